Background: an optimization exercise with open tools, aiming at small area. Do not read the settings as production practice.
Where RTL was checked, it was by simulation tests only, not by an equivalence proof against the original.
Runs are listed by start time; runs that overlapped did not see each other's results, and the first one shown may already differ from the original design.
Not every run is shown, and edits may drop behaviour that the tests do not exercise.
Function not checked in runs 2, 8, 9 and 13: the RTL went through the layout flow alone.
The clock port is modelled as an ideal driver, which makes a skipped or thinned clock tree look cheaper than it is; a real chip needs a root buffer or a tree.
Power and IR drop assume default switching activity.

`config.mk`:
```
export PLATFORM = sky130hd
export DESIGN_NAME = RS_232_top
export DESIGN_NICKNAME = RS_232_top
export VERILOG_FILES = /design/flow/design.v
export SDC_FILE = /design/flow/constraint.sdc
export NUM_CORES = 4
export LEC_CHECK = 0
export CAP_MARGIN = 20
export CORE_MARGIN = 2
export CORE_UTILIZATION = 40
export PLACE_DENSITY = 0.6
export SLEW_MARGIN = 20
```
`constraint.sdc`:
```
create_clock -name core_clock -period 10.0 [get_ports {clk_i}]
set_input_delay 2.0000 -clock core_clock [delete_from_list [all_inputs] [get_ports {clk_i}]]
set_output_delay 2.0000 -clock core_clock [all_outputs]
set_load 0.01 [all_outputs]
```
`design.v`:
```
`timescale 1ns / 1ps
module Receiver(
    input clk_i,
    input rst_i,
    input RXD_i,
    output [7:0] data,
    output state
    );
    reg [7:0] data_buff;
    reg state_buff;
    reg transmission;
    parameter baud = 9600;
    localparam integer cycle_time = 100000000/baud;
    integer counter;
    always @(posedge clk_i or posedge rst_i)
        begin
            if(rst_i) 
                begin
                    counter = 0;
                    data_buff <= 8'b00000000;
                    transmission = 0;
                    state_buff <= 0;
                end
            else 
                begin
                    if(RXD_i == 0 && transmission == 0)
                        transmission = 1;  
                    else if(transmission == 1)
                        begin
                            if(counter == cycle_time*3/2)
                                data_buff[0] <= RXD_i;
                            else if (counter == cycle_time*5/2)
                                data_buff[1] <= RXD_i;
                            else if (counter == cycle_time*7/2)
                                data_buff[2] <= RXD_i;
                            else if (counter == cycle_time*9/2)
                                data_buff[3] <= RXD_i;
                            else if (counter == cycle_time*11/2)
                                data_buff[4] <= RXD_i;
                            else if (counter == cycle_time*13/2)
                                data_buff[5] <= RXD_i;
                            else if (counter == cycle_time*15/2)
                                data_buff[6] <= RXD_i;
                            else if (counter == cycle_time*17/2)
                                data_buff[7] <= RXD_i;            
                            else if (counter > cycle_time*17/2 && RXD_i == 1)
                                begin
                                    state_buff <= !state_buff;
                                    counter = 0;
                                    transmission = 0;
                                end
                            counter = counter + 1;
                        end
                end
        end
    assign data = data_buff;
    assign state = state_buff;
endmodule
`timescale 1ns / 1ps
module Transceiver(
    input clk_i,
    input rst_i, 
    output reg TXD_o, 
    input state, 
    input [7:0] data
    );
    reg transmission;
    reg [7:0] data_buff;
    reg new_state;
    parameter baud = 9600;
    integer counter;
    localparam integer cycle_time = 100000000/baud;
    always @(posedge clk_i or posedge rst_i)
        begin
            if(rst_i)
               begin
                   transmission = 0;
                   TXD_o <= 1;
                   counter = 0;
                   new_state = 0;
               end
            else
                begin
                    if(state!=new_state)
                        begin
                            new_state=state;
                            transmission = 1;
                        end
                    else if (transmission == 1)
                        begin
                            if(counter < cycle_time)
                                begin
                                    TXD_o <= 0;
                                  data_buff = data + 32;
                                end
                            else if (counter == cycle_time)
                                TXD_o <= data_buff[0];
                            else if (counter == cycle_time * 2)
                                TXD_o <= data_buff[1];
                            else if (counter == cycle_time * 3)
                                TXD_o <= data_buff[2];
                            else if (counter == cycle_time * 4)
                                TXD_o <= data_buff[3];
                            else if (counter == cycle_time * 5)
                                TXD_o <= data_buff[4];
                            else if (counter == cycle_time * 6)
                                TXD_o <= data_buff[5];
                            else if (counter == cycle_time * 7)
                                TXD_o <= data_buff[6];
                            else if (counter == cycle_time * 8)
                                TXD_o <= data_buff[7];
                            else if (counter > cycle_time * 9)
                                begin
                                    TXD_o <= 1;
                                    transmission = 0;
                                    counter = 0;
                                end	
                            counter = counter +1;			
                        end
                end
        end
endmodule
`timescale 1ns / 1ps
module RS_232_top(
    input clk_i, 
    input rst_i, 
    input RXD_i, 
    output TXD_o
    );
    wire state;
    wire [7:0] data;
    Receiver odbiornik(.clk_i(clk_i), .rst_i(rst_i), .RXD_i(RXD_i), .data(data), .state(state));
    Transceiver nadajnik(.clk_i(clk_i), .rst_i(rst_i), .TXD_o(TXD_o), .data(data), .state(state));
endmodule
```
`run.sh`:
```
#!/bin/bash
# synth_recipe.tcl (not shown) runs the flow's synth.tcl, then flattens the netlist and writes it again
# the make line also repeats each setting of config.mk as NAME=value (left out here)
make -C /OpenROAD-flow-scripts/flow DESIGN_CONFIG=/design/flow/config.mk WORK_HOME=/design/flow/orfs CLKGATE_MAP_FILE= SYNTH_SCRIPT=/design/flow/synth_recipe.tcl finish
```
==> results of run 1 <==
## sequential cells by signal (all words and copies together), names as in the netlist
register                flops
nadajnik.TXD_o              1
nadajnik.counter           32
nadajnik.data_buff          8
nadajnik.new_state          1
nadajnik.transmission       1
odbiornik.counter          32
odbiornik.data_buff         8
odbiornik.state_buff        1
odbiornik.transmission      1
## worst register-to-register path, delay by kind of cell (launching register included)
kind | cells | cell delay [ns]
and+or+nand+nor | 9 | 3.13
adders and majority gates | 1 | 0.22
AOI/OAI and AO/OA | 4 | 1.05
DFF | 1 | 0.42
## cell families (layout without fill, tap and decap cells)
| family | count (synthesis) | count (layout) | synth area share (%) |
|---|---|---|---|
| simple gates | 276 | 276 | 29.7 |
| compound gates | 136 | 136 | 16.8 |
| flops | 85 | 85 | 42.2 |
| buf+inv | 61 | 43 | 5.21 |
| mux | 19 | 19 | 3.95 |
| xor+xnor | 8 | 8 | 1.36 |
| fa+ha+maj | 3 | 3 | 0.731 |
## final timing paths
check / slack, ns / cells after the start / endpoint / start
worst min-delay path: 0.44 / 0 / nadajnik.new_state$_DFFE_PP0P_ / odbiornik.state_buff$_DFFE_PP0P_
max in group asynchronous: 7.28 / 3 / odbiornik.counter[25]$_DFFE_PP0P_ / rst_i
min in group asynchronous: 2.03 / 2 / nadajnik.TXD_o$_DFFE_PP1P_ / rst_i
worst max register to register: 5.07 / 14 / nadajnik.counter[24]$_DFFE_PP0P_ / nadajnik.counter[0]$_DFFE_PP0P_
worst max-delay path: 5.07 / 14 / nadajnik.counter[24]$_DFFE_PP0P_ / nadajnik.counter[0]$_DFFE_PP0P_
worst min register to register: 0.44 / 0 / nadajnik.new_state$_DFFE_PP0P_ / odbiornik.state_buff$_DFFE_PP0P_
## layer usage
| metal | vias up | part of all wire [%] |
|---|---|---|
| li1 | 2112 | - |
| met1 | 2108 | 46 |
| met2 | 111 | 48 |
| met3 | 27 | 4.1 |
| met4 | 0 | 2.4 |
| met5 | - | 0 |
## where the power goes
| part | switching (uW) | leakage (uW) | internal, uW |
|---|---|---|---|
| logic | 240 | 0.00101 | 123 |
| registers | 90.6 | 0.00109 | 405 |
| clock network | 140 | 0.000175 | 268 |
## layout make-up
type / count / area (um^2) / share of cell area, %
Timing Repair Buffer: 7 / 63.8 / 1.14
Clock inverter: 7 / 136 / 2.44
Sequential cell: 85 / 2170 / 38.8
Multi-Input combinational cell: 442 / 2710 / 48.4
Clock buffer: 9 / 225 / 4.03
Tap cell: 172 / 215 / 3.85
Inverter: 20 / 76.3 / 1.37
## synthesized netlist by cell type, types with 9 or more instances
| master | n |
|---|---|
| nor2_1 | 37 |
| clkbuf_1 | 28 |
| a21oi_1 | 32 |
| mux2i_1 | 9 |
| inv_1 | 18 |
| a21o_1 | 10 |
| and3_1 | 21 |
| nand3_1 | 30 |
| a22o_1 | 9 |
| nor2b_1 | 11 |
| nand2_1 | 64 |
| nand4_1 | 15 |
| mux2_2 | 10 |
| dfrtp_1 | 76 |
| nor4_1 | 16 |
| buf_2 | 10 |
| o21ai_0 | 44 |
| nor3_1 | 19 |
| and2_1 | 14 |
## metrics by stage
step | instance area [um^2] | instances | total power [uW]
finish | 5590 | 742 | 1270
global route | 5590 | 742 | 1350
CTS | 5580 | 742 | 1270
detailed placement | 5220 | 726 | 861
global placement | 5220 | 726 | 851
floorplan | 5140 | 588 | 768
## cell usage in the layout, fill, tap and decap left out, types with 5 or more instances in the layout
cell        n
dfrtp_1    76
nand2_1    64
o21ai_0    44
nor2_1     37
a21oi_1    32
nand3_1    30
and3_1     21
nor3_1     18
inv_1      17
nor4_1     16
nand4_1    15
and2_1     14
nor2b_1    11
a21o_1     10
mux2_2     10
mux2i_1     9
a22o_1      9
clkbuf_16   9
nor3b_1     8
edfxtp_1    8
and4_1      7
nor4b_1     7
nand3b_1    6
o31ai_1     5
==> summary.md, run 1 <==
| Metric | Value |
|---|---|
| Avg WL per Cell | 16.2 um |
| M2 GR Usage | 29.3% |
| Top post-synthesis cells by area | dfrtp_1, edfxtp_1, nand2_1 |
| Final GP Congestion | 0.885 |
| Grt met1 use | between 20% and 30% |
| 1st-iter DRT viols | 350 |
| Final #Nets | 571 |
| Largest net degree at the start of global routing | 77 |
| Final Hold Vio Count | 0 |
| Fmax | 203 MHz |
| Worst hold margin | 0.444 ns |
| GRT Max-Usage Layer | met2 |
| Vias per inst | 5.87 |
| Async SR Flop Fraction | approximately nine tenths |
| Initial DRT Pass Iterations | 5 |
| Area Overhead vs Synth | 8.84% |
| Hold Crit Class | reg -> reg |
| Clock skew | 0.00818 ns |
| Setup WS pre-CTS | between 4 and 5 ns |
| Yosys cell types | 59 |
| Io pins | 4 |
| TritonCTS clock tree | done |
| Synthesized net count | 594 |
| Mapped Cells | 588 |
| Max_slew headroom | 43.6% |
| Minimum clock period | 4.93 ns |
| Syn. warnings | 2 |
| Core area | approximately 0.013 mm^2 |
| GRT overflow | 0 |
| Share of cells above drive strength 1 | 6.84% |
| Startpoint types | register |
| Reg clk slew, reported paths | about 0.070 ns |
| Arrival time worst endpoint | around 5.2 ns |
| Cell area after synthesis | 0.00514 mm^2 |
| Most used DFF post-synth | dfrtp_1 |
| Clk sinks | 85 |
| Row count | 41 |
| Static leakage | approximately 0.0023 uW |
| CP bufs+invs | 0 |
| Slowest-stage cell, CP | nor4_1 |
| RSZ-0062 raised after global routing | no |
| Residual DRC | 0 |
| Vias in the first global route | 4,139 |
| Initial antenna violation count | 0 |
| Die W | between 100 and 150 um |
| Final setup margin | between 5 and 6 ns |
| PwrDens | 227 mW/mm^2 |
| Final Cycle Share | 49.3% |
| WS Path Type | reg -> reg |
| Vias | 4,358 |
| Setup TNS | 0 ns |
| Max_cap viols | 0 |
| Bufs on Longest Clock Path | 2 |
| Port-buffer cells | 3 |
| Slowest cell delay on critical path | 0.61 ns |
| Hold-fix buffers at CTS | 0 |
| Num CTS Buffers | 9 |
| Antenna-violating nets left | 0 |
| Tot GR Track Use | 18.1% |
| Syn Area/Cell | 8.73 um^2 |
| Die footprint | 0.0138 mm^2 |
| Postcts setup bufs | 0 |
| Pins over their slew limit | 0 |
| Clock latency (worst-skew pair) | 0.35 ns |
| Sequential share of the synthesized area | 42.2% |
| First-pass GRT wire length | 20,600 um |
| H-tree depth | 3 |
| Chip Height | 117 um |
| Worst Path Max Fanout | 18 |
| Area share of the largest cell type after synthesis | a little under two fifths |
| Worst EP required | 10.24 ns |
| Starting Density | 40.9% |
| Fillers | between 1,000 and 1,500 |
| DP HPWL | 7980 um |
| Diode count | 0 |
| CP cell instances | nor4_1, nand2_1, o41ai_1, o21ai_1, nand2_1, and2_1, ha_1, nand3_1, or4_4, nor3b_4, and2_1, nand4_1, a21o_1, a22o_1 |
| #FFs+latches synth | 85 |
| Drt total wl | 12,100 um |
| Top Family by Delay on Critical Path | simple AND/OR/NAND/NOR gates |
| Setup violators final | 0 |
| Number of flops mapped to enable cells by yosys | 8 |
| CTS Root Cell | clkbuf_16 |
| Status | complete, no violations |
| Met3 GRT Util | 3.55% |
| Least-Margin Pin Slew | 0.838 ns |
| VDD IR max | 119 uV |
| CP Capture Type | register |
| Biggest area consumer among synthesized cells | dfrtp_1 |
| Core Util, Final | 44.5% |
| Post-CTS sizing | 0 |
==> run 2: changes to the inputs <==
==> design.v (replaced) <==
`timescale 1ns / 1ps
module Receiver(
    input clk_i,
    input rst_i,
    input RXD_i,
    output [7:0] data,
    output state
    );
    reg [7:0] data_buff;
    reg busy;
    reg [12:0] t;
    reg [4:0] h;
    wire wrap = (t & 13'd5207) == 13'd5207;
    wire h16 = h[4] & ~h[1] & ~h[0];
    wire run = busy & ~h16;
    always @(posedge clk_i or posedge rst_i)
        if (rst_i) begin
            busy <= 1'b0;
            t <= 13'd5207;
            h <= 5'd30;
        end else begin
            if (run) begin
                t <= (t + 13'd1) & ~(wrap ? 13'd5208 : 13'd0);
                h <= h + {4'd0, wrap};
            end
            if (!busy) begin
                busy <= ~RXD_i;
                if (h16)
                    h <= 5'd31;
            end else if (h16 && RXD_i)
                busy <= 1'b0;
        end
    always @(posedge clk_i)
        if (wrap && h[0] && !h[4])
            data_buff[h[3:1]] <= RXD_i;
    assign data = data_buff;
    assign state = ~busy & h16;
endmodule
`timescale 1ns / 1ps
module Transceiver(
    input clk_i,
    input rst_i,
    output reg TXD_o,
    input state,
    input [7:0] data
    );
    reg busy;
    reg [12:0] t;
    reg [4:0] h;
    reg c;
    wire wrap = (t & 13'd5207) == 13'd5207;
    wire run = busy & ~state;
    wire [2:0] j = h[3:1];
    wire ev = wrap & ~h[0] & ~h[4];
    wire fin = h[4] & ~h[1] & h[0];
    wire j5 = j == 3'd5;
    wire x = j5 | (c & j[2] & j[1]);
    wire d = data[j];
    always @(posedge clk_i or posedge rst_i)
        if (rst_i) begin
            busy <= 1'b0;
            TXD_o <= 1'b1;
            t <= 13'd5207;
            h <= 5'd30;
        end else begin
            if (state)
                busy <= 1'b1;
            else if (busy) begin
                if (fin) begin
                    busy <= 1'b0;
                    TXD_o <= 1'b1;
                    h <= 5'd31;
                end else begin
                    t <= (t + 13'd1) & ~(wrap ? 13'd5208 : 13'd0);
                    h <= h + {4'd0, wrap};
                    if (h[4] & h[1])
                        TXD_o <= 1'b0;
                    else if (ev)
                        TXD_o <= d ^ x;
                end
            end
        end
    always @(posedge clk_i)
        if (run && ev)
            c <= d & (c | j5);
endmodule
`timescale 1ns / 1ps
module RS_232_top(
    input clk_i, 
    input rst_i, 
    input RXD_i, 
    output TXD_o
    );
    wire state;
    wire [7:0] data;
    Receiver odbiornik(.clk_i(clk_i), .rst_i(rst_i), .RXD_i(RXD_i), .data(data), .state(state));
    Transceiver nadajnik(.clk_i(clk_i), .rst_i(rst_i), .TXD_o(TXD_o), .data(data), .state(state));
endmodule
==> summary.md, run 2 <==
| Metric | Value |
|---|---|
| Setup TNS | 0 ns |
| DP Cell Count | 321 |
| Cell area after synthesis | 0.00256 mm^2 |
| CP bufs+invs | 1 |
| Io pins | 4 |
| CP Capture Type | output pin |
| Vias | 1,772 |
| Number of flops mapped to enable cells by yosys | 9 |
| Async SR Flop Fraction | 81.3% |
| Placed instance area | 0.00266 mm^2 |
| Port-buffer cells | 3 |
| Final setup margin | 6.63 ns |
| Final GP Congestion | 0.726 |
| Levels on crit path | 1 |
| R2r setup slk | approximately 7.8 ns |
| DP HPWL | 3140 um |
| Reg clk slew, reported paths | 0.09 ns |
| Least-Margin Pin Slew | 0.753 ns |
| Filler-free cell count of the finished design | 329 |
| RSZ-0062 raised after global routing | no |
| Most frequent cells after synthesis | nand2_1, dfstp_2, o21ai_0 |
| Top post-synthesis cells by area | dfstp_2, dfrtp_1, edfxtp_1 |
| Hold Crit Class | reg -> reg |
| Core area | 0.00628 mm^2 |
| Biggest area consumer among synthesized cells | dfstp_2 |
| Share of cells above drive strength 1 | 17.1% |
| Arrival time worst endpoint | 1.37 ns |
| Syn. warnings | 2 |
| Pins over their slew limit | 0 |
| CTS Root Cell | clkbuf_8 |
| Clock latency (worst-skew pair) | around 0.30 ns |
| Synthesized net count | 263 |
| Drt total wl | 4420 um |
| Die footprint | 0.00706 mm^2 |
| Diode count | 0 |
| TritonCTS clock tree | done |
| Grt met1 use | 19.3% |
| Status | complete, no violations |
| Avg WL per Cell | about 13 um |
| Vias per inst | 5.39 |
| Critical Path Start | nadajnik.TXD_o$_DFFE_PP1P_ |
| H-tree depth | 2 |
| Final Cell Area | between 0.002 and 0.003 mm^2 |
| Setup violators final | 0 |
| Fmax | 297 MHz |
| Antenna-violating nets left | 0 |
| Syn Area/Cell | 10.3 um^2 |
| #FFs+latches synth | 48 |
| Max_slew headroom | 49.7% |
| Clk sinks | 48 |
| Row count | 29 |
| Commonest non-fill, non-tap cell in the layout | nand2_1 |
| Vias in the first global route | between 1,500 and 2,000 |
| Clock skew | 0.0108 ns |
| Worst Path Max Fanout | 3 |
| Yosys cell types | 39 |
| Mapped Cells | around 250 |
| Worst setup endpoint | TXD_o |
| Final Cycle Share | 33.7% |
| Final #Nets | 265 |
| GRT Max-Usage Layer | met2 |
| Startpoint types | register |
| Slowest-stage cell, CP | dfstp_2 |
| M2 GR Usage | 21.1% |
| Post-CTS sizing | 0 |
| Die W | 84 um |
| Sequential share of the synthesized area | 49.8% |
| Final Hold Vio Count | 0 |
| Slowest cell delay on critical path | 0.55 ns |
| Worst EP required | 8.00 ns |
| GRT overflow | 0 |
| R2R cell count | 5 |
| Area Overhead vs Synth | 7.48% |
| Top-count cell post-synth | nand2_1 |
| 1st-iter DRT viols | 85 |
| Critical R2R Capture | odbiornik.data_buff[4]$_DFFE_PP_ |
| Max_cap viols | 0 |
| Area share of the largest cell type after synthesis | 23.6% |
| Top Family by Delay on Critical Path | flip-flops |
| Reg-to-Reg Start | odbiornik.h[1]$_DFF_PP1_ |
| Setup WS pre-CTS | 6.90 ns |
| Highest-count cells in the layout ignoring fill and taps | nand2_1, dfstp_2, o21ai_0 |
| Postcts setup bufs | 0 |
| Initial DRT Pass Iterations | 4 |
| Initial antenna violation count | 0 |
| Hold-fix buffers at CTS | 0 |
| Bufs on Longest Clock Path | 2 |
| First-pass GRT wire length | 7910 um |
| Starting Density | 40.8% |
| CP cell instances | clkdlybuf4s50_1 |
| Met3 GRT Util | under 10% |
| Most used DFF post-synth | dfstp_2 |
| Largest net degree at the start of global routing | 40 |
| Residual DRC | 0 |
| Tot GR Track Use | about 14% |
| Minimum clock period | 3.37 ns |
| WS Path Type | reg -> out |
| Chip Height | 84 um |
| Num CTS Buffers | 5 |
## run 2: changes by cell type after synthesis, sizes merged, moves of 11 or more
cell | before | now
nor4 | 17 | 2
dfrtp | 76 | 16
and3 | 21 | 1
nor3 | 19 | 8
nand2 | 64 | 25
nor2 | 37 | 15
buf | 13 | 2
clkbuf | 28 | 7
nand3 | 31 | 14
and2 | 15 | 1
a21oi | 32 | 12
o21ai | 48 | 17
dfstp | 1 | 23
## run 2: logic make-up (layout without fill, tap and decap cells)
family,count (synthesis),after routing,synth area share (%)
xor+xnor,21,21,7.18
mux,12,12,6.06
compound gates,39,39,8.85
buf+inv,22,25,3.37
flops,48,48,49.8
simple gates,96,96,19.4
fa+ha+maj,11,11,5.38
## run 2: layout make-up
class | instances | area [um^2]
Clock inverter | 2 | 12.5
Tap cell | 77 | 96.3
Sequential cell | 48 | 1270
Timing Repair Buffer | 4 | 37.5
Clock buffer | 6 | 82.6
Fill cell | 605 | 3530
Multi-Input combinational cell | 179 | 1200
Inverter | 13 | 48.8
## run 2: worst min-delay path by stage
stage / startpoint / endpoint / depth (start not counted) / slack, ns
floorplan: nadajnik.t[7]$_DFFE_PP0P_ / nadajnik.t[7]$_DFFE_PP0P_ / 1 / 0.43
global route: odbiornik.t[12]$_DFFE_PP1N_ / odbiornik.t[12]$_DFFE_PP1N_ / 2 / 0.49
detailed placement: nadajnik.t[7]$_DFFE_PP0P_ / nadajnik.t[7]$_DFFE_PP0P_ / 1 / 0.46
CTS: nadajnik.t[7]$_DFFE_PP0P_ / nadajnik.t[7]$_DFFE_PP0P_ / 1 / 0.48
finish: odbiornik.t[12]$_DFFE_PP1N_ / odbiornik.t[12]$_DFFE_PP1N_ / 2 / 0.47
global placement: odbiornik.t[12]$_DFFE_PP1N_ / odbiornik.t[12]$_DFFE_PP1N_ / 2 / 0.45
## run 2: metal layers
layer,wire (um),share of wire (%)
met5,0,0
met4,31,0.70
met3,97,2.2
met2,2130,48
met1,2170,49
## run 2: stage by stage
| step | util [%] | hold WS, ns |
|---|---|---|
| floorplan | - | 0.435 |
| CTS | 43.8 | 0.476 |
| global route | 43.8 | 0.486 |
| detailed placement | 42.3 | 0.457 |
| global placement | 42.3 | 0.455 |
| finish | 43.8 | 0.470 |
Power of run 2 is not shown: the default activity estimate is doubtful for this run.
==> run 3: changes to the inputs <==
==> design.v (replaced) <==
`timescale 1ns / 1ps
module Receiver(
    input clk_i,
    input rst_i,
    input RXD_i,
    output [7:0] data,
    output state
    );
    reg [7:0] data_buff;
    reg busy;
    reg first;
    reg [12:0] t;
    reg [4:0] h;
    wire w = t[1] & t[2] & t[3] & ~t[4] & t[5] & ~t[7] & ~t[8] & ~t[9] & t[10] & t[11] & t[12];
    wire h16 = h[4] & ~h[0];
    wire run = busy & ~first & ~h16;
    wire g = run & ~w;
    always @(posedge clk_i or posedge rst_i)
        if (rst_i) begin
            busy <= 1'b0;
            first <= 1'b1;
        end else begin
            if (!busy)
                busy <= ~RXD_i;
            else if (h16 && RXD_i)
                busy <= 1'b0;
            if (busy)
                first <= 1'b0;
        end
    always @(posedge clk_i) begin
        t <= g ? {~t[11:0], t[3] ^ t[12]} : 13'h1fff;
        h <= busy ? h + {4'd0, run & w} : 5'd31;
        if (run && w && h[0] && !h[4])
            data_buff[h[3:1]] <= RXD_i;
    end
    assign data = data_buff;
    assign state = ~busy & h16;
endmodule
`timescale 1ns / 1ps
module Transceiver(
    input clk_i,
    input rst_i,
    output reg TXD_o,
    input state,
    input [7:0] data
    );
    reg busy;
    reg first;
    reg [12:0] t;
    reg [4:0] h;
    reg c;
    wire w = t[1] & t[2] & t[3] & ~t[4] & t[5] & ~t[7] & ~t[8] & ~t[9] & t[10] & t[11] & t[12];
    wire h17 = h[4] & ~h[1] & h[0];
    wire fin = busy & h17 & ~c & ~state;
    wire run = busy & ~first & ~fin;
    wire g = run & ~w;
    wire [2:0] j = h[3:1];
    wire ev = run & w & ~h[0] & ~h[4];
    wire j5 = j == 3'd5;
    wire x = j5 | (c & j[2] & j[1]);
    wire d = data[j];
    always @(posedge clk_i or posedge rst_i)
        if (rst_i) begin
            busy <= 1'b0;
            first <= 1'b1;
            TXD_o <= 1'b1;
        end else begin
            if (state)
                busy <= 1'b1;
            else if (fin)
                busy <= 1'b0;
            if (busy)
                first <= 1'b0;
            if (fin)
                TXD_o <= 1'b1;
            else if (busy & h[4] & h[1])
                TXD_o <= 1'b0;
            else if (ev)
                TXD_o <= d ^ x;
        end
    always @(posedge clk_i) begin
        t <= g ? {~t[11:0], t[3] ^ t[12]} : 13'h1fff;
        h <= busy ? h + {4'd0, run & w} : 5'd31;
        if (ev)
            c <= d & (j5 | (c & j == 3'd6));
        else if (busy & state & ~h17)
            c <= 1'b1;
        else if (busy & h17 & ~state)
            c <= 1'b0;
    end
endmodule
`timescale 1ns / 1ps
module RS_232_top(
    input clk_i, 
    input rst_i, 
    input RXD_i, 
    output TXD_o
    );
    wire state;
    wire [7:0] data;
    Receiver odbiornik(.clk_i(clk_i), .rst_i(rst_i), .RXD_i(RXD_i), .data(data), .state(state));
    Transceiver nadajnik(.clk_i(clk_i), .rst_i(rst_i), .TXD_o(TXD_o), .data(data), .state(state));
endmodule
==> summary.md, run 3 <==
| Metric | Value |
|---|---|
| Diode count | 0 |
| 1st-iter DRT viols | between 40 and 50 |
| Status | complete, no violations |
| WS Path Type | reg -> out |
| Number of flops mapped to enable cells by yosys | 9 |
| Async SR Flop Fraction | 10.0% |
| Vias | approximately 1,300 |
| Worst hold margin | between 0.3 and 0.4 ns |
| Comb pwr share | 18.1% |
| Highest-count cells in the layout ignoring fill and taps | nand2_1, dfxtp_1, nand3_1, o21ai_0, edfxtp_1 |
| Syn Area/Cell | 10.5 um^2 |
| Mapped Cells | 197 |
| Num CTS Buffers | 5 |
| Final setup margin | 6.64 ns |
| CP bufs+invs | 1 |
| Tot GR Track Use | around an eighth |
| Most used DFF post-synth | dfxtp_1 |
| Setup violators final | 0 |
| Arrival time worst endpoint | roughly 1.4 ns |
| Final Hold Vio Count | 0 |
| Pins over their slew limit | 0 |
| Postcts setup bufs | 0 |
| Clock skew | 0.00728 ns |
| Static leakage | 0.000922 uW |
| Setup WS pre-CTS | 6.91 ns |
| Antenna-violating nets left | 0 |
| Fmax | 298 MHz |
| Worst Path Max Fanout | 2 |
| Top-count cell post-synth | nand2_1 |
| CP Capture Type | output pin |
| Compound-Gate Fraction of Synth Area | 6.33% |
| DP HPWL | between 2000 and 2500 um |
| Post-synthesis xor/xnor area fraction | 4.22% |
| Power Total | 550 uW |
| Clk sinks | 50 |
| Max_cap viols | 0 |
| Residual DRC | 0 |
| GRT overflow | 0 |
| P_sw | 162 uW |
| Row count | 26 |
| Port-buffer cells | 3 |
| Hold Crit Class | reg -> reg |
| Initial antenna violation count | 0 |
| Core area | 0.00504 mm^2 |
| Least-Margin Pin Slew | roughly 0.68 ns |
| Synth Area in Adders | under 10% |
| Area Overhead vs Synth | 8.02% |
| Internal power | just under 400 uW |
| Synthesized net count | 208 |
| Die W | 76.0 um |
| H-tree depth | 2 |
| Register area | 0.00112 mm^2 |
| Vias per inst | 4.83 |
| Clock latency (worst-skew pair) | 0.30 ns |
| TritonCTS clock tree | done |
| Avg WL per Cell | 11.8 um |
| Yosys cell types | between 40 and 50 |
| Startpoint types | register |
| Slowest-stage cell, CP | dfstp_2 |
| Fillers | about 480 |
| Area share of the largest cell type after synthesis | a little over a third |
| Die footprint | 0.00578 mm^2 |
| Largest net degree at the start of global routing | 16 |
| Post-CTS sizing | 0 |
| Syn. warnings | 2 |
| Commonest non-fill, non-tap cell in the layout | nand2_1 |
| Multiplexer share of the synthesized area | 4.70% |
| CTS Root Cell | clkbuf_8 |
| Largest family of logic cells by synthesized area | simple AND/OR/NAND/NOR gates |
| Top post-synthesis cells by area | dfxtp_1, edfxtp_1, nand2_1 |
| Sequential share of the synthesized area | around 54% |
| Drt total wl | 3200 um |
| Final GP Congestion | 0.697 |
| Switching Share | 29.4% |
| Minimum clock period | 3.36 ns |
| Clock share of power | 24.8% |
| Starting Density | 41.1% |
| Sequential Power Share | 57.0% |
| Bufs on Longest Clock Path | 2 |
| CP cell instances | clkdlybuf4s50_1 |
| Setup TNS | 0 ns |
| RSZ-0062 raised after global routing | no |
| First-pass GRT wire length | around 5400 um |
| Max_slew headroom | between 50% and 60% |
| Slowest cell delay on critical path | 0.54 ns |
| Worst EP required | 8.00 ns |
| Cell area after synthesis | roughly 0.0021 mm^2 |
| Placed instance area | roughly 0.0021 mm^2 |
| Chip Height | between 70 and 80 um |
| Final #Nets | 210 |
| PwrDens | 245 mW/mm^2 |
| Post-Synth Simple-Gate Area | between 20% and 30% |
| Share of cells above drive strength 1 | a little over a tenth |
| Final Cell Area | 0.00224 mm^2 |
| Top Family by Delay on Critical Path | flip-flops |
| Final Cycle Share | around a third |
| VDD IR max | 98.2 uV |
| #FFs+latches synth | 50 |
| Multi-input logic area | ~870 um^2 |
| Initial DRT Pass Iterations | 4 |
| Most frequent cells after synthesis | nand2_1, dfxtp_1, edfxtp_1, nand3_1, o21ai_0 |
| Biggest area consumer among synthesized cells | dfxtp_1 |
| Reg clk slew, reported paths | 0.09 ns |
| Io pins | 4 |
| Vias in the first global route | 1,231 |
| Hold-fix buffers at CTS | 0 |
-- run 3: changes by cell type in the layout (fill, tap and decap cells not counted), moves of 11 or more --
cell	change
dfxtp_1	+36
nand2_1	+22
dfstp_2	-20
dfrtp_1	-14
a21oi_1	-11
-- run 3: logic make-up (layout without fill, tap and decap cells) --
family | Yosys count | count (layout)
AO/OA/AOI/OAI | 18 | 18
XOR/XNOR | 10 | 10
adder cells (fa/ha/maj) | 8 | 8
buffers and inverters | 13 | 16
flip-flops | 50 | 50
multiplexers | 9 | 9
AND/OR/NAND/NOR | 89 | 89
-- run 3: metrics by stage --
step | instances | util, %
floorplan | 197 | -
global placement | 262 | 42.2
detailed placement | 262 | 42.2
CTS | 270 | 44.4
global route | 270 | 44.4
finish | 270 | 44.4
-- run 3: layer usage --
metal / GRT usage (%) / vias to the layer above / part of all wire, %
met4: 7.09 / 0 / 2.0
met3: 3.20 / 5 / 1.9
met1: 15.8 / 623 / 51
li1: - / 671 / -
met2: 17.8 / 5 / 45
met5: 0 / - / 0
-- run 3: worst paths after layout --
| kind | start | cells after the start | end | slack, ns |
|---|---|---|---|---|
| worst min-delay path | nadajnik.t[6]$_SDFF_PN1_ | 1 | nadajnik.t[7]$_SDFF_PN1_ | 0.37 |
| max in group asynchronous | rst_i | 2 | nadajnik.TXD_o$_DFFE_PP1P_ | 7.84 |
| worst max-delay path | nadajnik.TXD_o$_DFFE_PP1P_ | 1 | TXD_o | 6.64 |
| worst min register to register | nadajnik.t[6]$_SDFF_PN1_ | 1 | nadajnik.t[7]$_SDFF_PN1_ | 0.37 |
| min in group asynchronous | rst_i | 2 | nadajnik.busy$_DFFE_PP0P_ | 1.92 |
| worst max register to register | odbiornik.t[4]$_SDFF_PN1_ | 5 | odbiornik.data_buff[4]$_DFFE_PP_ | 7.73 |
-- run 3: layout make-up --
type | count | area share (%)
tap | 70 | 3.91
sequential | 50 | 50.0
inverter | 5 | 0.838
timing repair buffer | 3 | 1.34
multi-input combinational | 134 | 39.0
clock buffer | 8 | 4.97
-- run 3: power by group through the flow --
| stage | Combinational [uW] | Clock [uW] | Sequential [uW] |
|---|---|---|---|
| after floorplan | 99.6 | 0 | 300 |
| after global placement | 98.8 | 0 | 317 |
| after detailed placement | 102 | 0 | 318 |
| after CTS | 103 | 140 | 314 |
| after global routing | 115 | 147 | 322 |
| final | 99.7 | 136 | 313 |
==> run 4: changes to the inputs <==
--- a/config.mk
+++ b/config.mk
@@ -7,2 +7,3 @@
 export LEC_CHECK = 0
+export ABC_AREA = 1
 export CAP_MARGIN = 20
==> summary.md, run 4 <==
| Metric | Value |
|---|---|
| Syn Area/Cell | 9.20 um^2 |
| GRT overflow | 0 |
| Clk sinks | 50 |
| Synthesized net count | 240 |
| Worst EP required | around 8 ns |
| Syn. warnings | 2 |
| Yosys cell types | 31 |
| Largest net degree at the start of global routing | 15 |
| Fmax | a little under 300 MHz |
| Initial DRT Pass Iterations | 4 |
| Clock skew | 0.00744 ns |
| RSZ-0062 raised after global routing | no |
| Core area | approximately 0.0051 mm^2 |
| Reg clk slew, reported paths | 0.08 ns |
| Share of cells above drive strength 1 | 9.91% |
| Vias in the first global route | 1,439 |
| Sequential Power Share | 57.8% |
| CP bufs+invs | 1 |
| Critical Path Start | nadajnik.TXD_o$_DFFE_PP1P_ |
| CP cell instances | clkdlybuf4s50_1 |
| Cell area after synthesis | 0.00211 mm^2 |
| Antenna-violating nets left | 0 |
| Tot GR Track Use | 13.1% |
| Diode count | 0 |
| Chip Height | about 77 um |
| Least-Margin Pin Slew | about 0.74 ns |
| DP HPWL | ~2500 um |
| Setup TNS | 0 ns |
| Slowest-stage cell, CP | dfstp_2 |
| Worst Path Max Fanout | 2 |
| Max_slew headroom | 50.7% |
| Final Cycle Share | between 30% and 40% |
| H-tree depth | 2 |
| Startpoint types | register |
| Port-buffer cells | 3 |
| CP Capture Type | output pin |
| Area share of the largest cell type after synthesis | 34.2% |
| #FFs+latches synth | 50 |
| PwrDens | roughly 240 mW/mm^2 |
| Initial antenna violation count | 0 |
| Residual DRC | 0 |
| HP Start | odbiornik.t[0]$_SDFF_PN1_ |
| Highest-count cells in the layout ignoring fill and taps | dfxtp_1, nand3_1, nand2_1 |
| Clock latency (worst-skew pair) | 0.30 ns |
| First-pass GRT wire length | between 6000 and 7000 um |
| Switching Share | 30.2% |
| Avg WL per Cell | 11.6 um |
| Arrival time worst endpoint | 1.35 ns |
| Hold-fix buffers at CTS | 0 |
| Reg-to-Reg Start | odbiornik.t[7]$_SDFF_PN1_ |
| Post-CTS sizing | 0 |
| Vias per inst | 4.98 |
| Final Cell Area | 0.00226 mm^2 |
| 1st-iter DRT viols | 129 |
| Postcts setup bufs | 0 |
| Vias | 1,503 |
| CTS Root Cell | clkbuf_8 |
| Minimum clock period | 3.35 ns |
| Status | complete, no violations |
| Num CTS Buffers | 5 |
| Pins over their slew limit | 0 |
| Drt total wl | roughly 3500 um |
| Bufs on Longest Clock Path | 2 |
| Hold Crit Class | reg -> reg |
| P_sw | roughly 160 uW |
| Worst hold margin | 0.393 ns |
| Area Overhead vs Synth | 7.43% |
| Static leakage | 0.000990 uW |
| Mapped Cells | 229 |
| Max_cap viols | 0 |
| Placed instance area | 0.00217 mm^2 |
| Final Hold Vio Count | 0 |
| Die W | 76.6 um |
| Most used DFF post-synth | dfxtp_1 |
| Die footprint | between 0.005 and 0.006 mm^2 |
| Sequential share of the synthesized area | between 50% and 60% |
| Final #Nets | around 240 |
| VDD IR max | around 140 uV |
| WS Path Type | reg -> out |
| Setup violators final | 0 |
| Top Family by Delay on Critical Path | flip-flops |
| Internal power | between 300 and 400 uW |
| Commonest non-fill, non-tap cell in the layout | dfxtp_1 |
| Biggest area consumer among synthesized cells | dfxtp_1 |
| Top-count cell post-synth | dfxtp_1 |
| Starting Density | 41.2% |
| Row count | 26 |
| Most frequent cells after synthesis | dfxtp_1, nand3_1, nand2_1 |
| Core Util, Final | 44.3% |
| Clock share of power | between 20 and 25% |
| Final GP Congestion | 0.710 |
| Top post-synthesis cells by area | dfxtp_1, edfxtp_1, nand3_1 |
| Io pins | 4 |
| TritonCTS clock tree | done |
| Slowest cell delay on critical path | 0.53 ns |
| Async SR Flop Fraction | about 10% |
| Comb pwr share | 20.3% |
| Number of flops mapped to enable cells by yosys | 9 |
## run 4: cell types whose count changed in the layout (fill, tap and decap cells not counted), moves of 4 or more
cell,before,now
nand3_1,9,30
nand2_1,47,27
xor2_1,4,0
inv_1,5,26
a21oi_1,1,5
mux2_2,6,0
o21ai_1,0,5
o21ai_0,9,15
nor2_2,0,4
nand4_1,3,17
## run 4: metrics by stage
step                instances  setup WS, ns  total power [uW]
finish                    302          6.65               537
global route              302          6.61               575
CTS                       302          6.64               543
detailed placement        294          6.73               423
global placement          294          6.78               422
floorplan                 229          7.44               399
## run 4: cell type report
type	instances	area, um^2
fillers	511	2850
inverters	30	120
repair buffers	3	30.0
clock buffers	7	86.3
well taps	70	87.6
multi-input cells	141	813
flip-flops and latches	50	1120
clock inverters	1	5.00
## run 4: layer usage
| metal | track usage, % | vias up | part of all wire [%] |
|---|---|---|---|
| li1 | - | 787 | - |
| met1 | 16.9 | 689 | 48 |
| met2 | 21.4 | 20 | 47 |
| met3 | 2.49 | 7 | 2.6 |
| met4 | 6.00 | 0 | 2.0 |
| met5 | 0 | - | 0 |
## run 4: cells by family after synthesis
logic type / share of synthesized area [%]
simple gates: 24.9
xor+xnor: 2.02
flops: 53.2
fa+ha+maj: 4.75
compound gates: 6.95
buf+inv: 8.20
## run 4: power by group through the flow
stage          Sequential (uW)  Combinational [uW]  Clock (uW)
4_1_cts                    310                 111         122
2_1_floorplan              300                99.6           0
3_5_place_dp               313                 111           0
6_report                   310                 109         117
5_1_grt                    319                 128         129
3_3_place_gp               314                 108           0
## run 4: worst paths after layout
check                                              endpoint  slack [ns]  cells past startpoint
hold reg to reg                   odbiornik.t[1]$_SDFF_PN1_        0.39                      1
max in group asynchronous        nadajnik.first$_DFFE_PP1P_        7.86                      2
hold / removal                    odbiornik.t[1]$_SDFF_PN1_        0.39                      1
setup / recovery                                      TXD_o        6.65                      1
min in group asynchronous         nadajnik.busy$_DFFE_PP0P_        1.89                      2
setup reg to reg           odbiornik.data_buff[3]$_DFFE_PP_        7.55                      6
==> run 5: changes to the inputs <==
--- a/config.mk
+++ b/config.mk
@@ -7,3 +7,3 @@
 export LEC_CHECK = 0
-export ABC_AREA = 1
+export ABC_CLOCK_PERIOD_IN_PS = 10000
 export CAP_MARGIN = 20
==> summary.md, run 5 <==
| Metric | Value |
|---|---|
| Status | complete, no violations |
| Num CTS Buffers | 5 |
| GRT overflow | 0 |
| Top Family by Delay on Critical Path | flip-flops |
| Biggest area consumer among synthesized cells | dfxtp_1 |
| DP HPWL | 2310 um |
| TritonCTS clock tree | done |
| Highest-count cells in the layout ignoring fill and taps | nand2_1, dfxtp_1, nand3_1, o21ai_0, edfxtp_1 |
| Switching Share | 29.4% |
| R2r setup slk | 7.73 ns |
| Pins over their slew limit | 0 |
| Clock latency (worst-skew pair) | 0.30 ns |
| Final Cycle Share | 33.6% |
| Synthesized net count | 208 |
| Comb pwr share | a little under a fifth |
| Setup TNS | 0 ns |
| Most frequent cells after synthesis | nand2_1, dfxtp_1, edfxtp_1, nand3_1, o21ai_0 |
| RSZ-0062 raised after global routing | no |
| Sequential share of the synthesized area | 54.0% |
| Least-Margin Pin Slew | 0.678 ns |
| Max_cap viols | 0 |
| Residual DRC | 0 |
| Worst EP required | 8.00 ns |
| Filler-free cell count of the finished design | 270 |
| Syn Area/Cell | 10.5 um^2 |
| Core area | 0.00504 mm^2 |
| HP Start | nadajnik.t[6]$_SDFF_PN1_ |
| CP bufs+invs | 1 |
| Most used DFF post-synth | dfxtp_1 |
| Internal power | 388 uW |
| #FFs+latches synth | 50 |
| Vias per inst | 4.83 |
| Top post-synthesis cells by area | dfxtp_1, edfxtp_1, nand2_1 |
| P_sw | 162 uW |
| CTS Root Cell | clkbuf_8 |
| Port-buffer cells | 3 |
| Final GP Congestion | roughly 0.7 |
| Cell area after synthesis | between 0.002 and 0.0025 mm^2 |
| Vias in the first global route | 1,231 |
| Chip Height | between 70 and 80 um |
| Hold Crit Class | reg -> reg |
| Bufs on Longest Clock Path | 2 |
| Hold path cells | 1 |
| VDD IR max | 98.2 uV |
| Sequential Power Share | 57.0% |
| Arrival time worst endpoint | 1.36 ns |
| Reg-to-Reg Start | odbiornik.t[4]$_SDFF_PN1_ |
| R2R cell count | 5 |
| Area Overhead vs Synth | 8.02% |
| DP Cell Count | 262 |
| Area share of the largest cell type after synthesis | between 30% and 40% |
| Syn. warnings | 2 |
| Yosys cell types | 41 |
| Postcts setup bufs | 0 |
| WS Path Type | reg -> out |
| Mapped Cells | 197 |
| Io pins | 4 |
| Avg WL per Cell | 11.8 um |
| CP cell instances | clkdlybuf4s50_1 |
| Minimum clock period | 3.36 ns |
| Share of cells above drive strength 1 | 11.0% |
| Final Hold Vio Count | 0 |
| Hold-fix buffers at CTS | 0 |
| Clock share of power | 24.8% |
| Antenna-violating nets left | 0 |
| Clk sinks | 50 |
| Startpoint types | register |
| H-tree depth | 2 |
| Clock skew | 0.00728 ns |
| Diode count | 0 |
| Post-CTS sizing | 0 |
| Worst Path Max Fanout | 2 |
| Die W | around 76 um |
| Commonest non-fill, non-tap cell in the layout | nand2_1 |
| Initial antenna violation count | 0 |
| Tot GR Track Use | 12.0% |
| Static leakage | 0.000922 uW |
| 1st-iter DRT viols | around 50 |
| Drt total wl | 3200 um |
| Top-count cell post-synth | nand2_1 |
| PwrDens | 245 mW/mm^2 |
| Vias | 1,304 |
| Largest net degree at the start of global routing | 16 |
| Async SR Flop Fraction | about a tenth |
| Die footprint | 0.00578 mm^2 |
| Initial DRT Pass Iterations | 4 |
| Fmax | 298 MHz |
| Starting Density | 41.1% |
| Row count | 26 |
| Slowest cell delay on critical path | 0.54 ns |
| Slowest-stage cell, CP | dfstp_2 |
| Number of flops mapped to enable cells by yosys | 9 |
| Reg clk slew, reported paths | ~0.090 ns |
| Critical R2R Capture | odbiornik.data_buff[4]$_DFFE_PP_ |
| Max_slew headroom | 54.7% |
| CP Capture Type | output pin |
| Setup violators final | 0 |
| First-pass GRT wire length | 5430 um |
| Final #Nets | 210 |
| Hold Path End | nadajnik.t[7]$_SDFF_PN1_ |
-- run 5: worst max-delay path by stage --
stage                                     startpoint                               end  cells past startpoint
after floorplan           nadajnik.TXD_o$_DFFE_PP1P_                             TXD_o                      0
after global placement                         RXD_i  odbiornik.data_buff[2]$_DFFE_PP_                      2
after detailed placement                       RXD_i  odbiornik.data_buff[2]$_DFFE_PP_                      2
after CTS                 nadajnik.TXD_o$_DFFE_PP1P_                             TXD_o                      1
after global routing      nadajnik.TXD_o$_DFFE_PP1P_                             TXD_o                      1
final                     nadajnik.TXD_o$_DFFE_PP1P_                             TXD_o                      1
-- run 5: cell families after synthesis --
group | synth area share, %
simple gates | 22.0
buf+inv | 3.92
mux | 4.70
fa+ha+maj | 4.83
xor+xnor | 4.22
compound gates | 6.33
flops | 54.0
-- run 5: routing by layer --
| layer | vias up | share of wire [%] | track usage (%) |
|---|---|---|---|
| li1 | 671 | - | - |
| met1 | 623 | 51 | 15.8 |
| met2 | 5 | 45 | 17.8 |
| met3 | 5 | 1.9 | 3.20 |
| met4 | 0 | 2.0 | 7.09 |
| met5 | - | 0 | 0 |
-- run 5: cell type report --
class	instances	area (um^2)
fillers	482	2800
flip-flops and latches	50	1120
multi-input cells	134	873
clock buffers	8	111
well taps	70	87.6
repair buffers	3	30.0
inverters	5	18.8
-- run 5: power by group through the flow --
stage / Sequential [uW] / Combinational [uW] / Clock (uW)
finish: 313 / 99.7 / 136
CTS: 314 / 103 / 140
global route: 322 / 115 / 147
floorplan: 300 / 99.6 / 0
global placement: 317 / 98.8 / 0
detailed placement: 318 / 102 / 0
-- run 5: through the flow --
| stage | utilization (%) | power [uW] | instance area [um^2] | worst slack (ns) | hold slack (ns) |
|---|---|---|---|---|---|
| finish | 44.4 | 550 | 2240 | 6.64 | 0.369 |
| global route | 44.4 | 584 | 2240 | 6.62 | 0.383 |
| CTS | 44.4 | 557 | 2240 | 6.63 | 0.373 |
| detailed placement | 42.2 | 420 | 2130 | 6.91 | 0.351 |
| global placement | 42.2 | 416 | 2130 | 6.91 | 0.344 |
| floorplan | - | 399 | 2070 | 7.47 | 0.343 |
==> run 6: changes to the inputs <==
--- a/design.v
+++ b/design.v
@@ -11,8 +11,9 @@
     reg first;
-    reg [12:0] t;
     reg [4:0] h;
-    wire w = t[1] & t[2] & t[3] & ~t[4] & t[5] & ~t[7] & ~t[8] & ~t[9] & t[10] & t[11] & t[12];
+    wire w;
     wire h16 = h[4] & ~h[0];
     wire run = busy & ~first & ~h16;
-    wire g = run & ~w;
+    wire e = run & w;
+    wire we = e & h[0] & ~h[4];
+    HalfBit timer(.clk_i(clk_i), .run(run), .w(w));
     always @(posedge clk_i or posedge rst_i)
@@ -29,7 +30,8 @@
         end
+    integer i;
     always @(posedge clk_i) begin
-        t <= g ? {~t[11:0], t[3] ^ t[12]} : 13'h1fff;
-        h <= busy ? h + {4'd0, run & w} : 5'd31;
-        if (run && w && h[0] && !h[4])
-            data_buff[h[3:1]] <= RXD_i;
+        h <= busy ? h + {4'd0, e} : 5'd31;
+        for (i = 0; i < 8; i = i + 1)
+            if (we && h[3:1] == i)
+                data_buff[i] <= RXD_i;
     end
@@ -37,2 +39,13 @@
     assign state = ~busy & h16;
+endmodule
+module HalfBit(
+    input clk_i,
+    input run,
+    output w
+    );
+    reg [12:0] t;
+    assign w = t[1] & t[2] & t[3] & ~t[4] & t[5] & ~t[7] & ~t[8] & ~t[9] & t[10] & t[11] & t[12];
+    wire g = run & ~w;
+    always @(posedge clk_i)
+        t <= g ? {~t[11:0], t[3] ^ t[12]} : 13'h1fff;
 endmodule
@@ -48,6 +61,5 @@
     reg first;
-    reg [12:0] t;
     reg [4:0] h;
     reg c;
-    wire w = t[1] & t[2] & t[3] & ~t[4] & t[5] & ~t[7] & ~t[8] & ~t[9] & t[10] & t[11] & t[12];
+    wire w;
     wire h17 = h[4] & ~h[1] & h[0];
@@ -55,3 +67,2 @@
     wire run = busy & ~first & ~fin;
-    wire g = run & ~w;
     wire [2:0] j = h[3:1];
@@ -61,2 +72,3 @@
     wire d = data[j];
+    HalfBit timer(.clk_i(clk_i), .run(run), .w(w));
     always @(posedge clk_i or posedge rst_i)
@@ -81,3 +93,2 @@
     always @(posedge clk_i) begin
-        t <= g ? {~t[11:0], t[3] ^ t[12]} : 13'h1fff;
         h <= busy ? h + {4'd0, run & w} : 5'd31;
--- a/config.mk
+++ b/config.mk
@@ -7,3 +7,2 @@
 export LEC_CHECK = 0
-export ABC_CLOCK_PERIOD_IN_PS = 10000
 export CAP_MARGIN = 20
==> summary.md, run 6 <==
| Metric | Value |
|---|---|
| Status | complete, no violations |
| Vias | approximately 1,100 |
| Worst EP required | 8.00 ns |
| H-tree depth | 2 |
| Core area | 0.00441 mm^2 |
| Multi-input logic area | 691 um^2 |
| DP Cell Count | between 200 and 250 |
| Cell area after synthesis | around 0.0019 mm^2 |
| Initial DRT Pass Iterations | 4 |
| Clock latency (worst-skew pair) | 0.30 ns |
| Row count | 24 |
| First-pass GRT wire length | a little under 5000 um |
| Area Overhead vs Synth | 10.5% |
| Chip Height | 72.2 um |
| GRT overflow | 0 |
| Reg clk slew, reported paths | 0.09 ns |
| Hold-fix buffers at CTS | 0 |
| Mapped Cells | 165 |
| Antenna-violating nets left | 0 |
| Max_slew headroom | 37.2% |
| Async SR Flop Fraction | 10.0% |
| Clk sinks | 50 |
| Register area | between 0.001 and 0.0015 mm^2 |
| VDD IR max | 114 uV |
| Biggest area consumer among synthesized cells | dfxtp_1 |
| Initial antenna violation count | 0 |
| 1st-iter DRT viols | 61 |
| Setup TNS | 0 ns |
| Starting Density | 42.2% |
| Bufs on Longest Clock Path | 2 |
| Syn. warnings | 3 |
| Worst Path Max Fanout | 2 |
| Highest-count cells in the layout ignoring fill and taps | nand2_1, dfxtp_1, edfxtp_1 |
| Max_cap viols | 0 |
| Pins over their slew limit | 0 |
| RSZ-0062 raised after global routing | no |
| Yosys cell types | 38 |
| Least-Margin Pin Slew | 0.940 ns |
| Num CTS Buffers | 5 |
| Worst hold margin | 0.370 ns |
| CP Capture Type | output pin |
| Top-count cell post-synth | nand2_1 |
| Die W | 72.2 um |
| Top Family by Delay on Critical Path | flip-flops |
| Drt total wl | 2690 um |
| Avg WL per Cell | 12.1 um |
| Post-CTS sizing | 0 |
| Share of cells above drive strength 1 | 10.0% |
| TritonCTS clock tree | done |
| CP bufs+invs | 1 |
| CP cell instances | clkdlybuf4s50_1 |
| CTS Root Cell | clkbuf_8 |
| Vias in the first global route | 1,100 |
| Area share of the largest cell type after synthesis | roughly two fifths |
| Hold Crit Class | reg -> reg |
| DP HPWL | 1970 um |
| WS Path Type | reg -> out |
| Arrival time worst endpoint | 1.37 ns |
| Commonest non-fill, non-tap cell in the layout | nand2_1 |
| Slowest-stage cell, CP | dfstp_2 |
| Final #Nets | 177 |
| Residual DRC | 0 |
| Final Hold Vio Count | 0 |
| Tot GR Track Use | 12.3% |
| Die footprint | 0.00522 mm^2 |
| Minimum clock period | ~3.4 ns |
| Most used DFF post-synth | dfxtp_1 |
| Fmax | 297 MHz |
| Final GP Congestion | 0.742 |
| Largest net degree at the start of global routing | 17 |
| Clock skew | between 0.01 and 0.015 ns |
| Io pins | 4 |
| Most frequent cells after synthesis | nand2_1, dfxtp_1, edfxtp_1 |
| Static leakage | 0.000825 uW |
| Startpoint types | register |
| Filler-free cell count of the finished design | 222 |
| Diode count | 0 |
| Slowest cell delay on critical path | 0.54 ns |
| Fillers | roughly 400 |
| Syn Area/Cell | 11.3 um^2 |
| Number of flops mapped to enable cells by yosys | 9 |
| Vias per inst | 5.00 |
| Final Cycle Share | 33.7% |
| PwrDens | around 260 mW/mm^2 |
| Top post-synthesis cells by area | dfxtp_1, edfxtp_1, nand2_1 |
| #FFs+latches synth | 50 |
| Synthesized net count | 173 |
| Postcts setup bufs | 0 |
| Sequential share of the synthesized area | 60.1% |
| Setup violators final | 0 |
| Port-buffer cells | 3 |
-- run 6: path summary, 6_finish.rpt --
check                                          startpoint  cells after the start                          endpoint  slack [ns]
hold / removal             nadajnik.timer.t[0]$_SDFF_PN1_                      1    nadajnik.timer.t[1]$_SDFF_PN1_        0.37
setup reg to reg                 odbiornik.busy$_DFF_PP0_                      6  odbiornik.data_buff[0]$_DFFE_PP_        7.59
hold reg to reg            nadajnik.timer.t[0]$_SDFF_PN1_                      1    nadajnik.timer.t[1]$_SDFF_PN1_        0.37
setup / recovery               nadajnik.TXD_o$_DFFE_PP1P_                      1                             TXD_o        6.63
min in group asynchronous                           rst_i                      2          odbiornik.busy$_DFF_PP0_        1.90
max in group asynchronous                           rst_i                      2        nadajnik.TXD_o$_DFFE_PP1P_        7.87
-- run 6: layout make-up --
| class | instances | area share, % |
|---|---|---|
| Multi-Input combinational cell | 104 | 33.6 |
| Clock inverter | 2 | 1.89 |
| Sequential cell | 50 | 54.4 |
| Clock buffer | 6 | 4.56 |
| Tap cell | 52 | 3.16 |
| Inverter | 5 | 0.912 |
| Timing Repair Buffer | 3 | 1.46 |
-- run 6: per-stage QoR --
step	setup WS (ns)	total power, uW	instance area, um^2	utilization (%)
finish	6.63	535	2060	46.6
floorplan	7.47	365	1860	-
detailed placement	6.96	386	1920	43.6
global placement	6.97	381	1920	43.6
CTS	6.61	544	2060	46.6
global route	6.57	573	2060	46.6
-- run 6: per-layer routing --
metal | wire length [um] | up-vias | global-route usage [%]
met5 | 0 | - | 0
met1 | 1260 | 521 | 15.2
met4 | 56 | 0 | 5.66
li1 | - | 571 | -
met2 | 1270 | 12 | 19.0
met3 | 103 | 5 | 4.72
-- run 6: cell families (layout without fill, tap and decap cells) --
logic type / Yosys count / in the layout / synth area share, %
muxes: 4 / 4 / 4.64
DFF: 50 / 50 / 60.1
adders and majority gates: 5 / 5 / 3.36
AOI/OAI and AO/OA: 9 / 9 / 4.03
buffers and inverters: 11 / 16 / 2.76
and+or+nand+nor: 76 / 76 / 20.4
xor gates and xnor gates: 10 / 10 / 4.70
-- run 6: where the power goes --
part / internal [uW] / switching (uW) / leakage [uW] / total (uW)
registers: 269 / 40.5 / 0.000433 / 309
logic: 33.4 / 37.6 / 0.000326 / 71.0
clock network: 90.1 / 65.0 / 0.0000665 / 155
total: 392 / 143 / 0.000825 / 535
==> run 7: changes to the inputs <==
==> flow/run.sh (new file) <==
#!/bin/bash
# Own layout flow: the standard flow (standard.sh, all ORFS steps) with
#  - an area-oriented ABC script for the combinational logic (the registers
#    come out of synthesis exactly as in the standard synthesis),
#  - buf_1 cells as the port buffers,
#  - a clock tree without dummy loads, built from small clock buffers.
# make's output goes to flow.log; each ORFS step keeps its own log under
# orfs/logs/.
set -euo pipefail
here=$(pwd)
rm -rf "$here/scripts"
cp -r "$FLOW_HOME/scripts" "$here/scripts"
cp "$here/flow/abc_area.script" "$here/scripts/abc_area.script"
bash "$here/standard.sh" SCRIPTS_DIR="$here/scripts" ABC_AREA=1 \
  BUFFER_PORTS_ARGS="-buffer_cell sky130_fd_sc_hd__buf_1" \
  CTS_ARGS="-sink_clustering_enable -repair_clock_nets -dont_use_dummy_load -buf_list sky130_fd_sc_hd__clkbuf_8" \
  finish > "$here/flow.log" 2>&1
==> flow/abc_area.script (new file) <==
&get -n
&st
&dch -f
&nf -R 1000
&put
topo
==> standard.sh (new file) <==
#!/bin/bash
# synth_recipe.tcl (not shown) runs the flow's synth.tcl, then flattens the netlist and writes it again
# the make line also repeats each setting of config.mk as NAME=value (left out here)
make -C /OpenROAD-flow-scripts/flow DESIGN_CONFIG=/design/flow/config.mk WORK_HOME=/design/flow/orfs CLKGATE_MAP_FILE= SYNTH_SCRIPT=/design/flow/synth_recipe.tcl "${@:-finish}"
removed: run.sh
==> summary.md, run 7 <==
| Metric | Value |
|---|---|
| Status | complete, no violations |
| TritonCTS clock tree | done |
| Startpoint types | register |
| P_sw | 140 uW |
| R2r setup slk | 7.44 ns |
| Sequential share of the synthesized area | 63.3% |
| Diode count | 0 |
| Multi-input logic area | about 640 um^2 |
| Critical R2R Capture | odbiornik.data_buff[3]$_DFFE_PP_ |
| Final #Nets | 180 |
| 1st-iter DRT viols | just under 70 |
| Setup violators final | 0 |
| Io pins | 4 |
| Fillers | 423 |
| Die footprint | ~0.0050 mm^2 |
| Chip Height | approximately 71 um |
| R2R cell count | 7 |
| Comb pwr share | 15.9% |
| RSZ-0062 raised after global routing | no |
| Compound-Gate Fraction of Synth Area | 2.83% |
| Slowest cell delay on critical path | 0.55 ns |
| Top-count cell post-synth | nand2_1 |
| Cell area after synthesis | 0.00177 mm^2 |
| Worst Path Max Fanout | 2 |
| Postcts setup bufs | 0 |
| Worst hold margin | ~0.35 ns |
| Highest-count cells in the layout ignoring fill and taps | nand2_1, dfxtp_1, nor2_1, edfxtp_1 |
| Post-synthesis xor/xnor area fraction | ~3.5% |
| Fmax | ~330 MHz |
| Reg-to-Reg Start | odbiornik.timer.t[4]$_SDFF_PN1_ |
| Hold-fix buffers at CTS | 0 |
| Async SR Flop Fraction | 10.0% |
| Largest family of logic cells by synthesized area | simple AND/OR/NAND/NOR gates |
| Yosys cell types | 28 |
| Sequential Power Share | 63.4% |
| Mapped Cells | roughly 160 |
| GRT overflow | 0 |
| Switching Share | 28.6% |
| Max_slew headroom | 55.0% |
| Final Hold Vio Count | 0 |
| Top post-synthesis cells by area | dfxtp_1, edfxtp_1, nand2_1 |
| Syn. warnings | 3 |
| Area share of the largest cell type after synthesis | 40.7% |
| Initial antenna violation count | 0 |
| DP HPWL | ~2000 um |
| Final setup margin | 7.01 ns |
| CP cell instances | buf_1 |
| Most frequent cells after synthesis | nand2_1, dfxtp_1, edfxtp_1, nor2_1 |
| Max_cap viols | 0 |
| Clock share of power | 20.7% |
| Share of cells above drive strength 1 | 6.47% |
| Vias in the first global route | 1,100 |
| Core area | 0.00429 mm^2 |
| Final GP Congestion | 0.754 |
| Hold Crit Class | reg -> reg |
| Antenna-violating nets left | 0 |
| Internal power | 348 uW |
| Reg clk slew, reported paths | 0.10 ns |
| Pins over their slew limit | 0 |
| Static leakage | approximately 0.00076 uW |
| Initial DRT Pass Iterations | 4 |
| Area Overhead vs Synth | 8.62% |
| Vias | 1,096 |
| Post-CTS sizing | 0 |
| Top Family by Delay on Critical Path | flip-flops |
| H-tree depth | 2 |
| First-pass GRT wire length | between 4000 and 5000 um |
| Syn Area/Cell | 11.0 um^2 |
| WS Path Type | reg -> out |
| Largest net degree at the start of global routing | 17 |
| Levels on crit path | 1 |
| Residual DRC | 0 |
| Synth Area in Adders | under 10% |
| Avg WL per Cell | roughly 12 um |
| Num CTS Buffers | 5 |
| Number of flops mapped to enable cells by yosys | 9 |
| Worst setup endpoint | TXD_o |
| Most used DFF post-synth | dfxtp_1 |
| Drt total wl | 2680 um |
| Setup WS pre-CTS | 7.34 ns |
| Setup TNS | 0 ns |
| Worst EP required | 8.00 ns |
| Minimum clock period | 2.99 ns |
| Synthesized net count | 169 |
| Final Cycle Share | 29.9% |
| Least-Margin Pin Slew | between 0.6 and 0.7 ns |
| Core Util, Final | 44.8% |
| VDD IR max | 132 uV |
| Multiplexer share of the synthesized area | 3.11% |
| PwrDens | 254 mW/mm^2 |
| Clock latency (worst-skew pair) | 0.30 ns |
| Row count | 24 |
| Commonest non-fill, non-tap cell in the layout | nand2_1 |
| Port-buffer cells | 3 |
| Clk sinks | 50 |
| CP bufs+invs | 1 |
| Post-Synth Simple-Gate Area | a little under a quarter |
| CTS Root Cell | clkbuf_8 |
| #FFs+latches synth | 50 |
| Vias per inst | 4.94 |
| Die W | 70.5 um |
| Biggest area consumer among synthesized cells | dfxtp_1 |
| Clock skew | 0.0229 ns |
| Starting Density | 41.2% |
| Register area | 0.00112 mm^2 |
| Bufs on Longest Clock Path | 2 |
| Tot GR Track Use | 12.5% |
| Slowest-stage cell, CP | dfstp_2 |
| Arrival time worst endpoint | a little under 1 ns |
| CP Capture Type | output pin |
| Critical Path Start | nadajnik.TXD_o$_DFFE_PP1P_ |
-- run 7: cell count changes after synthesis, sizes merged, moves of 2 or more --
| cell | previous run | this run |
|---|---|---|
| xor2 | 4 | 2 |
| a21oi | 0 | 2 |
| or4b | 0 | 2 |
| a31oi | 0 | 2 |
| buf | 3 | 0 |
| nor2 | 6 | 9 |
| clkbuf | 3 | 0 |
| nand2b | 5 | 8 |
| inv | 5 | 0 |
| nand3 | 6 | 8 |
| clkinv | 0 | 3 |
-- run 7: power groups by stage --
stage / Combinational, uW / Sequential [uW] / Clock, uW
6_report: 77.7 / 309 / 101
5_1_grt: 93.6 / 319 / 116
4_1_cts: 80.5 / 310 / 104
3_5_place_dp: 79.8 / 314 / 0
3_3_place_gp: 75.0 / 311 / 0
2_1_floorplan: 62.1 / 301 / 0
-- run 7: worst register-to-register path: cells and delay by family (launching register included) --
family	cells	cell delay, ns
and+or+nand+nor	6	1.71
DFF	1	0.31
adders and majority gates	1	0.26
-- run 7: per-stage QoR --
stage          instance area (um^2)  total power [uW]  instances
2_1_floorplan                  1770               363        161
3_3_place_gp                   1850               386        217
3_5_place_dp                   1850               394        217
4_1_cts                        1920               495        222
5_1_grt                        1920               529        222
6_report                       1920               488        222
-- run 7: worst min path at each step --
| stage | to | from | cells after the start |
|---|---|---|---|
| floorplan | nadajnik.timer.t[1]$_SDFF_PN1_ | nadajnik.timer.t[0]$_SDFF_PN1_ | 1 |
| global placement | nadajnik.timer.t[1]$_SDFF_PN1_ | nadajnik.timer.t[0]$_SDFF_PN1_ | 1 |
| detailed placement | nadajnik.timer.t[7]$_SDFF_PN1_ | nadajnik.timer.t[6]$_SDFF_PN1_ | 1 |
| CTS | nadajnik.timer.t[7]$_SDFF_PN1_ | nadajnik.timer.t[6]$_SDFF_PN1_ | 1 |
| global route | odbiornik.timer.t[7]$_SDFF_PN1_ | odbiornik.timer.t[6]$_SDFF_PN1_ | 1 |
| finish | nadajnik.timer.t[7]$_SDFF_PN1_ | nadajnik.timer.t[6]$_SDFF_PN1_ | 1 |
-- run 7: metal layers --
layer,track usage [%],vias to the layer above,wire (um)
met5,0,-,0
met4,6.92,0,43
met3,3.85,4,68
met2,19.9,10,1310
met1,15.3,518,1260
li1,-,564,-
-- run 7: cell families (layout without fill, tap and decap cells) --
family | after synthesis | after routing
AOI/OAI and AO/OA | 9 | 9
muxes | 3 | 3
buffers and inverters | 3 | 12
xor gates and xnor gates | 7 | 7
adders and majority gates | 5 | 5
DFF | 50 | 50
and+or+nand+nor | 84 | 84
-- run 7: cell type report --
cell class	instances	area share [%]
clock buffer	5	3.58
inverter	3	0.586
multi-input combinational	108	33.2
sequential	50	58.2
tap	52	3.38
timing repair buffer	4	0.976
==> run 8: changes to the inputs <==
--- a/design.v
+++ b/design.v
@@ -17,2 +17,8 @@
     wire we = e & h[0] & ~h[4];
+    wire hc0 = e;
+    wire hc1 = hc0 & h[0];
+    wire hc2 = hc1 & h[1];
+    wire hc3 = hc2 & h[2];
+    wire hc4 = hc3 & h[3];
+    wire [4:0] hc = {hc4, hc3, hc2, hc1, hc0};
     HalfBit timer(.clk_i(clk_i), .run(run), .w(w));
@@ -32,3 +38,3 @@
     always @(posedge clk_i) begin
-        h <= busy ? h + {4'd0, e} : 5'd31;
+        h <= busy ? h ^ hc : 5'd31;
         for (i = 0; i < 8; i = i + 1)
@@ -72,2 +78,8 @@
     wire d = data[j];
+    wire hc0 = run & w;
+    wire hc1 = hc0 & h[0];
+    wire hc2 = hc1 & h[1];
+    wire hc3 = hc2 & h[2];
+    wire hc4 = hc3 & h[3];
+    wire [4:0] hc = {hc4, hc3, hc2, hc1, hc0};
     HalfBit timer(.clk_i(clk_i), .run(run), .w(w));
@@ -93,3 +105,3 @@
     always @(posedge clk_i) begin
-        h <= busy ? h + {4'd0, run & w} : 5'd31;
+        h <= busy ? h ^ hc : 5'd31;
         if (ev)
--- a/flow/run.sh
+++ b/flow/run.sh
@@ -5,3 +5,4 @@
 #  - buf_1 cells as the port buffers,
-#  - a clock tree without dummy loads, built from small clock buffers.
+#  - a clock tree of clkbuf_4 without dummy loads, where cts_fix.tcl sizes up
+#    the buffers whose clock pins would see too high a slew.
 # make's output goes to flow.log; each ORFS step keeps its own log under
@@ -15,3 +16,4 @@
   BUFFER_PORTS_ARGS="-buffer_cell sky130_fd_sc_hd__buf_1" \
-  CTS_ARGS="-sink_clustering_enable -repair_clock_nets -dont_use_dummy_load -buf_list sky130_fd_sc_hd__clkbuf_8" \
+  CTS_ARGS="-sink_clustering_enable -repair_clock_nets -dont_use_dummy_load -buf_list sky130_fd_sc_hd__clkbuf_4" \
+  POST_CTS_TCL="$here/flow/cts_fix.tcl" \
   finish > "$here/flow.log" 2>&1
==> flow/cts_fix.tcl (new file) <==
estimate_parasitics -placement
foreach inst [get_cells clkbuf_*] {
  set out [get_pins -of_objects $inst -filter "direction==output"]
  set worst 0
  foreach p [get_pins -of_objects [get_nets -of_objects $out] -filter "direction==input"] {
    set s [get_property $p slew_max]
    if { $s > $worst } { set worst $s }
  }
  set ref [get_property $inst ref_name]
  if { $worst > 0.110 } {
    if { $ref == "sky130_fd_sc_hd__clkbuf_4" } {
      puts "cts_fix: [get_full_name $inst] $ref -> clkbuf_8 (slew $worst)"
      replace_cell $inst sky130_fd_sc_hd__clkbuf_8
    } elseif { $ref == "sky130_fd_sc_hd__clkbuf_8" } {
      puts "cts_fix: [get_full_name $inst] $ref -> clkbuf_16 (slew $worst)"
      replace_cell $inst sky130_fd_sc_hd__clkbuf_16
    }
  }
}
detailed_placement
estimate_parasitics -placement
repair_timing -hold -hold_margin 0
detailed_placement
check_placement -verbose
==> summary.md, run 8 <==
| Metric | Value |
|---|---|
| Status | complete, no violations |
| Residual DRC | 0 |
| VDD IR max | 117 uV |
| DP HPWL | approximately 1700 um |
| Clk sinks | 50 |
| Most used DFF post-synth | dfxtp_1 |
| Startpoint types | register |
| Grt met1 use | a little over an eighth |
| Avg WL per Cell | 10.7 um |
| Arrival time worst endpoint | ~1.0 ns |
| Die W | 70.5 um |
| First-pass GRT wire length | ~4200 um |
| Yosys cell types | 26 |
| Cell area after synthesis | 0.00177 mm^2 |
| Area Overhead vs Synth | 7.93% |
| Async SR Flop Fraction | 10.0% |
| Mapped Cells | 156 |
| Final Hold Vio Count | 0 |
| M2 GR Usage | 16.6% |
| Max_cap viols | 0 |
| Vias | about 1,100 |
| Slowest cell delay on critical path | around 0.54 ns |
| Reg clk slew, reported paths | roughly 0.09 ns |
| Die footprint | between 0.004 and 0.005 mm^2 |
| Static leakage | 0.000767 uW |
| Vias per inst | 4.84 |
| Area share of the largest cell type after synthesis | between 40% and 50% |
| Largest net degree at the start of global routing | 18 |
| Worst EP required | 8.00 ns |
| WS Path Type | reg -> out |
| Port-buffer cells | 3 |
| 1st-iter DRT viols | 44 |
| Post-synthesis xor/xnor area fraction | 1.98% |
| Fmax | 331 MHz |
| Syn Area/Cell | 11.3 um^2 |
| Final setup margin | 6.98 ns |
| GRT overflow | 0 |
| Final Cycle Share | 30.2% |
| Hold Crit Class | reg -> reg |
| Post-Synth Simple-Gate Area | 21.9% |
| GRT Max-Usage Layer | met2 |
| Compound-Gate Fraction of Synth Area | 2.83% |
| Least-Margin Pin Slew | between 0.7 and 0.8 ns |
| Power Total | 470 uW |
| Slowest-stage cell, CP | dfstp_2 |
| Setup violators final | 0 |
| Sequential share of the synthesized area | 63.4% |
| Fillers | 401 |
| CP cell instances | buf_1 |
| Syn. warnings | 3 |
| Minimum clock period | 3.02 ns |
| Biggest area consumer among synthesized cells | dfxtp_1 |
| CP bufs+invs | 1 |
| Core area | 0.00429 mm^2 |
| PwrDens | 246 mW/mm^2 |
| Largest family of logic cells by synthesized area | simple AND/OR/NAND/NOR gates |
| Row count | 24 |
| Max_slew headroom | 50.5% |
| Clock skew | 0.0187 ns |
| Top post-synthesis cells by area | dfxtp_1, edfxtp_1, nand2_1 |
| TritonCTS clock tree | done |
| Final #Nets | about 180 |
| Pins over their slew limit | 0 |
| Setup WS pre-CTS | roughly 7.3 ns |
| Final GP Congestion | 0.759 |
| Register area | 0.00112 mm^2 |
| Antenna-violating nets left | 0 |
| Synth Area in Adders | 6.37% |
| Synthesized net count | between 150 and 200 |
| Drt total wl | 2330 um |
| Share of cells above drive strength 1 | 6.67% |
| Top-count cell post-synth | dfxtp_1 |
| Highest-count cells in the layout ignoring fill and taps | dfxtp_1, nand2_1, nand2b_1 |
| Commonest non-fill, non-tap cell in the layout | dfxtp_1 |
| Clock latency (worst-skew pair) | 0.34 ns |
| Number of flops mapped to enable cells by yosys | 9 |
| Tot GR Track Use | 10.9% |
| #FFs+latches synth | 50 |
| Io pins | 4 |
| Core Util, Final | 44.4% |
| Multiplexer share of the synthesized area | under 10% |
| Vias in the first global route | just over 1,000 |
| Starting Density | 41.1% |
| Chip Height | 70.5 um |
| Top Family by Delay on Critical Path | flip-flops |
| Most frequent cells after synthesis | dfxtp_1, nand2_1, nand2b_1 |
| Initial antenna violation count | 0 |
| CP Capture Type | output pin |
| Met3 GRT Util | 4.33% |
| Initial DRT Pass Iterations | 4 |
| Worst Path Max Fanout | 2 |
| RSZ-0062 raised after global routing | no |
| Diode count | 0 |
| Setup TNS | 0 ns |
| Multi-input logic area | around 640 um^2 |
[run 8: cell count changes after synthesis, sizes merged, moves of 2 or more]
| cell | delta |
|---|---|
| ha | +4 |
| nand2b | +4 |
| nand3 | -4 |
| nand2 | -3 |
| xor2 | -2 |
[run 8: where the power goes]
part / leakage (uW) / internal (uW) / total [uW] / switching, uW
Sequential: 0.000435 / 267 / 306 / 39.3
Combinational: 0.000301 / 34.1 / 74.0 / 39.8
Clock: 0.0000308 / 36.4 / 90.1 / 53.7
Total: 0.000767 / 337 / 470 / 133
[run 8: final timing paths]
check | startpoint | end | slack (ns) | cells after the start
min in group asynchronous | rst_i | nadajnik.busy$_DFFE_PP0P_ | 1.49 | 2
hold / removal | nadajnik.timer.t[9]$_SDFF_PN1_ | nadajnik.timer.t[10]$_SDFF_PN1_ | 0.37 | 1
setup / recovery | nadajnik.TXD_o$_DFFE_PP1P_ | TXD_o | 6.98 | 1
hold reg to reg | nadajnik.timer.t[9]$_SDFF_PN1_ | nadajnik.timer.t[10]$_SDFF_PN1_ | 0.37 | 1
max in group asynchronous | rst_i | nadajnik.TXD_o$_DFFE_PP1P_ | 8.29 | 2
setup reg to reg | nadajnik.h[1]$_SDFF_PN1_ | nadajnik.h[4]$_SDFF_PN1_ | 7.50 | 11
[run 8: area by class of cell]
class                   count  area share, %
well taps                  52           3.41
repair buffers              4          0.984
inverters                   2          0.394
flip-flops and latches     50           58.7
multi-input cells         104           33.5
clock buffers               5           2.95
[run 8: routing by layer]
| metal | vias up | share of wire (%) |
|---|---|---|
| li1 | 551 | - |
| met1 | 486 | 48 |
| met2 | 7 | 46 |
| met3 | 7 | 3.4 |
| met4 | 0 | 2.4 |
| met5 | - | 0 |
[run 8: kinds of logic (layout without fill, tap and decap cells)]
logic type / after synthesis / after routing
simple gates: 79 / 79
flops: 50 / 50
fa+ha+maj: 9 / 9
compound gates: 9 / 9
xor+xnor: 4 / 4
mux: 3 / 3
buf+inv: 2 / 11
[run 8: metrics by stage]
step | area, um^2 | hold slack, ns | instances
floorplan | 1770 | 0.343 | 156
global placement | 1850 | 0.348 | 212
detailed placement | 1850 | 0.353 | 212
global route | 1910 | 0.379 | 217
finish | 1910 | 0.368 | 217
==> run 9: changes to the inputs <==
--- a/config.mk
+++ b/config.mk
@@ -9,4 +9,4 @@
 export CORE_MARGIN = 2
-export CORE_UTILIZATION = 40
-export PLACE_DENSITY = 0.6
+export CORE_UTILIZATION = 65
+export PLACE_DENSITY = 0.8
 export SLEW_MARGIN = 20
==> summary.md, run 9 <==
| Metric | Value |
|---|---|
| Largest net degree at the start of global routing | 17 |
| Vias | 1,073 |
| R2r setup slk | 7.48 ns |
| CP bufs+invs | 1 |
| Vias in the first global route | about 1,000 |
| Sequential share of the synthesized area | 63.4% |
| Clk sinks | 50 |
| Worst hold margin | 0.365 ns |
| #FFs+latches synth | 50 |
| CP Capture Type | output pin |
| Most frequent cells after synthesis | dfxtp_1, nand2_1, nand2b_1 |
| TritonCTS clock tree | done |
| Syn. warnings | 3 |
| Startpoint types | register |
| Core area | 0.00252 mm^2 |
| Syn Area/Cell | 11.3 um^2 |
| Final GP Congestion | about 0.74 |
| Worst EP required | 8.00 ns |
| Chip Height | 56.1 um |
| Max_cap viols | 0 |
| Yosys cell types | 26 |
| Avg WL per Cell | 13.1 um |
| Vias per inst | 5.53 |
| Io pins | 4 |
| First-pass GRT wire length | between 4000 and 5000 um |
| Top Family by Delay on Critical Path | flip-flops |
| Area Overhead vs Synth | 6.23% |
| Post-Synth Simple-Gate Area | between 20% and 30% |
| Initial antenna violation count | 0 |
| PwrDens | 254 mW/mm^2 |
| Final #Nets | 178 |
| Core Util, Final | between 70% and 80% |
| Fmax | 330 MHz |
| Final Hold Vio Count | 0 |
| Highest-count cells in the layout ignoring fill and taps | dfxtp_1, nand2_1, nand2b_1 |
| Share of cells above drive strength 1 | under 10% |
| Hold Crit Class | reg -> reg |
| Worst Path Max Fanout | 2 |
| Pins over their slew limit | 0 |
| Drt total wl | 2540 um |
| Mapped Cells | 156 |
| Commonest non-fill, non-tap cell in the layout | dfxtp_1 |
| Slowest-stage cell, CP | dfstp_2 |
| Setup violators final | 0 |
| Post-synthesis xor/xnor area fraction | 1.98% |
| DP Cell Count | 189 |
| Clock latency (worst-skew pair) | between 0.3 and 0.4 ns |
| Static leakage | approximately 0.00077 uW |
| Row count | 18 |
| WS Path Type | reg -> out |
| Final Cycle Share | 30.3% |
| Residual DRC | 0 |
| Top-count cell post-synth | dfxtp_1 |
| Tot GR Track Use | 18.1% |
| Slowest cell delay on critical path | 0.54 ns |
| DP HPWL | between 1500 and 2000 um |
| Port-buffer cells | 3 |
| Setup TNS | 0 ns |
| Top post-synthesis cells by area | dfxtp_1, edfxtp_1, nand2_1 |
| Diode count | 0 |
| Starting Density | 70.0% |
| Area share of the largest cell type after synthesis | between 40% and 50% |
| CP cell instances | buf_1 |
| Status | complete, no violations |
| Die footprint | 0.00315 mm^2 |
| Arrival time worst endpoint | 1.03 ns |
| Compound-Gate Fraction of Synth Area | 2.83% |
| Reg clk slew, reported paths | 0.09 ns |
| Die W | between 50 and 60 um |
| Antenna-violating nets left | 0 |
| Most used DFF post-synth | dfxtp_1 |
| Biggest area consumer among synthesized cells | dfxtp_1 |
| Minimum clock period | 3.03 ns |
| Multiplexer share of the synthesized area | 3.12% |
| 1st-iter DRT viols | 32 |
| Synth Area in Adders | 6.37% |
| Cell area after synthesis | 0.00177 mm^2 |
| Initial DRT Pass Iterations | 4 |
| VDD IR max | 265 uV |
| RSZ-0062 raised after global routing | no |
| Filler-free cell count of the finished design | 194 |
| Least-Margin Pin Slew | 0.825 ns |
| GRT overflow | 0 |
| Async SR Flop Fraction | 10.0% |
| Max_slew headroom | 44.9% |
| Number of flops mapped to enable cells by yosys | 9 |
| Clock skew | 0.0188 ns |
| Synthesized net count | 168 |
| Largest family of logic cells by synthesized area | simple AND/OR/NAND/NOR gates |
-- run 9: area by class of cell --
type                       instances  area, um^2
inverter                           2        7.51
fill                             187         646
tap                               30        37.5
multi-input combinational        104         644
timing repair buffer               3        11.3
clock buffer                       5        56.3
sequential                        50        1120
-- run 9: stage by stage --
step                      total power, uW  setup WS (ns)  area, um^2
after detailed placement              387           7.35        1820
after global placement                376           7.35        1820
after floorplan                       359           7.47        1770
after global routing                  505           6.94        1880
final                                 476           6.97        1880
-- run 9: cells by family (layout without fill, tap and decap cells) --
logic type / Yosys count / after routing
AOI/OAI and AO/OA: 9 / 9
xor gates and xnor gates: 4 / 4
adders and majority gates: 9 / 9
buffers and inverters: 2 / 10
DFF: 50 / 50
muxes: 3 / 3
and+or+nand+nor: 79 / 79
-- run 9: final timing paths --
check / start / to / depth (start not counted)
worst min register to register: odbiornik.timer.t[6]$_SDFF_PN1_ / odbiornik.timer.t[7]$_SDFF_PN1_ / 1
max in group asynchronous: rst_i / nadajnik.first$_DFFE_PP1P_ / 2
worst min-delay path: odbiornik.timer.t[6]$_SDFF_PN1_ / odbiornik.timer.t[7]$_SDFF_PN1_ / 1
worst max register to register: nadajnik.h[1]$_SDFF_PN1_ / nadajnik.h[3]$_SDFF_PN1_ / 10
min in group asynchronous: rst_i / nadajnik.busy$_DFFE_PP0P_ / 2
worst max-delay path: nadajnik.TXD_o$_DFFE_PP1P_ / TXD_o / 1
-- run 9: report_power, final --
| group | leakage [uW] | internal [uW] | switching [uW] |
|---|---|---|---|
| Clock | 0.0000308 | 36.4 | 55.7 |
| Combinational | 0.000300 | 32.3 | 43.4 |
| Sequential | 0.000435 | 267 | 41.5 |
| Total | 0.000765 | 335 | 141 |
-- run 9: metal layers --
layer	GRT usage [%]	vias to the layer above	part of all wire, %
li1	-	549	-
met1	23.6	504	46
met2	28.4	15	49
met3	4.88	5	3.1
met4	8.16	0	1.9
met5	0	-	0
==> run 10: changes to the inputs <==
--- a/design.v
+++ b/design.v
@@ -6,3 +6,4 @@
     output [7:0] data,
-    output state
+    output state,
+    output reg first
     );
@@ -10,9 +11,9 @@
     reg busy;
-    reg first;
     reg [4:0] h;
     wire w;
-    wire h16 = h[4] & ~h[0];
-    wire run = busy & ~first & ~h16;
-    wire e = run & w;
-    wire we = e & h[0] & ~h[4];
+    wire h16 = h[4] & ~h[1] & ~h[0];
+    wire h30 = h[4] & h[1] & ~h[0];
+    wire run = busy & ~h16 & ~h30;
+    wire e = run & w | busy & h30;
+    wire we = w & h[0] & ~h[4];
     wire hc0 = e;
@@ -33,11 +34,12 @@
                 busy <= 1'b0;
-            if (busy)
+            if (state)
                 first <= 1'b0;
         end
+    wire [7:0] din = {RXD_i ^ (data_buff[5] & ~data_buff[6]), RXD_i ^ data_buff[5], {6{RXD_i}}};
     integer i;
     always @(posedge clk_i) begin
-        h <= busy ? h ^ hc : 5'd31;
+        h <= busy ? h ^ hc : {4'b1111, ~first | h16};
         for (i = 0; i < 8; i = i + 1)
             if (we && h[3:1] == i)
-                data_buff[i] <= RXD_i;
+                data_buff[i] <= din[i];
     end
@@ -63,2 +65,3 @@
     input state,
+    input first,
     input [7:0] data
@@ -66,3 +69,2 @@
     reg busy;
-    reg first;
     reg [4:0] h;
@@ -72,9 +74,9 @@
     wire fin = busy & h17 & ~c & ~state;
-    wire run = busy & ~first & ~fin;
+    wire h30 = h[4] & h[1] & ~h[0];
+    wire run = busy & ~h30 & ~fin;
     wire [2:0] j = h[3:1];
     wire ev = run & w & ~h[0] & ~h[4];
-    wire j5 = j == 3'd5;
-    wire x = j5 | (c & j[2] & j[1]);
+    wire x = j == 3'd5;
     wire d = data[j];
-    wire hc0 = run & w;
+    wire hc0 = run & w | busy & h30;
     wire hc1 = hc0 & h[0];
@@ -88,3 +90,2 @@
             busy <= 1'b0;
-            first <= 1'b1;
             TXD_o <= 1'b1;
@@ -95,4 +96,2 @@
                 busy <= 1'b0;
-            if (busy)
-                first <= 1'b0;
             if (fin)
@@ -105,8 +104,8 @@
     always @(posedge clk_i) begin
-        h <= busy ? h ^ hc : 5'd31;
-        if (ev)
-            c <= d & (j5 | (c & j == 3'd6));
-        else if (busy & state & ~h17)
+        h <= busy ? h ^ hc : {4'b1111, ~first};
+        if (!busy)
+            c <= 1'b0;
+        else if (state & ~h17)
             c <= 1'b1;
-        else if (busy & h17 & ~state)
+        else if (h17 & ~state)
             c <= 1'b0;
@@ -122,5 +121,6 @@
     wire state;
+    wire first;
     wire [7:0] data;
-    Receiver odbiornik(.clk_i(clk_i), .rst_i(rst_i), .RXD_i(RXD_i), .data(data), .state(state));
-    Transceiver nadajnik(.clk_i(clk_i), .rst_i(rst_i), .TXD_o(TXD_o), .data(data), .state(state));
+    Receiver odbiornik(.clk_i(clk_i), .rst_i(rst_i), .RXD_i(RXD_i), .data(data), .state(state), .first(first));
+    Transceiver nadajnik(.clk_i(clk_i), .rst_i(rst_i), .TXD_o(TXD_o), .data(data), .state(state), .first(first));
 endmodule
--- a/config.mk
+++ b/config.mk
@@ -9,4 +9,4 @@
 export CORE_MARGIN = 2
-export CORE_UTILIZATION = 65
-export PLACE_DENSITY = 0.8
+export CORE_UTILIZATION = 40
+export PLACE_DENSITY = 0.6
 export SLEW_MARGIN = 20
==> summary.md, run 10 <==
| Metric | Value |
|---|---|
| Die footprint | a little under 0.005 mm^2 |
| CP Capture Type | output pin |
| Commonest non-fill, non-tap cell in the layout | dfxtp_1 |
| Die W | 69.8 um |
| Reg-to-Reg Start | nadajnik.busy$_DFFE_PP0P_ |
| Area share of the largest cell type after synthesis | 42.8% |
| Final Cell Area | 0.00186 mm^2 |
| Reg clk slew, reported paths | 0.10 ns |
| Max_slew headroom | a little over half |
| Hold path cells | 1 |
| DP HPWL | about 1900 um |
| Wire length on met3 | 82 um |
| Syn Area/Cell | 11.2 um^2 |
| Top Family by Delay on Critical Path | flip-flops |
| Status | complete, no violations |
| Slowest-stage cell, CP | dfstp_2 |
| Biggest area consumer among synthesized cells | dfxtp_1 |
| Diode count | 0 |
| Fmax | 332 MHz |
| Pins over their slew limit | 0 |
| Setup violators final | 0 |
| Tot GR Track Use | 12.1% |
| Clock skew | roughly 0.027 ns |
| Number of flops mapped to enable cells by yosys | 8 |
| Post-Synth Simple-Gate Area | 20.5% |
| Least-Margin Pin Slew | approximately 0.72 ns |
| Residual DRC | 0 |
| Minimum clock period | 3.02 ns |
| Hold Path End | odbiornik.timer.t[10]$_SDFF_PN1_ |
| Final Hold Vio Count | 0 |
| #FFs+latches synth | 49 |
| Sequential share of the synthesized area | a little over three fifths |
| P_sw | between 150 and 200 uW |
| Levels on crit path | 1 |
| Arrival time worst endpoint | 1.02 ns |
| WS Path Type | reg -> out |
| Antenna-violating nets left | 0 |
| Initial antenna violation count | 0 |
| Fillers | about 420 |
| First-pass GRT wire length | 4580 um |
| Power Total | 535 uW |
| Multi-input logic area | 633 um^2 |
| Async SR Flop Fraction | between 8 and 9% |
| Largest net degree at the start of global routing | 17 |
| Final Cycle Share | a little under a third |
| Top-count cell post-synth | dfxtp_1 |
| Final GP Congestion | 0.720 |
| Drt total wl | 2520 um |
| Final #Nets | about 180 |
| Met2 Routed Length | ~1300 um |
| Vias per inst | 4.96 |
| Compound-Gate Fraction of Synth Area | 2.60% |
| Mapped Cells | 155 |
| Comb pwr share | 24.4% |
| Top post-synthesis cells by area | dfxtp_1, edfxtp_1, nand2_1 |
| Internal power | 365 uW |
| TritonCTS clock tree | done |
| R2R cell count | 9 |
| CP cell instances | buf_1 |
| Max_cap viols | 0 |
| Avg WL per Cell | 11.8 um |
| Cell area after synthesis | ~0.0017 mm^2 |
| Hold Crit Class | reg -> reg |
| Synth Area in Adders | around 6.5% |
| Most frequent cells after synthesis | dfxtp_1, nand2_1, nor2_1 |
| Slowest cell delay on critical path | 0.54 ns |
| Most used DFF post-synth | dfxtp_1 |
| Clock share of power | 15.9% |
| Switching Share | 31.7% |
| 1st-iter DRT viols | 57 |
| HP Start | odbiornik.timer.t[9]$_SDFF_PN1_ |
| Worst EP required | 8.00 ns |
| Core area | 0.00409 mm^2 |
| RSZ-0062 raised after global routing | no |
| GRT overflow | 0 |
| Setup TNS | 0 ns |
| Sequential Power Share | 59.6% |
| Clk sinks | 49 |
| Share of cells above drive strength 1 | under 10% |
| Synthesized net count | 167 |
| VDD IR max | 128 uV |
| Placed instance area | 0.00181 mm^2 |
| Area Overhead vs Synth | 7.15% |
| Row count | 23 |
| Highest-count cells in the layout ignoring fill and taps | dfxtp_1, nand2_1, nor2_1 |
| Chip Height | 69.8 um |
| Vias in the first global route | 1,069 |
| Yosys cell types | 29 |
| Vias | 1,056 |
| R2r setup slk | roughly 7.3 ns |
| Worst hold margin | 0.367 ns |
| Startpoint types | register |
| Clock latency (worst-skew pair) | 0.34 ns |
| Starting Density | a little over two fifths |
| Io pins | 4 |
| CP bufs+invs | 1 |
| Port-buffer cells | 3 |
| Initial DRT Pass Iterations | 4 |
| Multiplexer share of the synthesized area | 4.41% |
| Register area | roughly 0.0011 mm^2 |
| Largest family of logic cells by synthesized area | simple AND/OR/NAND/NOR gates |
| PwrDens | 288 mW/mm^2 |
| Syn. warnings | 3 |
| Worst Path Max Fanout | 2 |
| Top Metal Used | met4 |
| Static leakage | 0.000753 uW |
| Post-synthesis xor/xnor area fraction | 2.53% |
| Critical R2R Capture | nadajnik.h[3]$_SDFF_PN1_ |
| M1 wire length | 1120 um |
[run 10: cell count changes in the layout (fill, tap and decap cells not counted), sizes merged, moves of 2 or more]
cell	before	now
nor2b	3	1
nand2b	12	9
or3b	2	0
a31oi	2	0
clkinv	2	4
[run 10: layer usage]
layer | track usage [%] | up-vias
met1 | 13.9 | 500
met3 | 4.51 | 6
met2 | 19.8 | 7
li1 | - | 543
met4 | 5.77 | 0
met5 | 0 | -
[run 10: cell type report]
type | count | share of cell area (%)
clock buffer | 5 | 2.70
inverter | 4 | 0.809
multi-input combinational | 102 | 34.1
sequential | 49 | 58.4
tap | 50 | 3.37
timing repair buffer | 3 | 0.607
[run 10: metrics by stage]
stage | utilization (%) | cells | setup slack (ns)
6_report | 45.4 | 213 | 6.98
5_1_grt | 45.4 | 213 | 6.94
3_5_place_dp | 44.2 | 208 | 7.02
3_3_place_gp | 44.2 | 208 | 7.09
2_1_floorplan | - | 155 | 7.34
[run 10: cells by family (layout without fill, tap and decap cells)]
kind of cell    Yosys count  in the layout
xor+xnor                  5              5
buf+inv                   4             12
simple gates             75             75
flops                    49             49
mux                       5              5
fa+ha+maj                 9              9
compound gates            8              8
[run 10: power by group through the flow]
stage / Clock (uW) / Sequential (uW) / Combinational, uW
3_3_place_gp: 0 / 321 / 125
2_1_floorplan: 0 / 310 / 109
5_1_grt: 99.0 / 329 / 159
6_report: 85.3 / 319 / 131
3_5_place_dp: 0 / 325 / 133
[run 10: worst max-delay path by stage]
stage / from / endpoint / slack (ns)
6_report: nadajnik.TXD_o$_DFFE_PP1P_ / TXD_o / 6.98
5_1_grt: nadajnik.TXD_o$_DFFE_PP1P_ / TXD_o / 6.94
3_5_place_dp: RXD_i / odbiornik.data_buff[7]$_DFFE_PP_ / 7.02
3_3_place_gp: RXD_i / odbiornik.data_buff[7]$_DFFE_PP_ / 7.09
2_1_floorplan: RXD_i / odbiornik.data_buff[7]$_DFFE_PP_ / 7.34
==> run 11: changes to the inputs <==
--- a/config.mk
+++ b/config.mk
@@ -10,3 +10,3 @@
 export CORE_UTILIZATION = 40
-export PLACE_DENSITY = 0.6
+export PLACE_DENSITY = 0.9
 export SLEW_MARGIN = 20
==> summary.md, run 11 <==
| Metric | Value |
|---|---|
| Status | complete, no violations |
| Startpoint types | register |
| Syn Area/Cell | 11.2 um^2 |
| Biggest area consumer among synthesized cells | dfxtp_1 |
| Hold path cells | 1 |
| Cell area after synthesis | around 0.0017 mm^2 |
| Top-count cell post-synth | dfxtp_1 |
| RSZ-0062 raised after global routing | no |
| Die W | 69.8 um |
| Final Cycle Share | between 30 and 40% |
| Sequential share of the synthesized area | 62.6% |
| Worst hold margin | 0.350 ns |
| Synthesized net count | 167 |
| PwrDens | 289 mW/mm^2 |
| Vias per inst | 4.80 |
| Clock skew | 0.0217 ns |
| CP cell instances | buf_1 |
| Hold Crit Class | reg -> reg |
| Static leakage | roughly 0.00076 uW |
| Largest net degree at the start of global routing | 16 |
| Max_cap viols | 0 |
| Tot GR Track Use | between 10% and 20% |
| Vias | 1,022 |
| Levels on crit path | 1 |
| Clk sinks | 49 |
| #FFs+latches synth | between 40 and 50 |
| Antenna-violating nets left | 0 |
| Highest-count cells in the layout ignoring fill and taps | dfxtp_1, nand2_1, nor2_1 |
| Number of flops mapped to enable cells by yosys | 8 |
| Initial DRT Pass Iterations | 4 |
| Die footprint | 0.00487 mm^2 |
| Worst Path Max Fanout | 2 |
| DP HPWL | 1790 um |
| Pins over their slew limit | 0 |
| WS Path Type | reg -> out |
| TritonCTS clock tree | done |
| Most frequent cells after synthesis | dfxtp_1, nand2_1, nor2_1 |
| 1st-iter DRT viols | 50 |
| CP bufs+invs | 1 |
| Setup TNS | 0 ns |
| VDD IR max | ~140 uV |
| Setup violators final | 0 |
| Power Total | between 500 and 600 uW |
| Core area | approximately 0.0041 mm^2 |
| Arrival time worst endpoint | 1.01 ns |
| Top Family by Delay on Critical Path | flip-flops |
| CP Capture Type | output pin |
| Starting Density | about 42% |
| Final #Nets | 177 |
| Row count | 23 |
| Area share of the largest cell type after synthesis | 42.8% |
| Clock latency (worst-skew pair) | between 0.3 and 0.4 ns |
| First-pass GRT wire length | about 4500 um |
| Avg WL per Cell | 11.4 um |
| Final Hold Vio Count | 0 |
| Syn. warnings | 3 |
| Slowest cell delay on critical path | 0.54 ns |
| Yosys cell types | 29 |
| Fmax | 332 MHz |
| Least-Margin Pin Slew | between 0.7 and 0.8 ns |
| Top post-synthesis cells by area | dfxtp_1, edfxtp_1, nand2_1 |
| Drt total wl | 2420 um |
| Most used DFF post-synth | dfxtp_1 |
| Port-buffer cells | 3 |
| Max_slew headroom | 51.1% |
| Chip Height | between 60 and 70 um |
| Mapped Cells | 155 |
| Initial antenna violation count | 0 |
| Area Overhead vs Synth | 7.51% |
| Share of cells above drive strength 1 | approximately 5.5% |
| Residual DRC | 0 |
| Diode count | 0 |
| Minimum clock period | 3.01 ns |
| Io pins | 4 |
| Commonest non-fill, non-tap cell in the layout | dfxtp_1 |
| Final GP Congestion | 0.792 |
| Vias in the first global route | 1,012 |
| Worst EP required | roughly 8.0 ns |
| R2R cell count | 10 |
| Reg clk slew, reported paths | 0.08 ns |
| Slowest-stage cell, CP | dfstp_2 |
| GRT overflow | 0 |
| Async SR Flop Fraction | 8.16% |
[run 11: path summary, 6_finish.rpt]
check / from / endpoint / slack, ns
max: nadajnik.TXD_o$_DFFE_PP1P_ / TXD_o / 6.99
min: nadajnik.timer.t[6]$_SDFF_PN1_ / nadajnik.timer.t[7]$_SDFF_PN1_ / 0.35
max reg2reg: nadajnik.busy$_DFFE_PP0P_ / nadajnik.h[4]$_SDFF_PN1_ / 7.33
min reg2reg: nadajnik.timer.t[6]$_SDFF_PN1_ / nadajnik.timer.t[7]$_SDFF_PN1_ / 0.35
max in group asynchronous: rst_i / nadajnik.TXD_o$_DFFE_PP1P_ / 8.28
min in group asynchronous: rst_i / nadajnik.busy$_DFFE_PP0P_ / 1.51
[run 11: per-stage QoR]
stage | std cells | util (%) | worst slack (ns) | instance area, um^2
finish | 213 | 45.6 | 6.99 | 1860
global route | 213 | 45.6 | 6.93 | 1860
detailed placement | 208 | 44.2 | 7.05 | 1810
global placement | 208 | 44.2 | 7.10 | 1810
floorplan | 155 | - | 7.34 | 1730
[run 11: power by group]
part	total, uW	internal, uW	switching [uW]
Sequential	318	270	48.5
Combinational	130	63.2	66.6
Clock	90.6	36.4	54.2
Total	539	369	169
[run 11: layer usage]
metal	global-route usage [%]	share of wire, %	vias up
li1	-	-	542
met1	14.7	49	469
met2	18.1	46	9
met3	5.67	3.9	2
met4	4.49	0.91	0
met5	0	0	-
[run 11: logic make-up (layout without fill, tap and decap cells)]
group / Yosys count / after routing / share of synthesized area, %
AND/OR/NAND/NOR: 75 / 75 / 20.5
adder cells (fa/ha/maj): 9 / 9 / 6.50
flip-flops: 49 / 49 / 62.6
multiplexers: 5 / 5 / 4.41
AO/OA/AOI/OAI: 8 / 8 / 2.60
buffers and inverters: 4 / 12 / 0.867
XOR/XNOR: 5 / 5 / 2.53
[run 11: layout make-up]
type / count / area (um^2)
fillers: 389 / 2220
flip-flops and latches: 49 / 1080
multi-input cells: 102 / 633
well taps: 50 / 62.6
clock buffers: 5 / 56.3
inverters: 4 / 15.0
repair buffers: 3 / 11.3
==> run 12: changes to the inputs <==
--- a/flow/run.sh
+++ b/flow/run.sh
@@ -5,6 +5,2 @@
 #  - buf_1 cells as the port buffers,
-#  - a clock tree of clkbuf_4 without dummy loads, where cts_fix.tcl sizes up
-#    the buffers whose clock pins would see too high a slew.
-# make's output goes to flow.log; each ORFS step keeps its own log under
-# orfs/logs/.
 set -euo pipefail
==> flow/cts_fix.tcl (replaced) <==
set slew_limit 0.115
set clk_net [get_nets [[[[ord::get_db_block] findBTerm clk_i] getNet] getName]]
set root_loads [get_pins -of_objects $clk_net -filter "direction==input"]
if { [llength $root_loads] == 1 } {
  set root [get_cells -of_objects [lindex $root_loads 0]]
  set root_out [get_pins -of_objects $root -filter "direction==output"]
  set leaf_loads [get_pins -of_objects [get_nets -of_objects $root_out] -filter "direction==input"]
  if { [llength $leaf_loads] <= 4 && [string match "*clkbuf*" [get_property $root ref_name]] } {
    puts "cts_fix: removing root clock buffer [get_full_name $root]"
    remove_buffers [list $root]
  }
}
proc worst_sink_slew { inst } {
  set out [get_pins -of_objects $inst -filter "direction==output"]
  set worst 0
  foreach p [get_pins -of_objects [get_nets -of_objects $out] -filter "direction==input"] {
    set s [get_property $p slew_max]
    if { $s > $worst } { set worst $s }
  }
  return $worst
}
foreach inst [get_cells clkbuf_*] {
  foreach size {4 8 16} {
    replace_cell $inst sky130_fd_sc_hd__clkbuf_$size
    estimate_parasitics -placement
    set s [worst_sink_slew $inst]
    puts "cts_fix: [get_full_name $inst] clkbuf_$size worst sink slew $s"
    if { $s <= $slew_limit } { break }
  }
}
detailed_placement
estimate_parasitics -placement
repair_timing -hold -hold_margin 0
detailed_placement
check_placement -verbose
--- a/config.mk
+++ b/config.mk
@@ -10,3 +10,3 @@
 export CORE_UTILIZATION = 40
-export PLACE_DENSITY = 0.9
+export PLACE_DENSITY = 0.6
 export SLEW_MARGIN = 20
==> summary.md, run 12 <==
| Metric | Value |
|---|---|
| Async SR Flop Fraction | 8.16% |
| Status | complete, no violations |
| Syn. warnings | 3 |
| Highest-count cells in the layout ignoring fill and taps | dfxtp_1, nand2_1, nor2_1 |
| CP cell instances | buf_1 |
| Syn Area/Cell | 11.2 um^2 |
| Startpoint types | register |
| Top-count cell post-synth | dfxtp_1 |
| Port-buffer cells | 3 |
| Placed instance area | 0.00181 mm^2 |
| Post-synthesis xor/xnor area fraction | 2.53% |
| Multiplexer share of the synthesized area | 4.41% |
| Internal power | 361 uW |
| Filler-free cell count of the finished design | ~210 |
| Worst EP required | 8.00 ns |
| Vias | 1,047 |
| Fillers | 415 |
| Area Overhead vs Synth | 6.72% |
| Commonest non-fill, non-tap cell in the layout | dfxtp_1 |
| WS Path Type | reg -> out |
| Sequential share of the synthesized area | between 60 and 70% |
| PwrDens | 283 mW/mm^2 |
| Hold Path End | odbiornik.timer.t[10]$_SDFF_PN1_ |
| Switching Share | 30.9% |
| Final GP Congestion | 0.720 |
| Synth Area in Adders | 6.50% |
| Reg-to-Reg Start | nadajnik.busy$_DFFE_PP0P_ |
| Clock skew | 0.0265 ns |
| Drt total wl | 2490 um |
| Max_slew headroom | 52.2% |
| Post-Synth Simple-Gate Area | between 20% and 30% |
| Worst hold margin | 0.366 ns |
| Vias in the first global route | 1,063 |
| P_sw | 161 uW |
| Static leakage | 0.000748 uW |
| Top post-synthesis cells by area | dfxtp_1, edfxtp_1, nand2_1 |
| Sequential Power Share | 61.0% |
| Yosys cell types | 29 |
| Final Cell Area | approximately 0.0018 mm^2 |
| DP Cell Count | 208 |
| Clk sinks | 49 |
| Register area | 0.00108 mm^2 |
| CP Capture Type | output pin |
| Max_cap viols | 0 |
| Number of flops mapped to enable cells by yosys | 8 |
| Chip Height | around 70 um |
| Slowest-stage cell, CP | dfstp_2 |
| Final #Nets | ~180 |
| Reg clk slew, reported paths | 0.10 ns |
| Minimum clock period | 2.84 ns |
| Biggest area consumer among synthesized cells | dfxtp_1 |
| Hold path cells | 1 |
| Pins over their slew limit | 0 |
| Die footprint | 0.00487 mm^2 |
| Most used DFF post-synth | dfxtp_1 |
| Cell area after synthesis | 0.00173 mm^2 |
| Comb pwr share | 25.0% |
| GRT overflow | 0 |
| #FFs+latches synth | 49 |
| Mapped Cells | approximately 160 |
| Starting Density | 42.4% |
| DP HPWL | 1930 um |
| Initial antenna violation count | 0 |
| Largest family of logic cells by synthesized area | simple AND/OR/NAND/NOR gates |
| VDD IR max | 128 uV |
| Die W | 69.8 um |
| Row count | 23 |
| Critical Path Start | nadajnik.TXD_o$_DFFE_PP1P_ |
| HP Start | odbiornik.timer.t[9]$_SDFF_PN1_ |
| Most frequent cells after synthesis | dfxtp_1, nand2_1, nor2_1 |
| Largest net degree at the start of global routing | 17 |
| Critical R2R Capture | nadajnik.h[3]$_SDFF_PN1_ |
| Final Hold Vio Count | 0 |
| Io pins | 4 |
| Residual DRC | 0 |
| Compound-Gate Fraction of Synth Area | about 2.6% |
| Setup TNS | 0 ns |
| 1st-iter DRT viols | 59 |
| CP bufs+invs | 1 |
| Share of cells above drive strength 1 | 4.94% |
| RSZ-0062 raised after global routing | no |
| R2R cell count | 9 |
| Least-Margin Pin Slew | 0.715 ns |
| Hold Crit Class | reg -> reg |
| Final Cycle Share | 28.4% |
| Setup violators final | 0 |
| First-pass GRT wire length | 4530 um |
| Worst Path Max Fanout | 2 |
| Synthesized net count | 167 |
| Initial DRT Pass Iterations | 4 |
| Top Family by Delay on Critical Path | flip-flops |
| Tot GR Track Use | 11.7% |
| Vias per inst | 4.94 |
| Fmax | ~350 MHz |
| Clock latency (worst-skew pair) | approximately 0.16 ns |
| R2r setup slk | 7.30 ns |
| Avg WL per Cell | between 10 and 15 um |
| Multi-input logic area | 633 um^2 |
| Area share of the largest cell type after synthesis | 42.8% |
| Diode count | 0 |
| Core area | approximately 0.0041 mm^2 |
| Arrival time worst endpoint | around 0.84 ns |
| Slowest cell delay on critical path | 0.54 ns |
| Clock share of power | 14.0% |
| Antenna-violating nets left | 0 |
==> run 12: changes by cell type in the layout (fill, tap and decap cells not counted), sizes merged <==
cell / delta
clkbuf: -1
==> run 12: power by group through the flow <==
stage	Sequential (uW)	Clock (uW)	Combinational, uW
5_1_grt	329	85.1	159
3_5_place_dp	325	0	133
3_3_place_gp	321	0	125
6_report	319	73.1	131
2_1_floorplan	310	0	109
==> run 12: worst max-delay path by stage <==
stage                                        to  cells after the start
2_1_floorplan  odbiornik.data_buff[7]$_DFFE_PP_                      2
3_3_place_gp   odbiornik.data_buff[7]$_DFFE_PP_                      3
3_5_place_dp   odbiornik.data_buff[7]$_DFFE_PP_                      3
5_1_grt                nadajnik.h[4]$_SDFF_PN1_                     11
6_report                                  TXD_o                      1
==> run 12: area by class of cell <==
class	instances	share of cell area (%)
clock buffer	4	2.30
inverter	4	0.812
timing repair buffer	3	0.609
sequential	49	58.6
multi-input combinational	102	34.3
tap	50	3.39
==> run 12: metrics by stage <==
stage,utilization [%],total power (uW),worst slack [ns]
floorplan,-,419,7.34
global placement,44.2,446,7.09
global route,45.2,573,7.07
finish,45.2,523,7.16
detailed placement,44.2,458,7.02
==> run 12: layer usage <==
layer / share of wire, % / track usage (%) / routed length [um]
met3: 2.9 / 4.07 / 72
met1: 45 / 13.9 / 1110
met5: 0 / 0 / 0
met2: 51 / 19.8 / 1280
met4: 1.2 / 3.85 / 30
==> run 12: cell families after synthesis <==
| family | Yosys count |
|---|---|
| buffers and inverters | 4 |
| adders and majority gates | 9 |
| and+or+nand+nor | 75 |
| DFF | 49 |
| xor gates and xnor gates | 5 |
| muxes | 5 |
| AOI/OAI and AO/OA | 8 |
==> run 12: worst register-to-register path: stages (launching register included) <==
cell      delay (ns)
dfrtp_1         0.55
clkinv_1        0.16
or4_1           0.61
nand4_1         0.15
o21ai_0         0.10
ha_1            0.21
ha_1            0.20
ha_1            0.19
ha_1            0.28
nand2b_1        0.14
==> run 13: changes to the inputs <==
--- a/design.v
+++ b/design.v
@@ -7,3 +7,3 @@
     output state,
-    output reg first
+    input first
     );
@@ -28,3 +28,2 @@
             busy <= 1'b0;
-            first <= 1'b1;
         end else begin
@@ -34,4 +33,2 @@
                 busy <= 1'b0;
-            if (state)
-                first <= 1'b0;
         end
@@ -65,3 +62,3 @@
     input state,
-    input first,
+    output first,
     input [7:0] data
@@ -76,2 +73,3 @@
     wire run = busy & ~h30 & ~fin;
+    assign first = c & ~busy;
     wire [2:0] j = h[3:1];
@@ -91,2 +89,3 @@
             TXD_o <= 1'b1;
+            c <= 1'b1;
         end else begin
@@ -102,12 +101,11 @@
                 TXD_o <= d ^ x;
+            if (!busy)
+                c <= c & ~state;
+            else if (state & ~h17)
+                c <= 1'b1;
+            else if (h17 & ~state)
+                c <= 1'b0;
         end
-    always @(posedge clk_i) begin
-        h <= busy ? h ^ hc : {4'b1111, ~first};
-        if (!busy)
-            c <= 1'b0;
-        else if (state & ~h17)
-            c <= 1'b1;
-        else if (h17 & ~state)
-            c <= 1'b0;
-    end
+    always @(posedge clk_i)
+        h <= busy ? h ^ hc : {4'b1111, ~c};
 endmodule
==> flow/abc_area.script (replaced) <==
&get -n
&st
&dch -x
&nf -R 1000
&put
topo
==> summary.md, run 13 <==
| Metric | Value |
|---|---|
| Area share of the largest cell type after synthesis | between 40 and 50% |
| Most used DFF post-synth | dfxtp_1 |
| Final Hold Vio Count | 0 |
| Io pins | 4 |
| Drt total wl | 2640 um |
| Initial DRT Pass Iterations | 4 |
| Top post-synthesis cells by area | dfxtp_1, edfxtp_1, nand2_1 |
| Avg WL per Cell | 12.5 um |
| Async SR Flop Fraction | 8.33% |
| Placed instance area | roughly 0.0018 mm^2 |
| Slowest cell delay on critical path | ~0.54 ns |
| Most frequent cells after synthesis | nand2_1, dfxtp_1, nand2b_1 |
| CP bufs+invs | 1 |
| Final GP Congestion | 0.761 |
| Port-buffer cells | 3 |
| Clock skew | 0.0273 ns |
| Mapped Cells | 155 |
| Core area | between 0.004 and 0.005 mm^2 |
| Biggest area consumer among synthesized cells | dfxtp_1 |
| Commonest non-fill, non-tap cell in the layout | nand2_1 |
| Highest-count cells in the layout ignoring fill and taps | nand2_1, dfxtp_1, nand2b_1 |
| First-pass GRT wire length | 4740 um |
| Final Cycle Share | approximately 29% |
| Final Cell Area | around 0.0018 mm^2 |
| CP Capture Type | output pin |
| Worst Path Max Fanout | 2 |
| Vias | 1,054 |
| Setup TNS | 0 ns |
| Final #Nets | roughly 180 |
| Worst EP required | 8.00 ns |
| Share of cells above drive strength 1 | 4.94% |
| GRT overflow | 0 |
| Clk sinks | 48 |
| RSZ-0062 raised after global routing | no |
| Sequential share of the synthesized area | 62.0% |
| PwrDens | 295 mW/mm^2 |
| Top-count cell post-synth | nand2_1 |
| Setup violators final | 0 |
| Slowest-stage cell, CP | dfstp_2 |
| Die footprint | 0.00482 mm^2 |
| Initial antenna violation count | 0 |
| Synthesized net count | 167 |
| Syn. warnings | 3 |
| Number of flops mapped to enable cells by yosys | 8 |
| Max_slew headroom | 48.6% |
| Minimum clock period | 2.86 ns |
| Area Overhead vs Synth | 6.79% |
| Top Family by Delay on Critical Path | flip-flops |
| Residual DRC | 0 |
| Fmax | 350 MHz |
| Arrival time worst endpoint | 0.86 ns |
| Tot GR Track Use | 12.6% |
| Starting Density | 42.2% |
| Syn Area/Cell | 11.1 um^2 |
| Core Util, Final | 45.1% |
| Least-Margin Pin Slew | 0.768 ns |
| Max_cap viols | 0 |
| Antenna-violating nets left | 0 |
| R2r setup slk | about 7 ns |
| 1st-iter DRT viols | about 50 |
| Status | complete, no violations |
| Startpoint types | register |
| Reg clk slew, reported paths | 0.11 ns |
| Vias in the first global route | roughly 1,000 |
| Clock latency (worst-skew pair) | 0.17 ns |
| #FFs+latches synth | 48 |
| Diode count | 0 |
| Vias per inst | 4.97 |
| Row count | 23 |
| Pins over their slew limit | 0 |
| Largest net degree at the start of global routing | 15 |
| Cell area after synthesis | 0.00171 mm^2 |
| Hold Crit Class | reg -> reg |
| WS Path Type | reg -> out |
| Yosys cell types | 31 |
| Chip Height | between 60 and 70 um |
| Die W | just under 70 um |
| DP HPWL | 1960 um |
| CP cell instances | buf_1 |
| VDD IR max | 133 uV |
| Static leakage | around 0.00073 uW |
==> run 13: logic make-up (layout without fill, tap and decap cells) <==
family          after synthesis  in the layout  synth area share [%]
compound gates               10             10                  3.80
xor+xnor                      5              5                  2.55
fa+ha+maj                     9              9                  6.57
buf+inv                       6             13                  1.31
flops                        48             48                  62.0
mux                           4              4                  3.87
simple gates                 73             73                  19.9
==> run 13: power breakdown <==
| group | switching (uW) | total [uW] | leakage (uW) | internal, uW |
|---|---|---|---|---|
| combinational | 77.6 | 145 | 0.000290 | 67.6 |
| clock | 46.1 | 74.0 | 0.0000236 | 28.0 |
| sequential | 52.6 | 322 | 0.000415 | 269 |
==> run 13: stage by stage <==
step	worst slack, ns	power, uW	cells	hold WS [ns]
floorplan	7.34	428	155	0.343
finish	7.14	541	212	0.366
global route	6.99	588	212	0.385
detailed placement	7.03	472	208	0.356
global placement	7.10	458	208	0.347
==> run 13: final timing paths <==
path / start / endpoint / depth (start not counted)
worst max-delay path: nadajnik.TXD_o$_DFFE_PP1P_ / TXD_o / 1
worst min-delay path: odbiornik.timer.t[10]$_SDFF_PN1_ / odbiornik.timer.t[11]$_SDFF_PN1_ / 1
worst max register to register: odbiornik.busy$_DFF_PP0_ / nadajnik.h[4]$_SDFF_PN1_ / 11
worst min register to register: odbiornik.timer.t[10]$_SDFF_PN1_ / odbiornik.timer.t[11]$_SDFF_PN1_ / 1
max in group asynchronous: rst_i / nadajnik.TXD_o$_DFFE_PP1P_ / 2
min in group asynchronous: rst_i / nadajnik.busy$_DFFE_PP0P_ / 2
==> run 13: cell type report <==
type	count	area (um^2)
Sequential cell	48	1060
Fill cell	392	2230
Multi-Input combinational cell	101	628
Timing Repair Buffer	3	11.3
Tap cell	50	62.6
Inverter	6	22.5
Clock buffer	4	42.5
==> run 13: layer usage <==
layer,up-vias,GRT usage [%],wire length [um]
met5,-,0,0
met3,3,4.94,95
met2,9,19.9,1280
met1,500,15.8,1240
li1,542,-,-
met4,0,3.92,23
==> run 14: changes to the inputs <==
--- a/design.v
+++ b/design.v
@@ -86,5 +86,13 @@
     always @(posedge clk_i or posedge rst_i)
+        if (rst_i)
+            TXD_o <= 1'b1;
+        else if (fin)
+            TXD_o <= 1'b1;
+        else if (busy & h[4] & h[1])
+            TXD_o <= 1'b0;
+        else if (ev)
+            TXD_o <= d ^ x;
+    always @(posedge clk_i)
         if (rst_i) begin
             busy <= 1'b0;
-            TXD_o <= 1'b1;
             c <= 1'b1;
@@ -95,8 +103,2 @@
                 busy <= 1'b0;
-            if (fin)
-                TXD_o <= 1'b1;
-            else if (busy & h[4] & h[1])
-                TXD_o <= 1'b0;
-            else if (ev)
-                TXD_o <= d ^ x;
             if (!busy)
==> summary.md, run 14 <==
| Metric | Value |
|---|---|
| Status | complete, no violations |
| First-pass GRT wire length | around 4500 um |
| Core area | 0.00406 mm^2 |
| Mapped Cells | 156 |
| Synth Area in Adders | between 6 and 7% |
| Filler-free cell count of the finished design | 213 |
| Row count | 23 |
| #FFs+latches synth | 48 |
| WS Path Type | reg -> reg |
| Number of flops mapped to enable cells by yosys | 8 |
| Area share of the largest cell type after synthesis | 44.5% |
| Least-Margin Pin Slew | 0.718 ns |
| Starting Density | 42.1% |
| Synthesized net count | 168 |
| Largest net degree at the start of global routing | 17 |
| Drt total wl | ~2400 um |
| DP HPWL | 1760 um |
| Diode count | 0 |
| Most used DFF post-synth | dfxtp_1 |
| Yosys cell types | 31 |
| 1st-iter DRT viols | 47 |
| Clock latency (worst-skew pair) | about 0.16 ns |
| PwrDens | 227 mW/mm^2 |
| DP Cell Count | between 200 and 250 |
| Vias in the first global route | 1,012 |
| Tot GR Track Use | 11.5% |
| Avg WL per Cell | 11.3 um |
| Die footprint | 0.00481 mm^2 |
| Hold Path End | odbiornik.timer.t[1]$_SDFF_PN1_ |
| Async SR Flop Fraction | 4.17% |
| Top-count cell post-synth | dfxtp_1 |
| Static leakage | about 0.00071 uW |
| HP Start | odbiornik.timer.t[0]$_SDFF_PN1_ |
| Highest-count cells in the layout ignoring fill and taps | dfxtp_1, nand2_1, nand2b_1, nor2_1, ha_1 |
| Area Overhead vs Synth | 6.45% |
| Final Hold Vio Count | 0 |
| Critical R2R Capture | nadajnik.h[4]$_SDFF_PN1_ |
| Clock skew | 0.0155 ns |
| Final GP Congestion | 0.656 |
| Biggest area consumer among synthesized cells | dfxtp_1 |
| Sequential share of the synthesized area | 61.6% |
| Pins over their slew limit | 0 |
| Cell area after synthesis | 0.00171 mm^2 |
| Post-synthesis xor/xnor area fraction | 2.56% |
| Compound-Gate Fraction of Synth Area | 5.49% |
| Clk sinks | 48 |
| R2R cell count | 10 |
| VDD IR max | roughly 120 uV |
| Power Total | 413 uW |
| Multiplexer share of the synthesized area | 2.56% |
| CP Capture Type | register |
| Io pins | 4 |
| Chip Height | ~69 um |
| Residual DRC | 0 |
| Reg-to-Reg Start | nadajnik.busy$_SDFFE_PP0P_ |
| Top post-synthesis cells by area | dfxtp_1, edfxtp_1, nand2_1 |
| Syn. warnings | 3 |
| Largest family of logic cells by synthesized area | simple AND/OR/NAND/NOR gates |
| R2r setup slk | 7.14 ns |
| GRT overflow | 0 |
| RSZ-0062 raised after global routing | no |
| Vias | 1,064 |
| Post-Synth Simple-Gate Area | between 20% and 30% |
| Commonest non-fill, non-tap cell in the layout | dfxtp_1 |
| Fmax | around 350 MHz |
| Worst EP required | 10.03 ns |
| Die W | 69.3 um |
| Most frequent cells after synthesis | dfxtp_1, nand2_1, nand2b_1, nor2_1, ha_1 |
| Final Cycle Share | 28.6% |
| Hold Crit Class | reg -> reg |
| Antenna-violating nets left | 0 |
| Final #Nets | 177 |
| Setup TNS | 0 ns |
| Fillers | 387 |
| Port-buffer cells | 3 |
| Arrival time worst endpoint | approximately 2.9 ns |
| Initial antenna violation count | 0 |
| Syn Area/Cell | 10.9 um^2 |
| Reg clk slew, reported paths | 0.11 ns |
| Vias per inst | 5.00 |
| Share of cells above drive strength 1 | 3.68% |
| Max_slew headroom | 52.0% |
| Worst Path Max Fanout | 15 |
| Minimum clock period | 2.86 ns |
| Max_cap viols | 0 |
| Setup violators final | 0 |
| Hold path cells | 1 |
| Initial DRT Pass Iterations | 4 |
| Startpoint types | register |
-- run 14: cell count changes after synthesis, moves of 2 or more --
cell      previous run  this run
a21oi_1              3         5
dfxtp_1             36        38
o211ai_1             2         0
clkinv_1             6         2
o21ai_0              2         6
nand2_1             39        35
-- run 14: stage by stage --
stage | hold slack [ns] | area, um^2 | utilization [%] | setup slack, ns
after floorplan | 0.343 | 1710 | - | 7.34
after global routing | 0.392 | 1820 | 44.8 | 6.87
after detailed placement | 0.350 | 1780 | 43.9 | 7.01
final | 0.370 | 1820 | 44.8 | 7.14
after global placement | 0.346 | 1780 | 43.9 | 7.09
-- run 14: worst max-delay path by stage --
stage / slack, ns / cells after the start / start / endpoint
3_5_place_dp: 7.01 / 3 / RXD_i / odbiornik.data_buff[7]$_DFFE_PP_
5_1_grt: 6.87 / 10 / nadajnik.busy$_SDFFE_PP0P_ / nadajnik.h[4]$_SDFF_PN1_
2_1_floorplan: 7.34 / 2 / RXD_i / odbiornik.data_buff[7]$_DFFE_PP_
3_3_place_gp: 7.09 / 3 / RXD_i / odbiornik.data_buff[7]$_DFFE_PP_
6_report: 7.14 / 10 / nadajnik.busy$_SDFFE_PP0P_ / nadajnik.h[4]$_SDFF_PN1_
-- run 14: final cells by class --
cell class	instances	area [um^2]	share of cell area (%)
multi-input combinational	106	648	35.7
tap	50	62.6	3.44
inverter	2	7.51	0.413
timing repair buffer	3	11.3	0.619
sequential	48	1050	57.9
clock buffer	4	36.3	2.00
-- run 14: worst max-delay path: stages, from the launching register on --
cell      delay, ns
dfxtp_1        0.63
clkinv_1       0.22
or4_1          0.63
nand4_1        0.14
o21ai_0        0.09
ha_1           0.21
ha_1           0.20
ha_1           0.20
ha_1           0.21
xnor2_1        0.14
nand2_1        0.07
-- run 14: cell families after synthesis --
| family | count (synthesis) |
|---|---|
| buf+inv | 2 |
| xor+xnor | 5 |
| compound gates | 15 |
| fa+ha+maj | 9 |
| flops | 48 |
| mux | 3 |
| simple gates | 74 |
-- run 14: power by group --
group | internal, uW | leakage [uW] | switching (uW)
registers | 237 | 0.000405 | 28.5
clock network | 23.6 | 0.0000210 | 44.0
logic | 40.0 | 0.000281 | 40.2
total | 301 | 0.000707 | 113
-- run 14: layer usage --
| metal | track usage, % | share of wire [%] | vias up |
|---|---|---|---|
| li1 | - | - | 552 |
| met1 | 14.9 | 49 | 499 |
| met2 | 18.1 | 46 | 7 |
| met3 | 3.49 | 2.7 | 6 |
| met4 | 4.58 | 1.7 | 0 |
| met5 | 0 | 0 | - |
==> run 15: changes to the inputs <==
==> flow/abc_area.script (replaced) <==
&get -n
&st
&dch -x
&nf -R 1000
&put
mfs3 -a
&get -n
&st
&dch -x
&nf -R 1000
&put
mfs3 -a
topo
==> summary.md, run 15 <==
| Metric | Value |
|---|---|
| Minimum clock period | 2.81 ns |
| Io pins | 4 |
| Syn Area/Cell | 10.5 um^2 |
| Worst EP required | 8.00 ns |
| Hold Path End | nadajnik.timer.t[7]$_SDFF_PN1_ |
| Slowest cell delay on critical path | 0.53 ns |
| Arrival time worst endpoint | 0.81 ns |
| Hold Crit Class | reg -> reg |
| CP bufs+invs | 1 |
| GRT overflow | 0 |
| Slowest-stage cell, CP | dfstp_2 |
| Drt total wl | 2450 um |
| Yosys cell types | 26 |
| Top Family by Delay on Critical Path | flip-flops |
| Most used DFF post-synth | dfxtp_1 |
| Chip Height | 69.1 um |
| Startpoint types | register |
| Synthesized net count | 174 |
| Biggest area consumer among synthesized cells | dfxtp_1 |
| WS Path Type | reg -> out |
| Highest-count cells in the layout ignoring fill and taps | nand2_1, dfxtp_1, nor2_1 |
| Core area | 0.00403 mm^2 |
| Least-Margin Pin Slew | 0.718 ns |
| PwrDens | 239 mW/mm^2 |
| CP cell instances | buf_1 |
| Area share of the largest cell type after synthesis | 44.9% |
| Area Overhead vs Synth | 7.90% |
| Clk sinks | 48 |
| Final Hold Vio Count | 0 |
| #FFs+latches synth | 48 |
| Clock latency (worst-skew pair) | 0.14 ns |
| 1st-iter DRT viols | 41 |
| CP Capture Type | output pin |
| Commonest non-fill, non-tap cell in the layout | nand2_1 |
| DP HPWL | 1820 um |
| Syn. warnings | 3 |
| Antenna-violating nets left | 0 |
| R2R cell count | 9 |
| Port-buffer cells | 3 |
| R2r setup slk | 7.76 ns |
| Vias | between 1,000 and 1,500 |
| Hold path cells | 1 |
| Die footprint | 0.00477 mm^2 |
| Critical R2R Capture | nadajnik.h[3]$_SDFF_PN1_ |
| RSZ-0062 raised after global routing | no |
| Largest net degree at the start of global routing | 14 |
| Final Cycle Share | 28.1% |
| Pins over their slew limit | 0 |
| Starting Density | approximately 42% |
| Die W | between 60 and 70 um |
| Tot GR Track Use | 11.0% |
| Reg clk slew, reported paths | 0.07 ns |
| Async SR Flop Fraction | 4.17% |
| Clock skew | 0.00296 ns |
| Vias per inst | 4.87 |
| Initial antenna violation count | 0 |
| Number of flops mapped to enable cells by yosys | 8 |
| Share of cells above drive strength 1 | ~4.1% |
| Setup violators final | 0 |
| Row count | 23 |
| Vias in the first global route | 1,012 |
| HP Start | nadajnik.timer.t[6]$_SDFF_PN1_ |
| Fmax | 356 MHz |
| Static leakage | ~0.00071 uW |
| Initial DRT Pass Iterations | 4 |
| Most frequent cells after synthesis | nand2_1, dfxtp_1, nor2_1 |
| Sequential share of the synthesized area | between 60% and 70% |
| Cell area after synthesis | 0.00169 mm^2 |
| Top post-synthesis cells by area | dfxtp_1, edfxtp_1, nand2_1 |
| Worst hold margin | 0.367 ns |
| Max_cap viols | 0 |
| VDD IR max | around 110 uV |
| Setup TNS | 0 ns |
| Max_slew headroom | 51.8% |
| Residual DRC | 0 |
| Final GP Congestion | ~0.7 |
| Mapped Cells | 162 |
| Reg-to-Reg Start | odbiornik.busy$_DFF_PP0_ |
| Top-count cell post-synth | nand2_1 |
| Avg WL per Cell | 11.2 um |
| Worst Path Max Fanout | 2 |
| First-pass GRT wire length | 4280 um |
| Status | complete, no violations |
| Diode count | 0 |
| Final #Nets | 183 |
-- run 15: kinds of logic after synthesis --
| group | Yosys count | share of synthesized area [%] |
|---|---|---|
| XOR/XNOR | 4 | 2.07 |
| multiplexers | 2 | 1.99 |
| AO/OA/AOI/OAI | 16 | 5.10 |
| buffers and inverters | 4 | 0.886 |
| flip-flops | 48 | 62.1 |
| adder cells (fa/ha/maj) | 9 | 6.65 |
| AND/OR/NAND/NOR | 79 | 21.2 |
-- run 15: final cells by class --
class / count / area [um^2]
inverter: 4 / 15.0
timing repair buffer: 3 / 11.3
multi-input combinational: 110 / 632
sequential: 48 / 1050
tap: 50 / 62.6
clock buffer: 4 / 55.1
fill: 391 / 2200
-- run 15: worst max path at each step --
stage                               start                          endpoint  slack, ns  depth (start not counted)
6_report       nadajnik.TXD_o$_DFFE_PP1P_                             TXD_o       7.19                          1
5_1_grt        nadajnik.TXD_o$_DFFE_PP1P_                             TXD_o       7.14                          1
3_5_place_dp                        RXD_i  odbiornik.data_buff[7]$_DFFE_PP_       7.07                          3
3_3_place_gp                        RXD_i  odbiornik.data_buff[7]$_DFFE_PP_       7.09                          3
2_1_floorplan                       RXD_i  odbiornik.data_buff[7]$_DFFE_PP_       7.34                          2
-- run 15: stage by stage --
| step | setup slack (ns) | cells | power (uW) | area [um^2] | utilization (%) |
|---|---|---|---|---|---|
| 3_5_place_dp | 7.07 | 215 | 360 | 1770 | 43.9 |
| 3_3_place_gp | 7.09 | 215 | 353 | 1770 | 43.9 |
| 6_report | 7.19 | 219 | 436 | 1830 | 45.4 |
| 2_1_floorplan | 7.34 | 162 | 335 | 1690 | - |
| 5_1_grt | 7.14 | 219 | 470 | 1830 | 45.4 |
-- run 15: report_power, final --
group	internal, uW	switching [uW]	leakage [uW]
registers	239	30.7	0.000405
clock network	36.6	45.2	0.0000288
logic	39.5	45.3	0.000273
total	315	121	0.000707
-- run 15: layer usage --
metal,track usage (%),part of all wire (%),vias up
met1,14.6,51,483
met2,16.8,44,17
met4,3.27,1.1,0
met3,4.09,4.5,4
met5,0,0,-
li1,-,-,562
==> run 16: changes to the inputs <==
--- a/flow/cts_fix.tcl
+++ b/flow/cts_fix.tcl
@@ -1,2 +1,3 @@
-set slew_limit 0.115
+set slew_limit 0.122
+set sizes {sky130_fd_sc_hd__clkbuf_4 sky130_fd_sc_hd__buf_6 sky130_fd_sc_hd__clkbuf_8 sky130_fd_sc_hd__clkbuf_16}
 set clk_net [get_nets [[[[ord::get_db_block] findBTerm clk_i] getNet] getName]]
@@ -21,10 +22,25 @@
 }
-foreach inst [get_cells clkbuf_*] {
-  foreach size {4 8 16} {
-    replace_cell $inst sky130_fd_sc_hd__clkbuf_$size
-    estimate_parasitics -placement
+set leaves [get_cells clkbuf_*]
+foreach inst $leaves {
+  replace_cell $inst [lindex $sizes 0]
+}
+estimate_parasitics -placement
+# size up, one step at a time, the leaf with the worst slew over the limit
+for { set pass 0 } { $pass < 16 } { incr pass } {
+  set worst_inst ""
+  set worst 0
+  foreach inst $leaves {
     set s [worst_sink_slew $inst]
-    puts "cts_fix: [get_full_name $inst] clkbuf_$size worst sink slew $s"
-    if { $s <= $slew_limit } { break }
+    if { $s > $slew_limit && $s > $worst } { set worst $s; set worst_inst $inst }
   }
+  if { $worst_inst == "" } { break }
+  set i [lsearch $sizes [get_property $worst_inst ref_name]]
+  if { $i < 0 || $i + 1 >= [llength $sizes] } { break }
+  set next [lindex $sizes [expr { $i + 1 }]]
+  puts "cts_fix: [get_full_name $worst_inst] slew $worst -> $next"
+  replace_cell $worst_inst $next
+  estimate_parasitics -placement
+}
+foreach inst $leaves {
+  puts "cts_fix: [get_full_name $inst] [get_property $inst ref_name] worst sink slew [worst_sink_slew $inst]"
 }
==> summary.md, run 16 <==
| Metric | Value |
|---|---|
| Diode count | 0 |
| Commonest non-fill, non-tap cell in the layout | nand2_1 |
| Final Cycle Share | 28.6% |
| Tot GR Track Use | 11.0% |
| Clock latency (worst-skew pair) | 0.17 ns |
| Io pins | 4 |
| Hold Crit Class | reg -> reg |
| Critical R2R Capture | nadajnik.h[3]$_SDFF_PN1_ |
| Vias | 1,058 |
| Number of flops mapped to enable cells by yosys | 8 |
| Top post-synthesis cells by area | dfxtp_1, edfxtp_1, nand2_1 |
| 1st-iter DRT viols | 38 |
| GRT overflow | 0 |
| Drt total wl | 2420 um |
| R2r setup slk | ~7.8 ns |
| WS Path Type | reg -> out |
| Worst Path Max Fanout | 2 |
| CP bufs+invs | 1 |
| Final Hold Vio Count | 0 |
| Reg clk slew, reported paths | around 0.11 ns |
| Mapped Cells | between 150 and 200 |
| Sequential share of the synthesized area | 62.1% |
| Worst EP required | approximately 8.0 ns |
| Hold Path End | odbiornik.timer.t[12]$_SDFF_PN1_ |
| Largest net degree at the start of global routing | 14 |
| Final Cell Area | about 0.0018 mm^2 |
| Die W | a little under 70 um |
| Highest-count cells in the layout ignoring fill and taps | nand2_1, dfxtp_1, nor2_1 |
| Synthesized net count | about 170 |
| Cell area after synthesis | approximately 0.0017 mm^2 |
| Setup violators final | 0 |
| Slowest-stage cell, CP | dfstp_2 |
| Starting Density | 42.0% |
| Initial DRT Pass Iterations | 4 |
| Area Overhead vs Synth | 6.65% |
| Yosys cell types | 26 |
| #FFs+latches synth | between 40 and 50 |
| Core area | 0.00403 mm^2 |
| Static leakage | 0.000698 uW |
| Vias per inst | 4.83 |
| Share of cells above drive strength 1 | 4.14% |
| Area share of the largest cell type after synthesis | 44.9% |
| CP cell instances | buf_1 |
| DP HPWL | about 1800 um |
| CP Capture Type | output pin |
| First-pass GRT wire length | 4250 um |
| RSZ-0062 raised after global routing | no |
| Slowest cell delay on critical path | approximately 0.55 ns |
| Residual DRC | 0 |
| Initial antenna violation count | 0 |
| Vias in the first global route | around 1,000 |
| Status | complete, no violations |
| Pins over their slew limit | 0 |
| Top-count cell post-synth | nand2_1 |
| Arrival time worst endpoint | 0.86 ns |
| Setup TNS | 0 ns |
| R2R cell count | 9 |
| Most frequent cells after synthesis | nand2_1, dfxtp_1, nor2_1 |
| Top Family by Delay on Critical Path | flip-flops |
| Max_slew headroom | 53.4% |
| Most used DFF post-synth | dfxtp_1 |
| Final #Nets | 183 |
| Reg-to-Reg Start | odbiornik.busy$_DFF_PP0_ |
| Final GP Congestion | 0.715 |
| Die footprint | around 0.0048 mm^2 |
| Max_cap viols | 0 |
| Row count | 23 |
| PwrDens | about 230 mW/mm^2 |
| Least-Margin Pin Slew | 0.696 ns |
| Clk sinks | between 40 and 50 |
| Placed instance area | 0.00177 mm^2 |
| Port-buffer cells | 3 |
| Antenna-violating nets left | 0 |
| Async SR Flop Fraction | between 4 and 5% |
| Avg WL per Cell | between 10 and 15 um |
| HP Start | odbiornik.timer.t[11]$_SDFF_PN1_ |
| Startpoint types | register |
| Clock skew | between 0.06 and 0.07 ns |
| Minimum clock period | 2.86 ns |
| Chip Height | a little under 70 um |
| Fmax | approximately 350 MHz |
| Syn. warnings | 3 |
| Biggest area consumer among synthesized cells | dfxtp_1 |
| Hold path cells | 1 |
| VDD IR max | roughly 110 uV |
| Syn Area/Cell | between 10 and 15 um^2 |
## run 16: cell count changes in the layout (fill, tap and decap cells not counted)
cell | before | now
clkbuf_4 | 0 | 3
clkbuf_8 | 4 | 0
buf_6 | 0 | 1
## run 16: final cells by class
| type | instances | area [um^2] |
|---|---|---|
| fillers | 394 | 2220 |
| flip-flops and latches | 48 | 1050 |
| multi-input cells | 110 | 632 |
| well taps | 50 | 62.6 |
| clock buffers | 4 | 33.8 |
| inverters | 4 | 15.0 |
| repair buffers | 3 | 11.3 |
## run 16: report_power, final
| part | switching, uW | internal (uW) | total, uW |
|---|---|---|---|
| clock network | 44.5 | 22.4 | 67.0 |
| logic | 45.4 | 39.5 | 84.9 |
| registers | 30.7 | 239 | 270 |
| total | 121 | 301 | 422 |
## run 16: cells by family (layout without fill, tap and decap cells)
group / after synthesis / count (layout) / synth area share, %
mux: 2 / 2 / 1.99
buf+inv: 4 / 11 / 0.886
compound gates: 16 / 16 / 5.10
simple gates: 79 / 79 / 21.2
flops: 48 / 48 / 62.1
fa+ha+maj: 9 / 9 / 6.65
xor+xnor: 4 / 4 / 2.07
## run 16: how the worst max path moves through the flow
stage / end / cells after the start / start / slack [ns]
2_1_floorplan: odbiornik.data_buff[7]$_DFFE_PP_ / 2 / RXD_i / 7.34
3_5_place_dp: odbiornik.data_buff[7]$_DFFE_PP_ / 3 / RXD_i / 7.07
5_1_grt: TXD_o / 1 / nadajnik.TXD_o$_DFFE_PP1P_ / 7.09
3_3_place_gp: odbiornik.data_buff[7]$_DFFE_PP_ / 3 / RXD_i / 7.09
6_report: TXD_o / 1 / nadajnik.TXD_o$_DFFE_PP1P_ / 7.14
## run 16: layer usage
metal	up-vias	GRT usage (%)	share of wire, %
li1	563	-	-
met1	479	14.5	51
met2	13	16.5	43
met3	3	4.09	4.4
met4	0	3.92	1.3
met5	-	0	0
## run 16: stage by stage
stage	util [%]	std cells	hold slack (ns)	setup WS (ns)	power [uW]
finish	44.8	219	0.327	7.14	422
global route	44.8	219	0.349	7.09	455
detailed placement	43.9	215	0.352	7.07	360
global placement	43.9	215	0.348	7.09	353
floorplan	-	162	0.343	7.34	335
==> run 17: changes to the inputs <==
--- a/config.mk
+++ b/config.mk
@@ -10,3 +10,3 @@
 export CORE_UTILIZATION = 40
-export PLACE_DENSITY = 0.6
+export PLACE_DENSITY = 0.85
 export SLEW_MARGIN = 20
==> summary.md, run 17 <==
| Metric | Value |
|---|---|
| CP bufs+invs | 1 |
| Starting Density | around 42% |
| Tot GR Track Use | between 10% and 20% |
| Top Metal Used | met4 |
| Most used DFF post-synth | dfxtp_1 |
| Slowest-stage cell, CP | dfstp_2 |
| Hold path cells | 1 |
| Worst Path Max Fanout | 2 |
| DP HPWL | about 1800 um |
| Initial DRT Pass Iterations | 4 |
| First-pass GRT wire length | between 4000 and 5000 um |
| Synthesized net count | 174 |
| Chip Height | 69.1 um |
| Startpoint types | register |
| HP Start | odbiornik.timer.t[9]$_SDFF_PN1_ |
| Setup violators final | 0 |
| Vias per inst | 4.81 |
| Setup WS pre-CTS | around 7.0 ns |
| VDD IR max | 119 uV |
| Async SR Flop Fraction | 4.17% |
| Die footprint | 0.00477 mm^2 |
| Max_slew headroom | 56.5% |
| GRT overflow | 0 |
| Worst EP required | 8.00 ns |
| Residual DRC | 0 |
| Arrival time worst endpoint | 0.81 ns |
| Avg WL per Cell | 10.6 um |
| Largest net degree at the start of global routing | 17 |
| Syn Area/Cell | about 10 um^2 |
| Filler-free cell count of the finished design | 219 |
| Commonest non-fill, non-tap cell in the layout | nand2_1 |
| RSZ-0062 raised after global routing | no |
| 1st-iter DRT viols | 69 |
| Area share of the largest cell type after synthesis | 44.9% |
| Status | complete, no violations |
| Clock skew | 0.0467 ns |
| Critical R2R Capture | nadajnik.h[3]$_SDFF_PN1_ |
| Biggest area consumer among synthesized cells | dfxtp_1 |
| Pins over their slew limit | 0 |
| Core area | 0.00403 mm^2 |
| Syn. warnings | 3 |
| Final setup margin | 7.19 ns |
| Antenna-violating nets left | 0 |
| Final Hold Vio Count | 0 |
| Max_cap viols | 0 |
| Sequential share of the synthesized area | 62.1% |
| DP Cell Count | 215 |
| Reg clk slew, reported paths | 0.11 ns |
| Minimum clock period | 2.81 ns |
| Port-buffer cells | 3 |
| Least-Margin Pin Slew | around 0.65 ns |
| Yosys cell types | 26 |
| Initial antenna violation count | 0 |
| Clock latency (worst-skew pair) | 0.17 ns |
| Most frequent cells after synthesis | nand2_1, dfxtp_1, nor2_1 |
| Static leakage | 0.000698 uW |
| Reg-to-Reg Start | odbiornik.busy$_DFF_PP0_ |
| M1 wire length | 1150 um |
| Number of flops mapped to enable cells by yosys | 8 |
| Cell area after synthesis | about 0.0017 mm^2 |
| Hold Crit Class | reg -> reg |
| Mapped Cells | 162 |
| Vias | around 1,100 |
| Row count | 23 |
| Top-count cell post-synth | nand2_1 |
| Top post-synthesis cells by area | dfxtp_1, edfxtp_1, nand2_1 |
| Share of cells above drive strength 1 | under 10% |
| Wire length on met3 | between 60 and 70 um |
| Clk sinks | 48 |
| Vias in the first global route | 1,006 |
| Highest-count cells in the layout ignoring fill and taps | nand2_1, dfxtp_1, nor2_1 |
| PwrDens | between 200 and 250 mW/mm^2 |
| Final GP Congestion | 0.802 |
| Top Family by Delay on Critical Path | flip-flops |
| Io pins | 4 |
| CP Capture Type | output pin |
| Diode count | 0 |
| Setup TNS | 0 ns |
| Fmax | 356 MHz |
| Die W | between 60 and 70 um |
| R2R cell count | 9 |
| Hold Path End | odbiornik.timer.t[10]$_SDFF_PN1_ |
| Area Overhead vs Synth | 6.65% |
| WS Path Type | reg -> out |
| R2r setup slk | 7.81 ns |
| Drt total wl | 2330 um |
| Final Cycle Share | 28.1% |
| Final #Nets | 183 |
| #FFs+latches synth | 48 |
| CP cell instances | buf_1 |
| Slowest cell delay on critical path | 0.54 ns |
| Met2 Routed Length | 1080 um |
run 17: cell counts after synthesis:
No cell type changed its count.
run 17: cells by family (layout without fill, tap and decap cells):
logic type	after synthesis	after routing	synth area share, %
AO/OA/AOI/OAI	16	16	5.10
XOR/XNOR	4	4	2.07
adder cells (fa/ha/maj)	9	9	6.65
buffers and inverters	4	11	0.886
flip-flops	48	48	62.1
multiplexers	2	2	1.99
AND/OR/NAND/NOR	79	79	21.2
run 17: report_power, final:
group / internal [uW] / switching, uW
Clock: 22.5 / 43.8
Sequential: 239 / 28.9
Combinational: 39.5 / 44.6
Total: 301 / 117
run 17: how the worst max path moves through the flow:
stage	startpoint	endpoint	slack (ns)	cells after the start
floorplan	RXD_i	odbiornik.data_buff[7]$_DFFE_PP_	7.34	2
global placement	RXD_i	odbiornik.data_buff[7]$_DFFE_PP_	7.09	3
detailed placement	RXD_i	odbiornik.data_buff[7]$_DFFE_PP_	7.02	3
global route	nadajnik.TXD_o$_DFFE_PP1P_	TXD_o	7.15	1
finish	nadajnik.TXD_o$_DFFE_PP1P_	TXD_o	7.19	1
run 17: area by class of cell:
type | count | area, um^2
repair buffers | 3 | 11.3
multi-input cells | 110 | 632
flip-flops and latches | 48 | 1050
inverters | 4 | 15.0
clock buffers | 4 | 33.8
fillers | 386 | 2220
well taps | 50 | 62.6
run 17: through the flow:
step	util, %	total power [uW]	instance area, um^2	hold slack, ns
5_1_grt	44.8	454	1810	0.369
3_3_place_gp	43.9	353	1770	0.346
3_5_place_dp	43.9	357	1770	0.351
6_report	44.8	418	1810	0.348
2_1_floorplan	-	335	1690	0.343
run 17: worst reg2reg max path, delay by kind of cell, from the launching register on:
family | cells | cell delay (ns)
AND/OR/NAND/NOR | 5 | 0.98
adder cells (fa/ha/maj) | 4 | 0.64
flip-flops | 1 | 0.47
run 17: per-layer routing:
metal | GRT usage, % | vias to the layer above
met5 | 0 | -
met4 | 3.92 | 0
met3 | 3.51 | 5
met2 | 17.6 | 5
met1 | 13.7 | 476
li1 | - | 568

static timing again, ports no longer ideal:
The flow's constraints put no driver on any port. The routed layouts listed below were extracted and timed again, unchanged, in two steps.
Step 1: set_driving_cell puts a clkbuf_16 on clk_i and a buf_2 on each other input, an assumption about the parent block.
Step 2 adds t to the input delays and takes it off the output delays; t is the mean of the earliest and latest rising clock arrival at the registers after step 1. Input paths then give back, and output paths get back, about the clock's delay inside the block.
Slacks: no drivers / after step 1 / after step 2; pairs: no drivers / after step 1.
run | shift t [ns] | slack for setup (ns) | worst setup path at the end | pins driven straight from the clock port
run 1 | 0.382 | 5.071 / 5.071 / 4.775 | input to register | 1
run 2 | 0.324 | 6.635 / 6.606 / 6.884 | input to register | 1
run 3 | 0.325 | 6.643 / 6.617 / 6.923 | input to register | 1
run 4 | 0.321 | 6.647 / 6.621 / 6.695 | input to register | 1
run 5 | 0.325 | 6.643 / 6.617 / 6.923 | input to register | 1
run 6 | 0.323 | 6.630 / 6.603 / 6.926 | register to output | 1
run 7 | 0.314 | 7.009 / 6.983 / 7.296 | register to output | 1
run 8 | 0.352 | 6.981 / 6.957 / 7.309 | register to output | 1
run 9 | 0.353 | 6.970 / 6.951 / 7.305 | register to output | 1
run 10 | 0.353 | 6.984 / 6.960 / 7.032 | input to register | 1
run 11 | 0.353 | 6.987 / 6.964 / 7.047 | input to register | 1
run 12 | 0.195 | 7.163 / 7.118 / 7.032 | input to register | 4
run 13 | 0.201 | 7.143 / 7.095 / 7.046 | input to register | 4
run 14 | 0.199 | 7.139 / 7.128 / 7.040 | input to register | 4
run 15 | 0.183 | 7.189 / 7.141 / 7.062 | input to register | 4
run 16 | 0.184 | 7.140 / 7.097 / 7.094 | input to register | 4
run 17 | 0.191 | 7.192 / 7.149 / 7.061 | input to register | 4
After both steps setup and hold are still met in every run listed. The setup slack of run 1, which loses most, moves by 0.000 ns with the drivers and by -0.296 ns with both steps.
